What follows belongs to an exercise in optimizing a design on an open flow for small area; a production flow would make more cautious choices.
RTL that was checked went through simulation tests only; none was proved equivalent to the original.
Runs are listed by start time; runs that overlapped did not see each other's results, and the first one shown may already differ from the original design.
The series may have gaps, and a smaller design here may also do less where the tests do not look.
Function not checked in runs 5 and 6: the RTL went through the layout flow alone.
Power and IR drop assume default switching activity. The clock port is modelled as an ideal driver; clocking choices that lean on that would not hold on a real chip.

--- design/flow/config.mk ---
export PLATFORM = sky130hd
export DESIGN_NAME = axi_bridge
export DESIGN_NICKNAME = axi_bridge
export VERILOG_FILES = /design/flow/design.v
export SDC_FILE = /design/flow/constraint.sdc
export NUM_CORES = 4
export LEC_CHECK = 0
export CAP_MARGIN = 20
export CORE_MARGIN = 2
export CORE_UTILIZATION = 40
export PLACE_DENSITY = 0.6
export SLEW_MARGIN = 20
--- design/flow/constraint.sdc ---
create_clock -name core_clock -period 5.0 [get_ports {axi_clk}]
set_input_delay 1.0000 -clock core_clock [delete_from_list [all_inputs] [get_ports {axi_clk}]]
set_output_delay 1.0000 -clock core_clock [all_outputs]
set_load 0.01 [all_outputs]
--- design/flow/design.v ---
`timescale 1ns/1ps
module axi_bridge (
    input               axi_clk         ,  
    input               axi_rst         ,  
    input     [31:00]   axi_araddr      ,  
    input     [02:00]   axi_arprot      ,  
    output reg          axi_arready     ,  
    input               axi_arvalid     ,  
    output reg[31:00]   axi_rdata       ,  
    input               axi_rready      ,  
    output reg[01:00]   axi_rresp       ,  
    output reg          axi_rvalid      ,  
    input     [31:00]   axi_awaddr      ,  
    input     [02:00]   axi_awprot      ,  
    output reg          axi_awready     ,  
    input               axi_awvalid     ,  
    input     [31:00]   axi_wdata       ,  
    output reg          axi_wready      ,  
    input     [03:00]   axi_wstrb       ,  
    input               axi_wvalid      ,  
    input               axi_bready      ,  
    output reg[01:00]   axi_bresp       ,  
    output reg          axi_bvalid      ,  
    output reg[31:00]   user_rd_data0   , 
    output reg[31:00]   user_rd_data1   , 
    output reg[31:00]   user_rd_data2   , 
    output reg[31:00]   user_rd_data3   , 
    output reg[31:00]   user_rd_data4   , 
    output reg[31:00]   user_rd_data5   , 
    output reg[31:00]   user_rd_data6   , 
    output reg[31:00]   user_rd_data7   , 
    input     [31:00]   user_wr_data0   , 
    input     [31:00]   user_wr_data1   , 
    input     [31:00]   user_wr_data2   , 
    input     [31:00]   user_wr_data3   , 
    input     [31:00]   user_wr_data4   , 
    input     [31:00]   user_wr_data5   , 
    input     [31:00]   user_wr_data6   , 
    input     [31:00]   user_wr_data7     
);
    reg             rd_addr_evt; 
    reg [15:00]     read_addr; 
    reg [31:00]     read_regtable[07:00];
    reg [31:00]     read_regtable_r0[07:00];
    reg [31:00]     read_regtable_r1[07:00]; 
    reg [15:00]     write_addr; 
    reg [31:00]     write_data; 
    reg             write_evt;
    reg [31:00]     rw_regtable[07:00];
    reg [31:00]     rw_regtable_r0[07:00];
    reg [31:00]     rw_regtable_r1[07:00];
    always @(posedge axi_clk or posedge axi_rst) begin
        if (axi_rst) begin 
            axi_arready <= 'b1;
            read_addr   <= 'h0; 
            rd_addr_evt <= 'b0;
        end else begin
            if (axi_arvalid) begin 
                axi_arready <= 0; 
            end else begin
                axi_arready <= 1;  
            end
            rd_addr_evt <= 0;
            if (axi_arready && axi_arvalid && axi_arprot == 3'b000) begin
                read_addr <= {2'h0,axi_araddr[15:02]};
                rd_addr_evt <= 1;
            end
        end
    end
    always @(posedge axi_clk) begin
        read_regtable[0] <= user_wr_data0;
        read_regtable[1] <= user_wr_data1;
        read_regtable[2] <= user_wr_data2;
        read_regtable[3] <= user_wr_data3;
        read_regtable[4] <= user_wr_data4;
        read_regtable[5] <= user_wr_data5;
        read_regtable[6] <= user_wr_data6;
        read_regtable[7] <= user_wr_data7;
    end
    generate
        begin: gen0 
            genvar i;
            for (i = 0; i < 8; i = i + 1)
            begin: axi_read 
                always @(posedge axi_clk) begin
                    read_regtable_r0[i] <= read_regtable[i];
                    read_regtable_r1[i] <= read_regtable_r0[i];
                end
            end
        end 
    endgenerate
    always @(posedge axi_clk or posedge axi_rst) begin
        if (axi_rst) begin 
            axi_rvalid <= 'b0;
            axi_rdata  <= 'h0; 
            axi_rresp  <= 'h0; 
        end else begin
            if (rd_addr_evt) begin 
                axi_rvalid <= 1;
            end else if (axi_rready && axi_rvalid) begin
                axi_rvalid <= 0; 
            end else begin
                axi_rvalid <= axi_rvalid;
            end
            if (rd_addr_evt) begin 
                axi_rresp <= 2'h0;  
                case(read_addr) 
                32'd0   : axi_rdata <= rw_regtable[0]; 
                32'd1   : axi_rdata <= rw_regtable[1]; 
                32'd2   : axi_rdata <= rw_regtable[2]; 
                32'd3   : axi_rdata <= rw_regtable[3]; 
                32'd4   : axi_rdata <= rw_regtable[4]; 
                32'd5   : axi_rdata <= rw_regtable[5]; 
                32'd6   : axi_rdata <= rw_regtable[6]; 
                32'd7   : axi_rdata <= rw_regtable[7]; 
                32'd8   : axi_rdata <= read_regtable_r1[0]; 
                32'd9   : axi_rdata <= read_regtable_r1[1]; 
                32'd10  : axi_rdata <= read_regtable_r1[2]; 
                32'd11  : axi_rdata <= read_regtable_r1[3]; 
                32'd12  : axi_rdata <= read_regtable_r1[4]; 
                32'd13  : axi_rdata <= read_regtable_r1[5]; 
                32'd14  : axi_rdata <= read_regtable_r1[6]; 
                32'd15  : axi_rdata <= read_regtable_r1[7]; 
                default : axi_rdata <= 32'h0         ; 
                endcase 
            end
        end
    end
    always @(posedge axi_clk or posedge axi_rst) begin
        if (axi_rst) begin
            axi_awready <= 'b1;
            write_addr  <= 'h0;
        end else begin
            if (axi_awvalid) begin 
                axi_awready <= 0; 
            end else begin 
                axi_awready <= 1;  
            end
            if (axi_awready && axi_awvalid && axi_awprot == 3'b000) begin
                write_addr <= {2'h0,axi_awaddr[15:02]}; 
            end
        end
    end
    always @(posedge axi_clk or posedge axi_rst) begin
        if (axi_rst) begin
            axi_wready <= 'b1;
            write_data <= 'h0;
            write_evt  <= 'b0;
        end else begin 
            if (axi_wvalid) begin 
                axi_wready <= 0; 
            end else begin 
                axi_wready <= 1;  
            end 
            write_evt <= 0;
            if (axi_wready && axi_wvalid && axi_wstrb == 4'hF) begin
                write_data <= axi_wdata;
                write_evt  <= 1;
            end
        end
    end
    always @(posedge axi_clk or posedge axi_rst) begin
        if (axi_rst) begin
            axi_bvalid   <= 'b0;
            axi_bresp    <= 'h0;
        end else begin 
            if (write_evt) begin
                axi_bvalid <= 1;
            end else if(axi_bready && axi_bvalid) begin
                axi_bvalid <= 0;
            end else begin
                axi_bvalid <= axi_bvalid;
            end
            if (write_evt) begin
                axi_bresp  <= 2'h0;  
            end
        end
    end
    always @(posedge axi_clk or posedge axi_rst) begin
        if (axi_rst) begin
            rw_regtable[0] <= 'h0;
            rw_regtable[1] <= 'h0;
            rw_regtable[2] <= 'h0;
            rw_regtable[3] <= 'h0;
            rw_regtable[4] <= 'h0;
            rw_regtable[5] <= 'h0;
            rw_regtable[6] <= 'h0;
            rw_regtable[7] <= 'h0;
        end else begin
            if (axi_bready && axi_bvalid) begin
                case(write_addr)
                32'd0   : rw_regtable[0] <= write_data;
                32'd1   : rw_regtable[1] <= write_data;
                32'd2   : rw_regtable[2] <= write_data;
                32'd3   : rw_regtable[3] <= write_data;
                32'd4   : rw_regtable[4] <= write_data;
                32'd5   : rw_regtable[5] <= write_data;
                32'd6   : rw_regtable[6] <= write_data;
                32'd7   : rw_regtable[7] <= write_data;
                default : ;
                endcase
            end  
        end
    end 
    generate
        begin : gen1 
            genvar i;
            for (i = 0; i < 8; i = i + 1)
            begin: axi_write 
                always @(posedge axi_clk) begin
                    rw_regtable_r0[i] <= rw_regtable[i];
                    rw_regtable_r1[i] <= rw_regtable_r0[i];
                end
            end
        end 
    endgenerate
    always @(posedge axi_clk) begin  
        user_rd_data0 <= rw_regtable_r1[0];
        user_rd_data1 <= rw_regtable_r1[1];
        user_rd_data2 <= rw_regtable_r1[2];
        user_rd_data3 <= rw_regtable_r1[3];
        user_rd_data4 <= rw_regtable_r1[4];
        user_rd_data5 <= rw_regtable_r1[5];
        user_rd_data6 <= rw_regtable_r1[6];
        user_rd_data7 <= rw_regtable_r1[7];
    end
endmodule 
--- design/flow/run.sh ---
#!/bin/bash
# synth_recipe.tcl (not shown) runs the flow's synth.tcl, then flattens the netlist and writes it again
# the make line also repeats each setting of config.mk as NAME=value (left out here)
make -C /OpenROAD-flow-scripts/flow DESIGN_CONFIG=/design/flow/config.mk WORK_HOME=/design/flow/orfs CLKGATE_MAP_FILE= SYNTH_SCRIPT=/design/flow/synth_recipe.tcl finish
==> impl_metrics.toml, run 1 <==
[synthesis]
synth_area_per_cell_um2 = 16.2
synth_seq_cells = 1891
yosys_warnings = 7
ys.flop_type = "dfxtp_1"
ys_seq_area_share_pct = 82.1
syn_inst = 2986
synth_edf_count = 0
yosysUniqueCellTypes = 60
syn_area_mm2 = 0.0483
async_reset_ff_share_pct = 18.8

[layout]
stdcell_area_mm2 = 0.0627
fill_cells = 10003
multi_input_area_mm2 = 0.00813
area_delta_synth_final_pct = 29.8
finalNetCount = 4088
final_cell_mix = "1536 x dfxtp_1, 625 x clkdlybuf4s50_1, 347 x dfrtp_1, 249 x mux2_2, 185 x clkbuf_16"
mostFrequentLayoutCell = "dfxtp_1"
seq_area_mm2 = 0.0396
drive_above_1_share_pct = 16.6

[detailed_routing]
wl_per_cell_um = 23.5
routed_via_density = 4.62
drc = 0
vias = 25393
dr.pass1.iters = 5
drtIter0Drc = 1584
drt-total-wl_mm = 129
ant_nets = 0

[floorplanning]
ioPinCount = 666
die_h_um = 351
dieArea_mm2 = 0.124
fp-row-count = 127
initial_core_util_pct = 40.3
core_mm2 = 0.120
fp.dieW_um = 351

[hold_path]
hp-class = "reg2reg"

[sta]
finalCritPeriodShare_pct = 68.7
rsz0062_at_grt = "false"
period_minus_slack_ps = 3440
relSlewSlack_pct = 23.2
fmax_mhz = 291
slew_violations = 0
setup_viol = 0
tns_ps = 0
tightestPinTransition_ps = 1150
whs_ps = 293
hold_viol_final = 0
finClkSkew_ps = 36.7

[setup_path]
path_delay_family = "compound AO/OA/AOI/OAI gates"
crit_path_top_delay_cell = "dfrtp_2"
critPathLaunchType = "register"
cp-end-kind = "register"
path_cells = "buf_4, nor4b_2, buf_4, a221o_1, o31ai_1, a31oi_1"
crit_type = "reg2reg"
crit_path_max_incr_delay_ps = 820
arrival_ps = 4060
cp_common_cell = "buf_4"
crit_required_ps = 5620
path_buf_inv = 2
cp_max_fo = 46

[job]
drv_cap = 0

[cts]
cts_root_buf = "clkbuf_16"
insertion_delay_ps = 780
cts_setup_buffers = 0
cts_made_buffers = 179
cts_max_path_buffers = 3
clkTransAtPathRegs_ps = 70
cts_tree = "built"
cts_htree_levels = 4
hold_buffers = 0
numClockSinks = 1891
post_cts_resized = 0

[status]
status = "timing/DRC/antenna clean"

[global_routing]
grt_start_max_net_pins = 92
grt_overflow = 0
grt_use_total_pct = 20.6
grt_antenna_before_repair = 22
grt_pass1_vias = 25414
grt_pass1_wl_mm = 179

[power]
p_sw_share_pct = 23.0
clkPwrFrac_pct = 43.6
p_sw_mw = 7.20
leakagePower_nw = 26.2
intPower_mw = 24.2
peakVddDrop_mv = 0.345
power_frac_comb_pct = 5.4
power.density_mw_per_mm2 = 501
power_frac_seq_pct = 51.1

[placement]
port_buffers = 625
dp_hpwl_mm = 88.7
place_area_mm2 = 0.0565
gp_congestion = 0.802
==> synth_stat cells, drive strengths merged, types with 2 or more instances <==
cell type     n  area [µm²]
or2           2        12.5
a21oi        58         290
a221oi       20         175
nor2         32         120
dfrtp       352        8810
o31ai         2        15.0
clkbuf       69         259
nor3b         4        52.6
a22o         34         298
a222oi       16         160
o221ai       10        87.6
o31a         18         158
a211oi        7        52.6
and3          6        37.5
nand2b        2        12.5
a22oi        93         698
a31oi         9        56.3
inv           8        30.0
a21boi       10        75.1
dfstp         3        78.8
nand3         8        52.6
nor4          9        75.1
o21ai        43         215
nor3          9        50.1
o22ai        23         144
a221o         2        20.0
or3b          5        43.8
nand3b       43         352
buf          58         399
nor2b         9        56.3
nor4bb        2        20.0
a21o         19         143
or4           5        37.5
mux2        304        3420
nand4         3        18.8
o22a          9        78.8
dfxtp      1536       30700
nand2        81         307
o221a         5        56.3
mux2i        49         490
==> kinds of logic (layout without fill, tap and decap cells) <==
kind of cell	after synthesis	in the layout	share of synthesized area, %
and+or+nand+nor	222	222	2.62
muxes	354	354	8.15
buffers and inverters	136	1022	1.43
DFF	1891	1891	82.1
AOI/OAI and AO/OA	382	382	5.71
other	1	11	0.00777
==> per-layer routing <==
| metal | up-vias | GRT usage, % | wire (µm) |
|---|---|---|---|
| li1 | 11756 | - | - |
| met2 | 858 | 32.4 | 59900 |
| met5 | - | 0 | 50 |
| met4 | 8 | 6.58 | 3090 |
| met3 | 190 | 5.08 | 8620 |
| met1 | 12581 | 27.9 | 57600 |
==> state kept, by name, indices dropped and copies added (netlist names), 14 cells and up <==
signal	cells
axi_rdata	32
read_addr	14
read_regtable	256
read_regtable_r0	256
read_regtable_r1	256
rw_regtable	256
rw_regtable_r0	256
rw_regtable_r1	256
user_rd_data0	32
user_rd_data1	32
user_rd_data2	32
user_rd_data3	32
user_rd_data4	32
user_rd_data5	32
user_rd_data6	32
user_rd_data7	32
write_addr	14
write_data	32
==> cell type report <==
type	count	area share, %
Antenna cell	7	0.0279
Inverter	9	0.0599
Timing Repair Buffer	676	10.7
Clock buffer	266	8.41
Clock inverter	71	1.41
Multi-Input combinational cell	962	13.0
Tap cell	1612	3.22
Sequential cell	1891	63.2
==> power groups by stage <==
stage          clock network (mW)  registers, mW  logic (mW)
3_5_place_dp                    0           16.4        1.71
3_3_place_gp                    0           16.3        1.70
4_1_cts                      14.0           16.0        1.71
2_1_floorplan                   0           16.1       0.779
5_1_grt                      14.6           16.1        1.79
6_report                     13.7           16.0        1.68
==> through the flow <==
step | utilization, % | std cells | worst slack [ps] | power (mW)
after CTS | 52.3 | 5487 | 1590 | 31.7
after detailed placement | 47.2 | 5150 | 1170 | 18.1
after global routing | 52.3 | 5490 | 1510 | 32.5
after floorplan | - | 2989 | -754 | 16.9
final | 52.3 | 5494 | 1560 | 31.4
after global placement | 47.2 | 5150 | 1270 | 18.0
==> final timing paths <==
kind	endpoint	cells past startpoint	slack [ps]	startpoint
min reg2reg	read_regtable_r0[2][23]	0	290	read_regtable[2][23]
min	read_regtable_r0[2][23]	0	290	read_regtable[2][23]
max reg2reg	axi_rdata[6]	6	1560	read_addr[3]
max	axi_rdata[6]	6	1560	read_addr[3]
max in group asynchronous	write_data[14]	4	3210	axi_rst
min in group asynchronous	axi_rdata[13]	2	680	axi_rst
==> worst reg2reg max path: cells and delay by family (launching register included) <==
| family | cells | cell delay (ps) |
|---|---|---|
| flip-flops | 1 | 820 |
| AND/OR/NAND/NOR | 1 | 150 |
| buffers and inverters | 2 | 920 |
| AO/OA/AOI/OAI | 3 | 1400 |
==> inputs of run 2 (changes only) <==
==> design/flow/design.v (replaced) <==
`timescale 1ns/1ps
module axi_bridge (
    input               axi_clk         ,
    input               axi_rst         ,
    input     [31:00]   axi_araddr      ,
    input     [02:00]   axi_arprot      ,
    output reg          axi_arready     ,
    input               axi_arvalid     ,
    output reg[31:00]   axi_rdata       ,
    input               axi_rready      ,
    output    [01:00]   axi_rresp       ,
    output reg          axi_rvalid      ,
    input     [31:00]   axi_awaddr      ,
    input     [02:00]   axi_awprot      ,
    output reg          axi_awready     ,
    input               axi_awvalid     ,
    input     [31:00]   axi_wdata       ,
    output reg          axi_wready      ,
    input     [03:00]   axi_wstrb       ,
    input               axi_wvalid      ,
    input               axi_bready      ,
    output    [01:00]   axi_bresp       ,
    output reg          axi_bvalid      ,
    output reg[31:00]   user_rd_data0   ,
    output reg[31:00]   user_rd_data1   ,
    output reg[31:00]   user_rd_data2   ,
    output reg[31:00]   user_rd_data3   ,
    output reg[31:00]   user_rd_data4   ,
    output reg[31:00]   user_rd_data5   ,
    output reg[31:00]   user_rd_data6   ,
    output reg[31:00]   user_rd_data7   ,
    input     [31:00]   user_wr_data0   ,
    input     [31:00]   user_wr_data1   ,
    input     [31:00]   user_wr_data2   ,
    input     [31:00]   user_wr_data3   ,
    input     [31:00]   user_wr_data4   ,
    input     [31:00]   user_wr_data5   ,
    input     [31:00]   user_wr_data6   ,
    input     [31:00]   user_wr_data7
);
    assign axi_rresp = 2'b00;
    assign axi_bresp = 2'b00;
    reg [255:0] smp_a, smp_b;
    always @(posedge axi_clk) begin
        smp_a <= {user_wr_data7, user_wr_data6, user_wr_data5, user_wr_data4,
                  user_wr_data3, user_wr_data2, user_wr_data1, user_wr_data0};
        smp_b <= smp_a;
    end
    reg  [2:0]  wa;       
    reg         wa_ok;    
    reg [31:0]  write_data;
    reg         write_evt;
    always @(posedge axi_clk or posedge axi_rst) begin
        if (axi_rst) begin
            axi_awready <= 1'b1;
            wa          <= 3'd0;
            wa_ok       <= 1'b1;
        end else begin
            axi_awready <= ~axi_awvalid;
            if (axi_awready && axi_awvalid && axi_awprot == 3'b000) begin
                wa    <= axi_awaddr[4:2];
                wa_ok <= (axi_awaddr[15:5] == 11'd0);
            end
        end
    end
    always @(posedge axi_clk or posedge axi_rst) begin
        if (axi_rst) begin
            axi_wready <= 1'b1;
            write_evt  <= 1'b0;
        end else begin
            axi_wready <= ~axi_wvalid;
            write_evt  <= axi_wready && axi_wvalid && axi_wstrb == 4'hF;
        end
    end
    always @(posedge axi_clk) begin
        if (axi_wready && axi_wvalid && axi_wstrb == 4'hF)
            write_data <= axi_wdata;
    end
    always @(posedge axi_clk or posedge axi_rst) begin
        if (axi_rst)
            axi_bvalid <= 1'b0;
        else if (write_evt)
            axi_bvalid <= 1'b1;
        else if (axi_bready && axi_bvalid)
            axi_bvalid <= 1'b0;
    end
    wire commit = axi_bvalid && axi_bready && wa_ok;
    reg         c0, c1, c2;       
    reg         v0, v1, v2;       
    reg  [2:0]  a0, a1, a2;
    reg [31:0]  e0, e1, e2;
    always @(posedge axi_clk or posedge axi_rst) begin
        if (axi_rst) c0 <= 1'b1;
        else         c0 <= 1'b0;
    end
    always @(posedge axi_clk) begin
        v0 <= commit;
        a0 <= wa;
        e0 <= write_data;
        c1 <= c0; v1 <= v0; a1 <= a0; e1 <= e0;
        c2 <= c1; v2 <= v1; a2 <= a1; e2 <= e1;
    end
    wire [31:0] e2m = c2 ? 32'd0 : e2;
    wire [7:0]  ld;
    genvar gk;
    generate
        for (gk = 0; gk < 8; gk = gk + 1) begin : g_ld
            assign ld[gk] = c2 || (v2 && a2 == gk);
        end
    endgenerate
    always @(posedge axi_clk) begin
        if (ld[0]) user_rd_data0 <= e2m;
        if (ld[1]) user_rd_data1 <= e2m;
        if (ld[2]) user_rd_data2 <= e2m;
        if (ld[3]) user_rd_data3 <= e2m;
        if (ld[4]) user_rd_data4 <= e2m;
        if (ld[5]) user_rd_data5 <= e2m;
        if (ld[6]) user_rd_data6 <= e2m;
        if (ld[7]) user_rd_data7 <= e2m;
    end
    wire [2:0] rw_w  = axi_araddr[4:2];
    wire       rd_hi = axi_araddr[5];
    wire       rd_ok = (axi_araddr[15:6] == 10'd0);
    reg [31:0] ud_sel;
    always @(*) begin
        case (rw_w)
            3'd0: ud_sel = user_rd_data0;
            3'd1: ud_sel = user_rd_data1;
            3'd2: ud_sel = user_rd_data2;
            3'd3: ud_sel = user_rd_data3;
            3'd4: ud_sel = user_rd_data4;
            3'd5: ud_sel = user_rd_data5;
            3'd6: ud_sel = user_rd_data6;
            default: ud_sel = user_rd_data7;
        endcase
    end
    wire [31:0] smp_sel = smp_b[rw_w*32 +: 32];
    wire [31:0] rw_val =
        (commit && wa == rw_w) ? write_data :
        c0                     ? 32'd0 :
        (v0 && a0 == rw_w)     ? e0 :
        c1                     ? 32'd0 :
        (v1 && a1 == rw_w)     ? e1 :
        c2                     ? 32'd0 :
        (v2 && a2 == rw_w)     ? e2 :
                                 ud_sel;
    wire [31:0] rd_val = !rd_ok ? 32'd0 : rd_hi ? smp_sel : rw_val;
    reg        rd_evt;
    reg [31:0] rd_next;
    always @(posedge axi_clk)
        rd_next <= rd_val;
    always @(posedge axi_clk or posedge axi_rst) begin
        if (axi_rst) begin
            axi_arready <= 1'b1;
            rd_evt      <= 1'b0;
            axi_rvalid  <= 1'b0;
            axi_rdata   <= 32'd0;
        end else begin
            axi_arready <= ~axi_arvalid;
            rd_evt      <= axi_arready && axi_arvalid && axi_arprot == 3'b000;
            if (rd_evt)
                axi_rvalid <= 1'b1;
            else if (axi_rready && axi_rvalid)
                axi_rvalid <= 1'b0;
            if (rd_evt)
                axi_rdata <= rd_next;
        end
    end
endmodule
==> impl_metrics.toml, run 2 <==
[status]
status = "timing/DRC/antenna clean"

[placement]
port_buffers = 625
place_area_mm2 = 0.0371
dp_hpwl_mm = 60.2
gp_congestion = 0.861

[synthesis]
synth_seq_cells = 986
synth-adder-area-share_pct = 0
syn_inst = 1876
yosysMostFrequentCell = "dfxtp_1"
synth.area.top_cells = "dfxtp_1 44%, edfxtp_1 29%, mux4_2 4.9%"
async_reset_ff_share_pct = 4.46
synth_edf_count = 288
synth_area_per_cell_um2 = 16.0
synth_top_family_by_area = "compound AO/OA/AOI/OAI gates"
synth_compound_area_share_pct = 10.9
synth_xor_area_share_pct = 0.375
syn_area_mm2 = 0.0300
yosys_warnings = 1
synthTopCellsByCount = "654 x dfxtp_1, 288 x edfxtp_1, 94 x nand2_1"
muxShareOfSynthArea_pct = 6.83
yosys.area_share.simple_pct = 3.28
synth_top_area_share_pct = 43.6
yosys.area.top_type = "dfxtp_1"
ys_seq_area_share_pct = 76.1
ys.flop_type = "dfxtp_1"
yosysUniqueCellTypes = 60

[setup_path]
path_cells = "buf_6, and2_0, nand2_1, o21ai_0, o21ai_0, o211ai_1, a211oi_2"
crit_type = "in2reg"
cp-end-kind = "register"
crit_path_max_incr_delay_ps = 720
cp_common_cell = "o21ai_0"
crit_required_ps = 5490
cp_max_fo = 59
crit_path_top_delay_cell = "nand2_1"
critPathLaunchType = "input port"
arrival_ps = 3770

[cts]
cts_root_buf = "clkbuf_16"
cts_setup_buffers = 0
numClockSinks = 986
hold_buffers = 0
cts_made_buffers = 95
cts_htree_levels = 3
cts_tree = "built"
insertion_delay_ps = 660
post_cts_resized = 0
cts_max_path_buffers = 3
clkTransAtPathRegs_ps = 60

[layout]
finalNetCount = 2876
mostFrequentLayoutCell = "dfxtp_1"
area_delta_synth_final_pct = 34.3
utilization_pct = 54.3
final_cell_mix = "653 x dfxtp_1, 621 x clkdlybuf4s50_1, 288 x edfxtp_1, 99 x clkbuf_16, 91 x nand2_1"
stdcell_area_mm2 = 0.0403
top_regs = "smp_a (256), smp_b (256)"
drive_above_1_share_pct = 14.7

[power]
leakagePower_nw = 15.1
clkPwrFrac_pct = 41.8
p_sw_share_pct = 21.8
p_sw_mw = 3.71
power_frac_seq_pct = 51.5
power_frac_comb_pct = 6.6
p_total_mw = 17.0
peakVddDrop_mv = 0.306
intPower_mw = 13.3
power.density_mw_per_mm2 = 421

[global_routing]
grt_pass1_vias = 18321
grt_overflow = 0
grt_start_max_net_pins = 116
grt_pass1_wl_mm = 122
grt_use_total_pct = 21.4
grt_antenna_before_repair = 7

[sta]
fmax_mhz = 305
tns_ps = 0
rsz0062_at_grt = "false"
finClkSkew_ps = 29.9
slew_violations = 0
tightestPinTransition_ps = 1140
period_minus_slack_ps = 3280
setup_viol = 0
hold_viol_final = 0
relSlewSlack_pct = 23.6
finalCritPeriodShare_pct = 65.5

[detailed_routing]
routed_via_density = 5.03
dr.pass1.iters = 6
drt-total-wl_mm = 84.8
wl_per_cell_um = 23.8
ant_nets = 0
drtIter0Drc = 1503
vias = 17889
drc = 0

[floorplanning]
fp-row-count = 100
fp.dieW_um = 278
dieArea_mm2 = 0.0772
ioPinCount = 666
die_h_um = 278
initial_core_util_pct = 40.4
core_mm2 = 0.0743

[job]
drv_cap = 0

[hold_path]
hp-class = "reg2reg"
[run 2: cell types whose count changed in the layout (fill, tap and decap cells not counted), moves of 40 or more]
cell	change
dfxtp_1	-883
a22oi_1	-88
mux4_2	+64
edfxtp_1	+288
mux2i_1	-41
nand3b_1	-40
mux2_1	-55
mux2_2	-204
dfrtp_1	-309
clkbuf_16	-86
[run 2: metrics by stage]
stage	hold WS, ps	instances	setup slack [ps]
after floorplan	310	1880	2110
after global placement	311	3379	1150
after detailed placement	312	3379	1140
after CTS	307	3556	1810
after global routing	315	3557	1550
final	311	3558	1720
[run 2: routing by layer]
metal / vias up / track usage, % / part of all wire, %
met4: 10 / 6.93 / 2.6
met2: 733 / 35.6 / 48
li1: 8199 / - / -
met1: 8814 / 27.5 / 42
met5: - / 0 / 0.074
met3: 133 / 5.01 / 7.1
[run 2: path summary, 6_finish.rpt]
path	startpoint	slack (ps)	cells after the start	end
setup / recovery	axi_araddr[2]	1720	7	rd_next[22]
hold / removal	smp_a[224]	310	0	smp_b[224]
setup reg to reg	a2[0]	2320	7	rd_next[18]
hold reg to reg	smp_a[224]	310	0	smp_b[224]
max in group asynchronous	axi_rst	3640	3	axi_rdata[2]
min in group asynchronous	axi_rst	870	3	axi_rdata[31]
[run 2: final cells by class]
type | instances | area [µm²]
fill | 6026 | 34000
sequential | 986 | 22900
multi-input combinational | 737 | 6470
timing repair buffer | 649 | 6460
clock buffer | 138 | 2760
tap | 969 | 1210
clock inverter | 39 | 412
inverter | 38 | 143
antenna | 2 | 5.00
[run 2: worst max-delay path: cells and delay by family]
kind                   cells  cell delay [ps]
buffers and inverters      1              390
AO/OA/AOI/OAI              4             1070
AND/OR/NAND/NOR            2             1240
[run 2: kinds of logic (layout without fill, tap and decap cells)]
logic type                Yosys count  count (layout)
AOI/OAI and AO/OA                 395             395
xor gates and xnor gates           12              12
buffers and inverters             157             864
DFF                               986             986
muxes                             118             118
other                               1               7
and+or+nand+nor                   207             207
[run 2: power by group through the flow]
stage	registers (mW)	logic [mW]	clock network (mW)
after CTS	8.76	1.14	7.27
after global placement	8.92	1.12	0
final	8.76	1.13	7.11
after global routing	8.79	1.19	7.59
after detailed placement	8.93	1.13	0
after floorplan	8.91	0.437	0
==> inputs of run 3 (changes only) <==
--- a/design/flow/config.mk
+++ b/design/flow/config.mk
@@ -5,8 +5,10 @@
 export SDC_FILE = /design/flow/constraint.sdc
 export NUM_CORES = 4
 export LEC_CHECK = 0
+export ABC_AREA = 1
 export CAP_MARGIN = 20
 export CORE_MARGIN = 2
 export CORE_UTILIZATION = 40
+export CTS_BUF_LIST = sky130_fd_sc_hd__clkbuf_4 sky130_fd_sc_hd__clkbuf_8
 export PLACE_DENSITY = 0.6
 export SLEW_MARGIN = 20
==> impl_metrics.toml, run 3 <==
[synthesis]
muxShareOfSynthArea_pct = 0
synth-adder-area-share_pct = 0
yosys.area_share.simple_pct = 18.9
ys.flop_type = "dfxtp_1"
syn_inst = 2752
async_reset_ff_share_pct = 4.46
ys_seq_area_share_pct = 74.8
syn_area_mm2 = 0.0305
yosysMostFrequentCell = "nand2_1"
synth_seq_cells = 986
yosysUniqueCellTypes = 38
synthTopCellsByCount = "893 x nand2_1, 654 x dfxtp_1, 288 x edfxtp_1"
synth_xor_area_share_pct = 0.143
synth_top_area_share_pct = 42.9
yosys_warnings = 1
synth.area.top_cells = "dfxtp_1 43%, edfxtp_1 28%, nand2_1 11%"
synth_edf_count = 288
synth_area_per_cell_um2 = 11.1
yosys.area.top_type = "dfxtp_1"
synth_top_family_by_area = "simple AND/OR/NAND/NOR gates"
synth_compound_area_share_pct = 2.36

[sta]
tightestPinTransition_ps = 960
finClkSkew_ps = 45.9
finalCritPeriodShare_pct = 59.8
period_minus_slack_ps = 2990
hold_viol_final = 0
setup_viol = 0
slew_violations = 0
tns_ps = 0
whs_ps = 314
timing.final.ws_setup_ps = 2010
rsz0062_at_grt = "false"
fmax_mhz = 334
relSlewSlack_pct = 35.8

[floorplanning]
core_mm2 = 0.0758
fp-row-count = 101
fp.dieW_um = 280
ioPinCount = 666
dieArea_mm2 = 0.0786
die_h_um = 280
initial_core_util_pct = 40.3

[layout]
final_cell_mix = "893 x nand2_1, 653 x dfxtp_1, 622 x clkdlybuf4s50_1, 288 x edfxtp_1, 193 x nor2_1"
top_regs = "smp_a (256), smp_b (256)"
utilization_pct = 54.5
area_delta_synth_final_pct = 35.3
drive_above_1_share_pct = 10.0
mostFrequentLayoutCell = "nand2_1"
finalNetCount = 3813

[setup_path]
r2r-start = "c2"
arrival_ps = 3710
crit_required_ps = 5720
cp-end-kind = "register"
critPathLaunchType = "input port"
r2r_cells = 4
crit_type = "in2reg"
worstSetupStartpoint = "axi_araddr[4]"
ff2ff_setup_slack_ps = 2640
cp_max_fo = 49

[cts]
cts_setup_buffers = 0
clkTransAtPathRegs_ps = 60
cts_root_buf = "clkbuf_8"
numClockSinks = 986
cts_htree_levels = 4
cts_max_path_buffers = 3
cts_made_buffers = 154
insertion_delay_ps = 800
hold_buffers = 0
post_cts_resized = 0
cts_tree = "built"

[global_routing]
grt_use_total_pct = 23.8
grt_pass1_wl_mm = 137
grt_start_max_net_pins = 113
grt_overflow = 0
grt_antenna_before_repair = 18
grt_pass1_vias = 22134

[detailed_routing]
ant_nets = 0
wl_per_cell_um = 20.9
dr.pass1.iters = 5
routed_via_density = 4.78
drc = 0
drtIter0Drc = 1572
drt-total-wl_mm = 95.2
vias = 21770

[power]
power.density_mw_per_mm2 = 415
peakVddDrop_mv = 0.324
p_total_mw = 17.1
leakagePower_nw = 17.4

[hold_path]
hp-class = "reg2reg"
worstHoldStart = "smp_a[237]"
hold_depth = 0

[placement]
dp_hpwl_mm = 67.2
dp_slack_ps = 1210
gp_congestion = 0.895
port_buffers = 625

[status]
status = "timing/DRC/antenna clean"

[job]
drv_cap = 0
## run 3: layout make-up
type                       count  area (µm²)
antenna                       10        25.0
clock inverter                49         502
clock buffer                 231        2860
tap                          978        1220
multi-input combinational   1513        6720
timing repair buffer         672        6700
sequential                   986       22800
fill                        6489       34500
inverter                     117         445
## run 3: stage by stage
stage                     instance area, µm²  std cells
after floorplan                        30600       2756
after global routing                   41300       4555
after CTS                              41300       4545
after global placement                 37900       4265
after detailed placement               37900       4265
final                                  41300       4556
## run 3: path summary, 6_finish.rpt
path / to
worst max register to register: user_rd_data2[16]
min in group asynchronous: axi_rdata[19]
worst max-delay path: rd_next[12]
max in group asynchronous: axi_rdata[16]
worst min-delay path: smp_b[237]
worst min register to register: smp_b[237]
## run 3: logic make-up after synthesis
group	count (synthesis)
xor gates and xnor gates	5
DFF	986
other	1
AOI/OAI and AO/OA	123
and+or+nand+nor	1380
buffers and inverters	257
## run 3: worst max-delay path, cell delays in order
cell,delay [ps]
buf_6,200
inv_4,450
buf_4,510
nand3_1,260
nand2_1,130
nor2_1,40
nand2_1,180
nand2_1,170
nand2_1,100
nand2_1,50
nand2_1,90
nand2_1,50
nand2_1,100
nand2_1,80
a21oi_1,160
## run 3: power by group
part / switching [mW] / total, mW / internal [mW]
combinational: 0.688 / 1.25 / 0.560
sequential: 0.149 / 8.75 / 8.60
clock: 3.19 / 7.14 / 3.95
total: 4.02 / 17.1 / 13.1
## run 3: metal layers
metal  track usage [%]  wire length, µm  share of wire [%]  vias up
met2              38.5            44800                 47      922
li1                  -                -                  -    10409
met1              29.4            39100                 41    10232
met5                 0               94              0.099        -
met3              6.60             7540                7.9      191
met4              11.5             3660                3.8       16
==> inputs of run 4 (changes only) <==
==> design/flow/flow/run.sh (new file) <==
#!/bin/bash
# Standard layout, with the smallest buffer on the ports.
set -euo pipefail
export BUFFER_PORTS_ARGS="-buffer_cell sky130_fd_sc_hd__buf_1"
bash standard.sh finish > flow_make.log 2>&1
==> design/flow/standard.sh (new file) <==
#!/bin/bash
# synth_recipe.tcl (not shown) runs the flow's synth.tcl, then flattens the netlist and writes it again
# the make line also repeats each setting of config.mk as NAME=value (left out here)
make -C /OpenROAD-flow-scripts/flow DESIGN_CONFIG=/design/flow/config.mk WORK_HOME=/design/flow/orfs CLKGATE_MAP_FILE= SYNTH_SCRIPT=/design/flow/synth_recipe.tcl "${@:-finish}"
removed: design/flow/run.sh
==> impl_metrics.toml, run 4 <==
[detailed_routing]
drtIter0Drc = 1348
wl_met1_mm = 39.1
met2_length_mm = 43.0
dr.pass1.iters = 9
ant_nets = 0
maxUsedRoutingLayer = "met5"
drc = 0
wl_per_cell_um = 20.3
vias = 21432
drt-total-wl_mm = 92.3
wl_met3_mm = 6.98
routed_via_density = 4.72

[global_routing]
grt_pass1_vias = 20764
grt_overflow = 0
grt_use_total_pct = 23.1
grt_antenna_before_repair = 17
grt_start_max_net_pins = 72
grt_pass1_wl_mm = 132

[layout]
mostFrequentLayoutCell = "nand2_1"
final_cell_mix = "893 x nand2_1, 653 x dfxtp_1, 622 x buf_1, 288 x edfxtp_1, 193 x nor2_1"
drive_above_1_share_pct = 9.81
area_delta_synth_final_pct = 22.2
multi_input_area_mm2 = 0.00672
seq_area_mm2 = 0.0228
finalNetCount = 3808
utilization_pct = 49.2
top_regs = "smp_a (256), smp_b (256)"
instances_no_fill = 4544
fill_cells = 7080

[synthesis]
yosys.area.top_type = "dfxtp_1"
ys.flop_type = "dfxtp_1"
yosysMostFrequentCell = "nand2_1"
synth.area.top_cells = "dfxtp_1 43%, edfxtp_1 28%, nand2_1 11%"
syn_area_mm2 = 0.0305
synth_top_area_share_pct = 42.9
yosysUniqueCellTypes = 38
yosys_warnings = 1
ys_seq_area_share_pct = 74.8
synth_seq_cells = 986
synthTopCellsByCount = "893 x nand2_1, 654 x dfxtp_1, 288 x edfxtp_1"
synth_area_per_cell_um2 = 11.1
syn_inst = 2752
synth_edf_count = 288
async_reset_ff_share_pct = 4.46

[cts]
clkTransAtPathRegs_ps = 60
cts_made_buffers = 154
cts_htree_levels = 4
cts_max_path_buffers = 3
post_cts_resized = 0
cts_root_buf = "clkbuf_8"
cts_tree = "built"
cts_setup_buffers = 0
hold_buffers = 0
numClockSinks = 986
insertion_delay_ps = 820

[sta]
finalCritPeriodShare_pct = 57.0
timing.final.ws_setup_ps = 2150
hold_viol_final = 0
finClkSkew_ps = 51.2
setup_viol = 0
tns_ps = 0
rsz0062_at_grt = "false"
relSlewSlack_pct = 36.7
fmax_mhz = 351
tightestPinTransition_ps = 948
slew_violations = 0
period_minus_slack_ps = 2850

[setup_path]
r2r_cells = 3
crit_required_ps = 5700
cp-end-kind = "register"
cp_max_fo = 20
arrival_ps = 3550
crit_type = "in2reg"
critPathLaunchType = "input port"

[floorplanning]
initial_core_util_pct = 40.3
fp-row-count = 101
dieArea_mm2 = 0.0786
die_h_um = 280
fp.dieW_um = 280
core_mm2 = 0.0758
ioPinCount = 666

[placement]
dp_slack_ps = 1270
dp_hpwl_mm = 63.9
port_buffers = 625
dpl.cell_count = 4260
gp_congestion = 0.834

[hold_path]
hp-class = "in2reg"
hold_depth = 1

[power]
peakVddDrop_mv = 0.301
power.density_mw_per_mm2 = 451
leakagePower_nw = 15.7
p_total_mw = 16.8

[status]
status = "timing/DRC/antenna clean"

[job]
drv_cap = 0
-- run 4: cell count changes in the layout (fill, tap and decap cells not counted), sizes merged --
cell	delta
diode	-1
clkinvlp	-2
bufinv	-1
buf	+614
clkbuf	+12
clkdlybuf4s50	-622
clkinv	-13
inv	+1
-- run 4: final cells by class --
type,count,area share [%]
Inverter,117,1.19
Timing Repair Buffer,667,7.31
Clock buffer,240,7.89
Clock inverter,34,1.06
Tap cell,978,3.28
Multi-Input combinational cell,1513,18.0
Sequential cell,986,61.2
Antenna cell,9,0.0603
-- run 4: critical path, cell delays in order --
cell,delay (ps)
clkbuf_2,220
inv_2,470
o22ai_1,230
nor3_4,740
buf_4,340
nand2_1,80
nand2_1,90
nand2_1,50
nand2_1,90
nand2_1,70
a21oi_1,160
-- run 4: stage by stage --
| stage | hold WS, ps | cell area (µm²) |
|---|---|---|
| finish | 267 | 37300 |
| global route | 211 | 37300 |
| CTS | 198 | 37300 |
| global placement | 310 | 33900 |
| floorplan | 310 | 30600 |
| detailed placement | 312 | 33900 |
-- run 4: final timing paths --
kind / from / end / slack, ps
setup / recovery: axi_araddr[3] / rd_next[13] / 2150
hold / removal: user_wr_data1[7] / smp_a[39] / 270
setup reg to reg: c2 / user_rd_data2[15] / 2350
hold reg to reg: smp_a[62] / smp_b[62] / 320
max in group asynchronous: axi_rst / axi_rdata[8] / 4170
min in group asynchronous: axi_rst / axi_rdata[6] / 380
-- run 4: power by group --
group,internal (mW),switching [mW],leakage [nW],total [mW]
logic,0.265,0.683,4.93,0.948
registers,8.60,0.141,8.99,8.74
clock network,3.97,3.16,1.77,7.13
total,12.8,3.98,15.7,16.8
-- run 4: kinds of logic after synthesis --
logic type	Yosys count	share of synthesized area, %
other	1	0.0123
AND/OR/NAND/NOR	1380	18.9
AO/OA/AOI/OAI	123	2.36
flip-flops	986	74.8
buffers and inverters	257	3.73
XOR/XNOR	5	0.143
-- run 4: metal layers --
metal	vias to the layer above	track usage [%]
li1	10388	-
met1	9940	29.1
met2	875	37.1
met3	207	6.64
met4	22	9.53
met5	-	0
==> inputs of run 5 (changes only) <==
--- a/design/flow/design.v
+++ b/design/flow/design.v
@@ -121,30 +121,29 @@
     wire [2:0] rw_w  = axi_araddr[4:2];
     wire       rd_hi = axi_araddr[5];
     wire       rd_ok = (axi_araddr[15:6] == 10'd0);
-    reg [31:0] ud_sel;
+    wire        rd_lo   = rd_ok && !rd_hi;
+    wire        hit_c   = commit && wa == rw_w;
+    wire        hit_0   = v0 && a0 == rw_w;
+    wire        hit_1   = v1 && a1 == rw_w;
+    wire        hit_2   = v2 && a2 == rw_w;
+    wire        sel_c   = rd_lo && hit_c;
+    wire        sel_0   = rd_lo && !hit_c && !c0 && hit_0;
+    wire        sel_1   = rd_lo && !hit_c && !c0 && !hit_0 && !c1 && hit_1;
+    wire        sel_2   = rd_lo && !hit_c && !c0 && !hit_0 && !c1 && !hit_1 && !c2 && hit_2;
+    wire        sel_y   = rd_lo && !hit_c && !c0 && !hit_0 && !c1 && !hit_1 && !c2 && !hit_2;
+    wire        sel_b   = rd_ok && rd_hi;
+    wire [255:0] ud_all = {user_rd_data7, user_rd_data6, user_rd_data5, user_rd_data4,
+                           user_rd_data3, user_rd_data2, user_rd_data1, user_rd_data0};
+    reg [31:0] rd_val;
+    integer k;
     always @(*) begin
-        case (rw_w)
-            3'd0: ud_sel = user_rd_data0;
-            3'd1: ud_sel = user_rd_data1;
-            3'd2: ud_sel = user_rd_data2;
-            3'd3: ud_sel = user_rd_data3;
-            3'd4: ud_sel = user_rd_data4;
-            3'd5: ud_sel = user_rd_data5;
-            3'd6: ud_sel = user_rd_data6;
-            default: ud_sel = user_rd_data7;
-        endcase
+        rd_val = ({32{sel_c}} & write_data) | ({32{sel_0}} & e0) |
+                 ({32{sel_1}} & e1) | ({32{sel_2}} & e2);
+        for (k = 0; k < 8; k = k + 1) begin
+            rd_val = rd_val | ({32{sel_y && rw_w == k}} & ud_all[k*32 +: 32])
+                            | ({32{sel_b && rw_w == k}} & smp_b[k*32 +: 32]);
+        end
     end
-    wire [31:0] smp_sel = smp_b[rw_w*32 +: 32];
-    wire [31:0] rw_val =
-        (commit && wa == rw_w) ? write_data :
-        c0                     ? 32'd0 :
-        (v0 && a0 == rw_w)     ? e0 :
-        c1                     ? 32'd0 :
-        (v1 && a1 == rw_w)     ? e1 :
-        c2                     ? 32'd0 :
-        (v2 && a2 == rw_w)     ? e2 :
-                                 ud_sel;
-    wire [31:0] rd_val = !rd_ok ? 32'd0 : rd_hi ? smp_sel : rw_val;
     reg        rd_evt;
     reg [31:0] rd_next;
     always @(posedge axi_clk)
==> design/flow/flow/run.sh (replaced) <==
#!/bin/bash
# Standard layout, with the smallest buffer on the ports and a clock tree
# of larger sink clusters without dummy loads.
set -euo pipefail
export BUFFER_PORTS_ARGS="-buffer_cell sky130_fd_sc_hd__buf_1"
export CTS_ARGS="-sink_clustering_enable -repair_clock_nets -dont_use_dummy_load -sink_clustering_size 30 -sink_clustering_max_diameter 100"
bash standard.sh finish > flow_make.log 2>&1
==> design/flow/config.mk (replaced) <==
export PLATFORM = sky130hd
export DESIGN_NAME = axi_bridge
export DESIGN_NICKNAME = axi_bridge
export VERILOG_FILES = /design/flow/design.v
export SDC_FILE = /design/flow/constraint.sdc
export NUM_CORES = 4
export LEC_CHECK = 0
export CAP_MARGIN = 20
export CORE_MARGIN = 2
export CORE_UTILIZATION = 40
export PLACE_DENSITY = 0.6
export SLEW_MARGIN = 20
==> impl_metrics.toml, run 5 <==
[setup_path]
crit_end = "rd_next[5]"
crit_required_ps = 5530
arrival_ps = 4220
r2r_cells = 6
crit_type = "in2reg"
worstSetupStartpoint = "axi_araddr[15]"
critPathLaunchType = "input port"
cp-end-kind = "register"
ff2ff_setup_slack_ps = 2180
r2r-start = "wa_ok"
cp_max_fo = 14
reg2reg_to = "rd_next[25]"

[synthesis]
syn_area_mm2 = 0.0292
async_reset_ff_share_pct = 4.46
yosysMostFrequentCell = "dfxtp_1"
synthTopCellsByCount = "654 x dfxtp_1, 288 x edfxtp_1, 79 x nand2_1"
yosys_warnings = 1
synth_xor_area_share_pct = 0.359
synth_edf_count = 288
synth_top_area_share_pct = 44.8
synth_top_family_by_area = "multiplexers"
yosysUniqueCellTypes = 75
synth-adder-area-share_pct = 0
synth_seq_cells = 986
ys_seq_area_share_pct = 78.1
muxShareOfSynthArea_pct = 8.06
synth_area_per_cell_um2 = 16.2
ys.flop_type = "dfxtp_1"
syn_inst = 1802
yosys.area_share.simple_pct = 4.52
synth_compound_area_share_pct = 7.00
yosys.area.top_type = "dfxtp_1"
synth.area.top_cells = "dfxtp_1 45%, edfxtp_1 30%, dfrtp_1 3.3%"

[placement]
dp_hpwl_mm = 68.8
gp_congestion = 0.846
port_buffers = 625

[sta]
period_minus_slack_ps = 3690
finalCritPeriodShare_pct = 73.8
slew_violations = 0
finClkSkew_ps = 71.0
tightestPinTransition_ps = 1140
relSlewSlack_pct = 24.3
rsz0062_at_grt = "false"
setup_viol = 0
tns_ps = 0
hold_viol_final = 0
fmax_mhz = 271

[layout]
final_cell_mix = "653 x dfxtp_1, 622 x buf_1, 288 x edfxtp_1, 79 x nand2_1, 77 x mux2i_1"
fill_cells = 6436
finalNetCount = 2799
utilization_pct = 46.6
mostFrequentLayoutCell = "dfxtp_1"
top_regs = "smp_a (256), smp_b (256)"
seq_area_mm2 = 0.0229
drive_above_1_share_pct = 9.88
area_delta_synth_final_pct = 15.8
multi_input_area_mm2 = 0.00592

[cts]
cts_htree_levels = 2
cts_max_path_buffers = 3
insertion_delay_ps = 610
cts_made_buffers = 42
numClockSinks = 986
cts_tree = "built"
clkTransAtPathRegs_ps = 110
cts_setup_buffers = 0
post_cts_resized = 0
cts_root_buf = "clkbuf_16"
hold_buffers = 0

[global_routing]
grt_util_met3_pct = 5.45
grt_pass1_vias = 17073
grt_use_total_pct = 23.9
grt_pass1_wl_mm = 126
busiest_layer = "met2"
use_met2_pct = 40.6
use_met1_pct = 30.8
grt_antenna_before_repair = 23
grt_start_max_net_pins = 44
grt_overflow = 0

[detailed_routing]
ant_nets = 0
drt-total-wl_mm = 92.9
routed_via_density = 5.14
drc = 0
vias = 17468
wl_per_cell_um = 27.3
dr.pass1.iters = 6
drtIter0Drc = 1551

[floorplanning]
fp-row-count = 99
die_h_um = 274
dieArea_mm2 = 0.0753
ioPinCount = 666
initial_core_util_pct = 40.2
fp.dieW_um = 274
core_mm2 = 0.0727

[status]
status = "timing/DRC/antenna clean"

[power]
peakVddDrop_mv = 0.316
leakagePower_nw = 12.6
power.density_mw_per_mm2 = 394

[job]
drv_cap = 0

[hold_path]
hp-class = "in2async"
## run 5: changes by cell type after synthesis, moves of 27 or more
cell and delta:
nor2b_1 +40, mux2i_1 +77, inv_1 -98, nand3_1 -140, nor2_1 -157, buf_2 -45, nand2_1 -814, mux4_2 +34
a22oi_1 +27, nand4_1 -104, o21ai_1 -30, mux2_2 +73
## run 5: cell families after synthesis
| family | after synthesis |
|---|---|
| XOR/XNOR | 12 |
| multiplexers | 184 |
| flip-flops | 986 |
| other | 1 |
| buffers and inverters | 109 |
| AO/OA/AOI/OAI | 267 |
| AND/OR/NAND/NOR | 243 |
## run 5: routing by layer
layer	up-vias	share of wire (%)
met3	116	7.2
met5	-	0.15
li1	7835	-
met4	22	2.6
met1	8768	41
met2	727	49
## run 5: cell type report
class / count / share of cell area [%]
flip-flops and latches: 986 / 67.5
multi-input cells: 711 / 17.5
repair buffers: 674 / 8.12
well taps: 959 / 3.54
clock buffers: 42 / 3.10
inverters: 15 / 0.166
diodes: 11 / 0.0813
## run 5: critical path: stages
cell,delay (ps)
buf_1,90
or4_1,810
nor4_4,460
nand4b_2,510
nor3_4,920
a222oi_1,230
nand4_1,180
## run 5: worst min path at each step
stage	start	endpoint	depth (start not counted)	slack, ps
floorplan	smp_a[0]	smp_b[0]	0	310
global placement	smp_a[74]	smp_b[74]	0	310
detailed placement	smp_a[102]	smp_b[102]	0	310
CTS	axi_rst	axi_bvalid	2	200
global route	axi_rst	axi_bvalid	2	210
finish	axi_rst	axi_bvalid	2	230
## run 5: report_power, final
part           internal, mW  leakage [nW]  switching (mW)
sequential             8.58          8.98           0.148
clock                  1.52         0.518            2.29
combinational         0.284          3.05           0.506
## run 5: per-stage QoR
stage / setup WS, ps / hold slack [ps] / instances / total power, mW / cell area, µm²
after global routing: 1150 / 214 / 3393 / 13.8 / 33800
after CTS: 1330 / 203 / 3387 / 13.4 / 33800
after floorplan: 2110 / 310 / 1806 / 9.26 / 29300
final: 1310 / 234 / 3398 / 13.3 / 33900
after global placement: 794 / 312 / 3345 / 9.69 / 32800
after detailed placement: 700 / 312 / 3345 / 9.71 / 32800
==> inputs of run 6 (changes only) <==
==> design/flow/flow/run.sh (replaced) <==
#!/bin/bash
# Standard layout, with the smallest buffer on the ports.
set -euo pipefail
export BUFFER_PORTS_ARGS="-buffer_cell sky130_fd_sc_hd__buf_1"
bash standard.sh finish > flow_make.log 2>&1
--- a/design/flow/config.mk
+++ b/design/flow/config.mk
@@ -8,5 +8,7 @@
 export CAP_MARGIN = 20
 export CORE_MARGIN = 2
 export CORE_UTILIZATION = 40
+export CTS_CLUSTER_DIAMETER = 100
+export CTS_CLUSTER_SIZE = 30
 export PLACE_DENSITY = 0.6
 export SLEW_MARGIN = 20
==> impl_metrics.toml, run 6 <==
[floorplanning]
fp-row-count = 99
die_h_um = 274
ioPinCount = 666
fp.dieW_um = 274
core_mm2 = 0.0727
initial_core_util_pct = 40.2
dieArea_mm2 = 0.0753

[synthesis]
ys_seq_area_share_pct = 78.1
synth_edf_count = 288
synth_top_area_share_pct = 44.8
yosysUniqueCellTypes = 75
yosysMostFrequentCell = "dfxtp_1"
synthTopCellsByCount = "654 x dfxtp_1, 288 x edfxtp_1, 79 x nand2_1"
syn_area_mm2 = 0.0292
synth.area.top_cells = "dfxtp_1 45%, edfxtp_1 30%, dfrtp_1 3.3%"
yosys.area.top_type = "dfxtp_1"
yosys_warnings = 1
synth_seq_cells = 986
async_reset_ff_share_pct = 4.46
ys.flop_type = "dfxtp_1"
syn_inst = 1802
synth_area_per_cell_um2 = 16.2

[detailed_routing]
routed_via_density = 5.11
wl_per_cell_um = 27.1
drt-total-wl_mm = 92.9
drtIter0Drc = 1436
ant_nets = 0
drc = 0
vias = 17508
dr.pass1.iters = 8

[setup_path]
ff2ff_setup_slack_ps = 2140
r2r_cells = 6
reg2reg_to = "rd_next[25]"
arrival_ps = 4220
crit_type = "in2reg"
cp-end-kind = "register"
worstSetupStartpoint = "axi_araddr[15]"
cp_max_fo = 14
crit_end = "rd_next[5]"
crit_required_ps = 5560
critPathLaunchType = "input port"
r2r-start = "wa_ok"

[global_routing]
grt_start_max_net_pins = 44
grt_use_total_pct = 24.0
grt_antenna_before_repair = 23
grt_overflow = 0
grt_pass1_vias = 17037
grt_pass1_wl_mm = 126

[cts]
cts_setup_buffers = 0
cts_max_path_buffers = 3
cts_made_buffers = 42
insertion_delay_ps = 620
cts_root_buf = "clkbuf_16"
numClockSinks = 986
clkTransAtPathRegs_ps = 110
cts_tree = "built"
post_cts_resized = 0
cts_htree_levels = 2
hold_buffers = 0

[sta]
slew_violations = 0
tns_ps = 0
whs_ps = 204
hold_viol_final = 0
relSlewSlack_pct = 23.7
setup_viol = 0
period_minus_slack_ps = 3660
tightestPinTransition_ps = 1140
fmax_mhz = 273
finalCritPeriodShare_pct = 73.1
finClkSkew_ps = 26.9
rsz0062_at_grt = "false"

[placement]
gp_congestion = 0.846
place_area_mm2 = 0.0328
dp_hpwl_mm = 68.8
port_buffers = 625

[status]
status = "timing/DRC/antenna clean"

[layout]
area_delta_synth_final_pct = 16.7
seq_area_mm2 = 0.0229
mostFrequentLayoutCell = "dfxtp_1"
finalNetCount = 2799
top_regs = "smp_a (256), smp_b (256)"
multi_input_area_mm2 = 0.00592
stdcell_area_mm2 = 0.0341
drive_above_1_share_pct = 10.3
final_cell_mix = "653 x dfxtp_1, 622 x buf_1, 288 x edfxtp_1, 79 x nand2_1, 77 x mux2i_1"
fill_cells = 6411

[power]
leakagePower_nw = 12.7
p_total_mw = 13.7
peakVddDrop_mv = 0.316
power.density_mw_per_mm2 = 401

[job]
drv_cap = 0

[hold_path]
hp-class = "in2async"
run 6: worst min path at each step:
stage | start | end | slack [ps] | depth (start not counted)
CTS | axi_rst | axi_bvalid | 180 | 2
detailed placement | smp_a[102] | smp_b[102] | 310 | 0
finish | axi_rst | axi_bvalid | 200 | 2
global placement | smp_a[74] | smp_b[74] | 310 | 0
floorplan | smp_a[0] | smp_b[0] | 310 | 0
global route | axi_rst | axi_bvalid | 180 | 2
run 6: layer usage:
| layer | vias to the layer above | GRT usage [%] | part of all wire, % |
|---|---|---|---|
| met5 | - | 0 | 0.15 |
| met4 | 22 | 6.71 | 2.6 |
| met3 | 126 | 5.28 | 7.2 |
| met2 | 763 | 40.5 | 49 |
| met1 | 8731 | 31.0 | 41 |
| li1 | 7866 | - | - |
run 6: layout make-up:
| class | count | area share, % |
|---|---|---|
| timing repair buffer | 674 | 8.06 |
| inverter | 15 | 0.165 |
| clock inverter | 14 | 0.572 |
| tap | 959 | 3.52 |
| sequential | 986 | 67.0 |
| clock buffer | 56 | 3.30 |
| antenna | 8 | 0.0587 |
| multi-input combinational | 711 | 17.4 |
run 6: power breakdown:
| part | switching (mW) | internal [mW] |
|---|---|---|
| Combinational | 0.507 | 0.284 |
| Clock | 2.50 | 1.68 |
| Sequential | 0.149 | 8.58 |
run 6: kinds of logic after synthesis:
kind of cell | Yosys count | synth area share, %
other cells | 1 | 0.0128
xor+xnor | 12 | 0.359
buf+inv | 109 | 1.92
mux | 184 | 8.06
simple gates | 243 | 4.52
compound gates | 267 | 7.00
flops | 986 | 78.1
run 6: metrics by stage:
stage               util [%]  cells  worst slack [ps]
floorplan                  -   1806              2110
global placement        45.0   3345               794
detailed placement      45.1   3345               700
CTS                     46.9   3415              1370
global route            46.9   3421              1200
finish                  46.9   3423              1340
run 6: critical path, stage by stage:
cell	delay (ps)
buf_1	90
or4_1	820
nor4_4	450
nand4b_2	510
nor3_4	930
a222oi_1	230
nand4_1	170
==> inputs of run 7 (changes only) <==
--- a/design/flow/design.v
+++ b/design/flow/design.v
@@ -121,33 +121,35 @@
     wire [2:0] rw_w  = axi_araddr[4:2];
     wire       rd_hi = axi_araddr[5];
     wire       rd_ok = (axi_araddr[15:6] == 10'd0);
-    wire        rd_lo   = rd_ok && !rd_hi;
-    wire        hit_c   = commit && wa == rw_w;
-    wire        hit_0   = v0 && a0 == rw_w;
-    wire        hit_1   = v1 && a1 == rw_w;
-    wire        hit_2   = v2 && a2 == rw_w;
-    wire        sel_c   = rd_lo && hit_c;
-    wire        sel_0   = rd_lo && !hit_c && !c0 && hit_0;
-    wire        sel_1   = rd_lo && !hit_c && !c0 && !hit_0 && !c1 && hit_1;
-    wire        sel_2   = rd_lo && !hit_c && !c0 && !hit_0 && !c1 && !hit_1 && !c2 && hit_2;
-    wire        sel_y   = rd_lo && !hit_c && !c0 && !hit_0 && !c1 && !hit_1 && !c2 && !hit_2;
-    wire        sel_b   = rd_ok && rd_hi;
-    wire [255:0] ud_all = {user_rd_data7, user_rd_data6, user_rd_data5, user_rd_data4,
-                           user_rd_data3, user_rd_data2, user_rd_data1, user_rd_data0};
-    reg [31:0] rd_val;
-    integer k;
-    always @(*) begin
-        rd_val = ({32{sel_c}} & write_data) | ({32{sel_0}} & e0) |
-                 ({32{sel_1}} & e1) | ({32{sel_2}} & e2);
-        for (k = 0; k < 8; k = k + 1) begin
-            rd_val = rd_val | ({32{sel_y && rw_w == k}} & ud_all[k*32 +: 32])
-                            | ({32{sel_b && rw_w == k}} & smp_b[k*32 +: 32]);
-        end
+    wire       rd_lo = rd_ok && !rd_hi;
+    wire       hit_c = commit && wa == rw_w;
+    wire       hit_0 = v0 && a0 == rw_w;
+    wire       hit_1 = v1 && a1 == rw_w;
+    reg [31:0] smp_w;
+    reg        q_b, q_e0, q_e1, q_e2;
+    reg  [7:0] q_y;
+    reg        rd_evt;
+    always @(posedge axi_clk) begin
+        smp_w <= smp_b[rw_w*32 +: 32];
+        q_b   <= rd_ok && rd_hi;
+        q_e0  <= rd_lo && hit_c;
+        q_e1  <= rd_lo && !hit_c && !c0 && hit_0;
+        q_e2  <= rd_lo && !hit_c && !c0 && !hit_0 && !c1 && hit_1;
+        q_y   <= {8{rd_lo && !hit_c && !c0 && !hit_0 && !c1 && !hit_1}} & (8'd1 << rw_w);
     end
-    reg        rd_evt;
-    reg [31:0] rd_next;
-    always @(posedge axi_clk)
-        rd_next <= rd_val;
+    wire [31:0] rd_val =
+        ({32{q_b}}    & smp_w) |
+        ({32{q_e0}}   & e0) |
+        ({32{q_e1}}   & e1) |
+        ({32{q_e2}}   & e2) |
+        ({32{q_y[0]}} & user_rd_data0) |
+        ({32{q_y[1]}} & user_rd_data1) |
+        ({32{q_y[2]}} & user_rd_data2) |
+        ({32{q_y[3]}} & user_rd_data3) |
+        ({32{q_y[4]}} & user_rd_data4) |
+        ({32{q_y[5]}} & user_rd_data5) |
+        ({32{q_y[6]}} & user_rd_data6) |
+        ({32{q_y[7]}} & user_rd_data7);
     always @(posedge axi_clk or posedge axi_rst) begin
         if (axi_rst) begin
             axi_arready <= 1'b1;
@@ -162,7 +164,7 @@
             else if (axi_rready && axi_rvalid)
                 axi_rvalid <= 1'b0;
             if (rd_evt)
-                axi_rdata <= rd_next;
+                axi_rdata <= rd_val;
         end
     end
 endmodule
==> design/flow/flow/run.sh (replaced) <==
#!/bin/bash
# Standard layout, with the smallest buffer on the ports and a clock tree
# of larger sink clusters without dummy loads.
set -euo pipefail
export BUFFER_PORTS_ARGS="-buffer_cell sky130_fd_sc_hd__buf_1"
export CTS_ARGS="-sink_clustering_enable -repair_clock_nets -dont_use_dummy_load -sink_clustering_size 30 -sink_clustering_max_diameter 100"
bash standard.sh finish > flow_make.log 2>&1
--- a/design/flow/config.mk
+++ b/design/flow/config.mk
@@ -8,7 +8,5 @@
 export CAP_MARGIN = 20
 export CORE_MARGIN = 2
 export CORE_UTILIZATION = 40
-export CTS_CLUSTER_DIAMETER = 100
-export CTS_CLUSTER_SIZE = 30
 export PLACE_DENSITY = 0.6
 export SLEW_MARGIN = 20
==> impl_metrics.toml, run 7 <==
[power]
p_sw_mw = 2.90
leakagePower_nw = 11.6
p_total_mw = 13.4
power_frac_comb_pct = 5.5
power_frac_seq_pct = 67.0
intPower_mw = 10.5
p_sw_share_pct = 21.6
power.density_mw_per_mm2 = 414
clkPwrFrac_pct = 27.5
peakVddDrop_mv = 0.311

[layout]
drive_above_1_share_pct = 8.68
finalNetCount = 2548
top_regs = "smp_a (256), smp_b (256)"
area_delta_synth_final_pct = 16.0
fill_cells = 6048
multi_input_area_mm2 = 0.00459
seq_area_mm2 = 0.0231
mostFrequentLayoutCell = "dfxtp_1"
final_cell_mix = "653 x dfxtp_1, 622 x buf_1, 288 x edfxtp_1, 128 x a22oi_1, 64 x mux4_2"

[setup_path]
r2r_cells = 2
arrival_ps = 2900
critPathLaunchType = "input port"
crit_required_ps = 5480
cp-end-kind = "register"
crit_type = "in2reg"
crit_path_top_delay_cell = "or4_1"
crit_path_max_incr_delay_ps = 680
path_cells = "clkbuf_4, xnor2_1, and4_1, or4_1, nor4_1"
cp_max_fo = 40

[floorplanning]
dieArea_mm2 = 0.0720
initial_core_util_pct = 40.6
core_mm2 = 0.0688
fp-row-count = 96
die_h_um = 268
fp.dieW_um = 268
ioPinCount = 666

[sta]
rsz0062_at_grt = "false"
hold_viol_final = 0
relSlewSlack_pct = 21.4
tns_ps = 0
finalCritPeriodShare_pct = 48.4
setup_viol = 0
fmax_mhz = 413
slew_violations = 0
tightestPinTransition_ps = 1180
timing.final.ws_setup_ps = 2580
period_minus_slack_ps = 2420
finClkSkew_ps = 52.0

[synthesis]
synth_seq_cells = 998
synth_top_area_share_pct = 47.7
yosysMostFrequentCell = "dfxtp_1"
synthTopCellsByCount = "666 x dfxtp_1, 288 x edfxtp_1, 128 x a22oi_1"
syn_inst = 1565
async_reset_ff_share_pct = 4.41
synth.area.top_cells = "dfxtp_1 48%, edfxtp_1 31%, mux4_2 5.2%"
yosysUniqueCellTypes = 33
synth_area_per_cell_um2 = 17.9
yosys_warnings = 1
yosys.area.top_type = "dfxtp_1"
ys_seq_area_share_pct = 82.6
syn_area_mm2 = 0.0279
synth_edf_count = 288
ys.flop_type = "dfxtp_1"

[cts]
clkTransAtPathRegs_ps = 110
cts_made_buffers = 40
cts_setup_buffers = 0
numClockSinks = 998
post_cts_resized = 0
cts_tree = "built"
cts_max_path_buffers = 3
cts_root_buf = "clkbuf_16"
cts_htree_levels = 2
hold_buffers = 0
insertion_delay_ps = 590

[global_routing]
grt_pass1_vias = 16103
grt_start_max_net_pins = 66
grt_pass1_wl_mm = 109
grt_overflow = 0
grt_use_total_pct = 21.3
grt_antenna_before_repair = 6

[detailed_routing]
routed_via_density = 5.07
drc = 0
dr.pass1.iters = 6
ant_nets = 0
vias = 15784
drtIter0Drc = 1560
drt-total-wl_mm = 79.1
wl_per_cell_um = 25.4

[status]
status = "timing/DRC/antenna clean"

[hold_path]
hold_depth = 0
hp-class = "reg2reg"

[placement]
dp_hpwl_mm = 55.1
port_buffers = 625
gp_congestion = 0.855
dp_slack_ps = 1950

[job]
drv_cap = 0
[run 7: cell types whose count changed in the layout (fill, tap and decap cells not counted), sizes merged, moves of 30 or more]
| cell | previous run | this run |
|---|---|---|
| a22oi | 49 | 128 |
| mux4 | 34 | 64 |
| nor2 | 42 | 7 |
| buf | 671 | 638 |
| nand2 | 79 | 40 |
| o22a | 0 | 32 |
| mux2i | 77 | 0 |
| a21oi | 41 | 0 |
| mux2 | 73 | 35 |
[run 7: kinds of logic (layout without fill, tap and decap cells)]
logic type,count (synthesis),count (layout),share of synthesized area (%)
buffers and inverters,83,691,1.23
AOI/OAI and AO/OA,203,203,5.92
other,1,9,0.0134
xor gates and xnor gates,9,9,0.282
and+or+nand+nor,172,172,3.35
muxes,99,99,6.57
DFF,998,998,82.6
[run 7: area by class of cell]
cell class                      count  share of cell area (%)
Sequential cell                   998                    71.3
Multi-Input combinational cell    488                    14.2
Timing Repair Buffer              641                    7.68
Tap cell                          931                    3.60
Clock buffer                       40                    3.09
Inverter                           10                   0.120
Antenna cell                        4                  0.0309
[run 7: layer usage]
metal  global-route usage (%)  wire [µm]  vias to the layer above
li1                         -          -                     7002
met5                        0         26                        -
met2                     36.9      39700                      715
met4                     7.40       2750                        4
met3                     5.19       6470                      129
met1                     25.9      30200                     7934
[run 7: power groups by stage]
stage          logic [mW]  clock network (mW)  registers (mW)
3_5_place_dp        0.747                   0            9.18
6_report            0.736                3.69            9.00
2_1_floorplan       0.289                   0            9.16
3_3_place_gp        0.740                   0            9.17
4_1_cts             0.749                3.79            9.00
5_1_grt             0.791                4.04            9.04
[run 7: path summary, 6_finish.rpt]
path	from	endpoint	slack, ps
worst max-delay path	axi_araddr[3]	q_y[7]	2580
worst min-delay path	smp_a[131]	smp_b[131]	290
worst max register to register	c2	user_rd_data7[14]	2770
worst min register to register	smp_a[131]	smp_b[131]	290
max in group asynchronous	axi_rst	axi_rdata[20]	3710
min in group asynchronous	axi_rst	axi_rdata[25]	600
[run 7: per-stage QoR]
step | std cells | util [%] | cell area (µm²) | hold slack [ps]
after floorplan | 1569 | - | 28000 | 310
after global placement | 3068 | 45.6 | 31400 | 311
after detailed placement | 3068 | 45.6 | 31400 | 312
after CTS | 3108 | 47.0 | 32400 | 285
after global routing | 3109 | 47.1 | 32400 | 285
final | 3112 | 47.1 | 32400 | 286
[run 7: worst max-delay path: cells and delay by family]
family        cells  cell delay [ps]
xor+xnor          1              110
simple gates      3             1240
buf+inv           1              540
==> inputs of run 8 (changes only) <==
==> design/flow/flow/run.sh (replaced) <==
#!/bin/bash
set -euo pipefail
export BUFFER_PORTS_ARGS="-buffer_cell sky130_fd_sc_hd__buf_1"
export CTS_ARGS="-sink_clustering_enable -repair_clock_nets -dont_use_dummy_load -sink_clustering_size 36 -sink_clustering_max_diameter 60"
bash standard.sh finish > flow_make.log 2>&1
==> impl_metrics.toml, run 8 <==
[setup_path]
crit_path_top_delay_cell = "or4_1"
worstSetupStartpoint = "axi_araddr[3]"
crit_type = "in2reg"
cp_max_fo = 40
critPathLaunchType = "input port"
r2r_cells = 2
crit_required_ps = 5490
path_cells = "clkbuf_4, xnor2_1, and4_1, or4_1, nor4_1"
arrival_ps = 2910
path_delay_family = "simple AND/OR/NAND/NOR gates"
path_buf_inv = 1
cp-end-kind = "register"
crit_path_max_incr_delay_ps = 690
ff2ff_setup_slack_ps = 2790
r2r-start = "c2"
cp_num_cells = 5
crit_end = "q_y[7]"
reg2reg_to = "user_rd_data7[25]"

[global_routing]
grt_pass1_wl_mm = 110
grt_start_max_net_pins = 66
grt_antenna_before_repair = 6
grt_pass1_vias = 16144
grt_overflow = 0
grt_use_total_pct = 21.4

[detailed_routing]
wl_per_cell_um = 25.4
vias = 15919
ant_nets = 0
drc = 0
drtIter0Drc = 1484
drt-total-wl_mm = 79.4
routed_via_density = 5.10
dr.pass1.iters = 5

[layout]
multi_input_area_mm2 = 0.00459
drive_above_1_share_pct = 9.18
top_regs = "smp_a (256), smp_b (256)"
seq_area_mm2 = 0.0231
mostFrequentLayoutCell = "dfxtp_1"
finalNetCount = 2560
fill_cells = 6008
area_delta_synth_final_pct = 17.0
final_cell_mix = "653 x dfxtp_1, 622 x buf_1, 288 x edfxtp_1, 128 x a22oi_1, 64 x mux4_2"

[sta]
setup_viol = 0
slew_violations = 0
fmax_mhz = 412
relSlewSlack_pct = 22.2
timing.final.ws_setup_ps = 2570
tns_ps = 0
hold_viol_final = 0
tightestPinTransition_ps = 1170
period_minus_slack_ps = 2430
finalCritPeriodShare_pct = 48.5
finClkSkew_ps = 46.6
rsz0062_at_grt = "false"

[synthesis]
yosysMostFrequentCell = "dfxtp_1"
syn_area_mm2 = 0.0279
ys.flop_type = "dfxtp_1"
yosys.area.top_type = "dfxtp_1"
synth_edf_count = 288
synth_seq_cells = 998
syn_inst = 1565
synth_top_area_share_pct = 47.7
async_reset_ff_share_pct = 4.41
ys_seq_area_share_pct = 82.6
synth_area_per_cell_um2 = 17.9
yosysUniqueCellTypes = 33
synth.area.top_cells = "dfxtp_1 48%, edfxtp_1 31%, mux4_2 5.2%"
synthTopCellsByCount = "666 x dfxtp_1, 288 x edfxtp_1, 128 x a22oi_1"
yosys_warnings = 1

[cts]
insertion_delay_ps = 630
cts_root_buf = "clkbuf_16"
cts_made_buffers = 52
cts_htree_levels = 2
cts_tree = "built"
clkTransAtPathRegs_ps = 110
numClockSinks = 998
post_cts_resized = 0
cts_setup_buffers = 0
hold_buffers = 0
cts_max_path_buffers = 3

[floorplanning]
initial_core_util_pct = 40.6
core_mm2 = 0.0688
ioPinCount = 666
die_h_um = 268
dieArea_mm2 = 0.0720
fp-row-count = 96
fp.dieW_um = 268

[placement]
gp_congestion = 0.855
dp_hpwl_mm = 55.1
port_buffers = 625
dp_slack_ps = 1950

[job]
drv_cap = 0

[power]
power.density_mw_per_mm2 = 425
leakagePower_nw = 11.7
peakVddDrop_mv = 0.328

[hold_path]
hp-class = "reg2reg"

[status]
status = "timing/DRC/antenna clean"
## run 8: cell types whose count changed in the layout (fill, tap and decap cells not counted)
cell       before  now
clkbuf_16      40   52
diode_2         4    3
## run 8: worst min-delay path by stage
stage | from | end | depth (start not counted)
floorplan | smp_a[0] | smp_b[0] | 0
detailed placement | smp_a[107] | smp_b[107] | 0
global route | smp_a[168] | smp_b[168] | 0
global placement | smp_a[113] | smp_b[113] | 0
finish | smp_a[168] | smp_b[168] | 0
CTS | smp_a[168] | smp_b[168] | 0
## run 8: cell type report
class / count / area share [%]
Antenna cell: 3 / 0.0230
Clock buffer: 52 / 3.98
Inverter: 10 / 0.119
Multi-Input combinational cell: 488 / 14.0
Sequential cell: 998 / 70.7
Tap cell: 931 / 3.56
Timing Repair Buffer: 641 / 7.61
## run 8: layer usage
| layer | wire (µm) | vias up | track usage, % | part of all wire, % |
|---|---|---|---|---|
| met1 | 30100 | 7987 | 25.9 | 38 |
| met2 | 39700 | 755 | 36.7 | 50 |
| met5 | 26 | - | 0 | 0.033 |
| met3 | 6770 | 144 | 5.71 | 8.5 |
| li1 | - | 7029 | - | - |
| met4 | 2840 | 4 | 7.61 | 3.6 |
## run 8: kinds of logic (layout without fill, tap and decap cells)
kind of cell,count (synthesis),after routing,share of synthesized area (%)
flops,998,998,82.6
other cells,1,8,0.0134
compound gates,203,203,5.92
mux,99,99,6.57
simple gates,172,172,3.35
xor+xnor,9,9,0.282
buf+inv,83,703,1.23
## run 8: where the power goes
group | leakage [nW] | switching (mW) | internal, mW
sequential | 9.03 | 0.228 | 8.77
clock | 0.641 | 2.32 | 1.85
combinational | 2.06 | 0.434 | 0.303
## run 8: through the flow
step,std cells,total power [mW],hold WS [ps],utilization (%),instance area (µm²)
2_1_floorplan,1569,9.45,310,-,28000
3_3_place_gp,3068,9.91,311,45.6,31400
3_5_place_dp,3068,9.93,312,45.6,31400
4_1_cts,3120,14.0,297,47.5,32700
5_1_grt,3121,14.4,299,47.5,32700
6_report,3123,13.9,293,47.5,32700
==> inputs of run 9 (changes only) <==
==> design/flow/flow/run.sh (replaced) <==
#!/bin/bash
set -euo pipefail
export BUFFER_PORTS_ARGS="-buffer_cell sky130_fd_sc_hd__buf_1"
export CTS_ARGS="-sink_clustering_enable -repair_clock_nets -dont_use_dummy_load -sink_clustering_size 30 -sink_clustering_max_diameter 100"
bash standard.sh finish > flow_make.log 2>&1
==> design/flow/config.mk (replaced) <==
export PLATFORM = sky130hd
export DESIGN_NAME = axi_bridge
export DESIGN_NICKNAME = axi_bridge
export VERILOG_FILES = /design/flow/design.v
export SDC_FILE = /design/flow/constraint.sdc
export NUM_CORES = 4
export LEC_CHECK = 0
export CAP_MARGIN = 10
export CORE_MARGIN = 2
export CORE_UTILIZATION = 65
export PLACE_DENSITY = 0.8
export SLEW_MARGIN = 10
==> impl_metrics.toml, run 9 <==
[synthesis]
yosysMostFrequentCell = "dfxtp_1"
yosys_warnings = 1
async_reset_ff_share_pct = 4.41
synthTopCellsByCount = "666 x dfxtp_1, 288 x edfxtp_1, 128 x a22oi_1"
ys.flop_type = "dfxtp_1"
synth.area.top_cells = "dfxtp_1 48%, edfxtp_1 31%, mux4_2 5.2%"
synth_area_per_cell_um2 = 17.9
yosysUniqueCellTypes = 33
synth_edf_count = 288
syn_inst = 1565
yosys.area.top_type = "dfxtp_1"
syn_area_mm2 = 0.0279
synth_seq_cells = 998
ys_seq_area_share_pct = 82.6
synth_top_area_share_pct = 47.7

[global_routing]
grt_use_total_pct = 33.7
grt_antenna_before_repair = 6
grt_start_max_net_pins = 66
grt_overflow = 0
grt_pass1_wl_mm = 106
grt_pass1_vias = 16527

[hold_path]
hp-class = "reg2reg"
hold_depth = 0

[setup_path]
crit_required_ps = 5180
crit_path_top_delay_cell = "a31o_2"
path_buf_inv = 0
crit_type = "reg2reg"
r2r_cells = 1
cp_num_cells = 1
cp_max_fo = 40
arrival_ps = 2810
cp-end-kind = "register"
crit_path_max_incr_delay_ps = 1130
path_delay_family = "compound AO/OA/AOI/OAI gates"
critPathLaunchType = "register"
path_cells = "a31o_2"

[cts]
hold_buffers = 0
clkTransAtPathRegs_ps = 110
cts_max_path_buffers = 3
cts_root_buf = "clkbuf_16"
cts_htree_levels = 2
cts_tree = "built"
cts_setup_buffers = 0
post_cts_resized = 0
insertion_delay_ps = 610
numClockSinks = 998
cts_made_buffers = 39

[floorplanning]
dieArea_mm2 = 0.0447
ioPinCount = 666
fp-row-count = 75
core_mm2 = 0.0422
die_h_um = 211
initial_core_util_pct = 66.2
fp.dieW_um = 211

[sta]
hold_viol_final = 0
rsz0062_at_grt = "false"
period_minus_slack_ps = 2640
setup_viol = 0
tightestPinTransition_ps = 1350
finalCritPeriodShare_pct = 52.7
slew_violations = 0
relSlewSlack_pct = 9.95
finClkSkew_ps = 62.4
fmax_mhz = 379
tns_ps = 0

[power]
clkPwrFrac_pct = 27.1
intPower_mw = 10.5
power_frac_seq_pct = 67.4
power.density_mw_per_mm2 = 421
peakVddDrop_mv = 0.435
power_frac_comb_pct = 5.5
p_sw_mw = 2.89
p_total_mw = 13.4
p_sw_share_pct = 21.6
leakagePower_nw = 11.5

[layout]
instances_no_fill = 2714
top_regs = "smp_a (256), smp_b (256)"
finalNetCount = 2540
mostFrequentLayoutCell = "dfxtp_1"
drive_above_1_share_pct = 8.34
fill_cells = 2450
stdcell_area_mm2 = 0.0318
area_delta_synth_final_pct = 13.7
final_cell_mix = "653 x dfxtp_1, 622 x buf_1, 288 x edfxtp_1, 128 x a22oi_1, 64 x mux4_2"

[job]
drv_cap = 0

[status]
status = "timing/DRC/antenna clean"

[detailed_routing]
drt-total-wl_mm = 76.5
wl_per_cell_um = 28.2
routed_via_density = 6.05
vias = 16407
dr.pass1.iters = 9
ant_nets = 0
drc = 0
drtIter0Drc = 1715

[placement]
dpl.cell_count = 2669
port_buffers = 625
dp_hpwl_mm = 51.0
gp_congestion = 0.864
place_area_mm2 = 0.0308
-- run 9: cell count changes in the layout (fill, tap and decap cells not counted), moves of 3 or more --
cell,before,now
clkbuf_16,52,39
buf_4,15,8
a31o_2,0,4
a31o_4,4,0
diode_2,3,6
-- run 9: layout make-up --
cell class / count / area (µm²) / share of cell area, %
diodes: 6 / 15.0 / 0.0472
clock buffers: 39 / 976 / 3.07
inverters: 10 / 37.5 / 0.118
multi-input cells: 488 / 4530 / 14.3
flip-flops and latches: 998 / 23100 / 72.7
well taps: 539 / 674 / 2.12
repair buffers: 634 / 2430 / 7.66
-- run 9: path summary, 6_finish.rpt --
kind / slack (ps) / start / end
min in group asynchronous: 600 / axi_rst / axi_rdata[29]
setup reg to reg: 2360 / c2 / user_rd_data1[17]
setup / recovery: 2360 / c2 / user_rd_data1[17]
max in group asynchronous: 3840 / axi_rst / rd_evt
hold reg to reg: 270 / smp_a[162] / smp_b[162]
hold / removal: 270 / smp_a[162] / smp_b[162]
-- run 9: power groups by stage --
stage          sequential [mW]  clock, mW  combinational (mW)
3_3_place_gp              9.16          0               0.712
6_report                  9.01       3.62               0.742
5_1_grt                   9.04       3.93               0.783
2_1_floorplan             9.16          0               0.289
4_1_cts                   9.00       3.66               0.741
3_5_place_dp              9.18          0               0.731
-- run 9: cell families after synthesis --
| group | synth area share (%) |
|---|---|
| simple gates | 3.35 |
| flops | 82.6 |
| compound gates | 5.92 |
| other cells | 0.0134 |
| xor+xnor | 0.282 |
| buf+inv | 1.23 |
| mux | 6.57 |
-- run 9: stage by stage --
| step | util (%) | hold WS, ps | worst slack (ps) |
|---|---|---|---|
| floorplan | - | 310 | 2110 |
| global placement | 72.9 | 310 | 2100 |
| detailed placement | 72.9 | 312 | 1970 |
| CTS | 75.2 | 272 | 2370 |
| global route | 75.2 | 268 | 2350 |
| finish | 75.3 | 269 | 2360 |
-- run 9: metal layers --
| metal | up-vias | global-route usage [%] | part of all wire, % |
|---|---|---|---|
| met1 | 8050 | 38.8 | 33 |
| met5 | - | 0 | 0.041 |
| met3 | 212 | 10.0 | 12 |
| met4 | 4 | 18.6 | 5.7 |
| li1 | 6997 | - | - |
| met2 | 1144 | 57.0 | 50 |
==> inputs of run 10 (changes only) <==
--- a/design/flow/config.mk
+++ b/design/flow/config.mk
@@ -7,6 +7,6 @@
 export LEC_CHECK = 0
 export CAP_MARGIN = 10
 export CORE_MARGIN = 2
-export CORE_UTILIZATION = 65
-export PLACE_DENSITY = 0.8
+export CORE_UTILIZATION = 75
+export PLACE_DENSITY = 0.85
 export SLEW_MARGIN = 10
==> impl_metrics.toml, run 10 <==
[status]
status = "timing/DRC/antenna clean"

[setup_path]
arrival_ps = 3100
critPathLaunchType = "input port"
cp_num_cells = 5
path_cells = "clkbuf_4, xnor2_1, and4_1, or4_1, nor4_1"
r2r-start = "c2"
path_delay_family = "simple AND/OR/NAND/NOR gates"
crit_required_ps = 5460
crit_type = "in2reg"
cp-end-kind = "register"
crit_path_top_delay_cell = "or4_1"
path_buf_inv = 1
worstSetupStartpoint = "axi_araddr[2]"
crit_path_max_incr_delay_ps = 700
r2r_cells = 1
cp_max_fo = 34

[layout]
mostFrequentLayoutCell = "dfxtp_1"
utilization_pct = 86.6
finalNetCount = 2543
top_regs = "smp_a (256), smp_b (256)"
area_delta_synth_final_pct = 13.5
final_cell_mix = "653 x dfxtp_1, 622 x buf_1, 288 x edfxtp_1, 128 x a22oi_1, 64 x mux4_2"
fill_cells = 1543
drive_above_1_share_pct = 8.47
instances_no_fill = 2652

[sta]
fmax_mhz = 379
tightestPinTransition_ps = 1150
setup_viol = 0
timing.final.ws_setup_ps = 2360
whs_ps = 330
finalCritPeriodShare_pct = 52.7
relSlewSlack_pct = 23.2
finClkSkew_ps = 57.8
rsz0062_at_grt = "false"
period_minus_slack_ps = 2640
tns_ps = 0
slew_violations = 0
hold_viol_final = 0

[synthesis]
synth_edf_count = 288
synth_compound_area_share_pct = 5.92
yosys.area.top_type = "dfxtp_1"
muxShareOfSynthArea_pct = 6.57
synth_top_family_by_area = "multiplexers"
synth_top_area_share_pct = 47.7
synthTopCellsByCount = "666 x dfxtp_1, 288 x edfxtp_1, 128 x a22oi_1"
syn_area_mm2 = 0.0279
ys_seq_area_share_pct = 82.6
synth_area_per_cell_um2 = 17.9
yosys.area_share.simple_pct = 3.35
yosysUniqueCellTypes = 33
synth.area.top_cells = "dfxtp_1 48%, edfxtp_1 31%, mux4_2 5.2%"
syn_inst = 1565
async_reset_ff_share_pct = 4.41
ys.flop_type = "dfxtp_1"
synth_seq_cells = 998
synth-adder-area-share_pct = 0
yosys_warnings = 1
synth_xor_area_share_pct = 0.282
yosysMostFrequentCell = "dfxtp_1"

[detailed_routing]
wl_per_cell_um = 31.3
drtIter0Drc = 2100
vias = 17237
dr.pass1.iters = 9
ant_nets = 0
drc = 0
drt-total-wl_mm = 83.1
routed_via_density = 6.50

[hold_path]
hold_depth = 0
hp-class = "reg2reg"
worstHoldStart = "smp_a[181]"

[cts]
cts_made_buffers = 39
numClockSinks = 998
cts_htree_levels = 2
post_cts_resized = 0
cts_root_buf = "clkbuf_16"
cts_setup_buffers = 0
clkTransAtPathRegs_ps = 110
cts_tree = "built"
hold_buffers = 0
cts_max_path_buffers = 3
insertion_delay_ps = 580

[job]
drv_cap = 0

[global_routing]
grt_overflow = 0
grt_pass1_vias = 17331
grt_start_max_net_pins = 66
grt_pass1_wl_mm = 114
grt_use_total_pct = 41.9
grt_antenna_before_repair = 11

[power]
power.density_mw_per_mm2 = 425
peakVddDrop_mv = 0.375
leakagePower_nw = 11.5

[floorplanning]
fp.dieW_um = 197
fp-row-count = 70
initial_core_util_pct = 76.3
die_h_um = 197
dieArea_mm2 = 0.0388
ioPinCount = 666
core_mm2 = 0.0366

[placement]
dp_slack_ps = 1830
dp_hpwl_mm = 53.6
dpl.cell_count = 2601
gp_congestion = 0.945
port_buffers = 625
run 10: where the power goes:
group	internal (mW)	switching [mW]	total [mW]
Sequential	8.77	0.263	9.04
Combinational	0.302	0.472	0.775
Clock	1.42	2.24	3.65
run 10: layout make-up:
type	instances	area, µm²	area share, %
clock buffers	39	976	3.08
flip-flops and latches	998	23100	72.9
repair buffers	637	2440	7.71
inverters	10	37.5	0.118
diodes	12	30.0	0.0947
well taps	468	586	1.85
multi-input cells	488	4530	14.3
run 10: final timing paths:
kind	end	slack, ps
worst min-delay path	smp_b[181]	330
min in group asynchronous	axi_rdata[13]	630
worst max-delay path	q_y[7]	2360
max in group asynchronous	rd_evt	3840
worst max register to register	user_rd_data7[15]	2520
worst min register to register	smp_b[181]	330
run 10: per-stage QoR:
| stage | cell area (µm²) | power (mW) |
|---|---|---|
| after floorplan | 28000 | 9.45 |
| after global placement | 30700 | 9.87 |
| after detailed placement | 30700 | 9.93 |
| after CTS | 31700 | 13.4 |
| after global routing | 31700 | 13.8 |
| final | 31700 | 13.5 |
run 10: cells by family (layout without fill, tap and decap cells):
family / Yosys count / after routing
mux: 99 / 99
buf+inv: 83 / 686
flops: 998 / 998
xor+xnor: 9 / 9
other cells: 1 / 17
simple gates: 172 / 172
compound gates: 203 / 203
run 10: per-layer routing:
| metal | vias to the layer above | GRT usage [%] | wire length, µm |
|---|---|---|---|
| li1 | 7007 | - | - |
| met1 | 8473 | 47.9 | 25000 |
| met2 | 1424 | 71.4 | 41600 |
| met3 | 331 | 10.8 | 10000 |
| met4 | 2 | 25.5 | 6500 |
| met5 | - | 0 | 12 |
==> inputs of run 11 (changes only) <==
==> design/flow/flow/run.sh (replaced) <==
#!/bin/bash
set -euo pipefail
export BUFFER_PORTS_ARGS="-buffer_cell sky130_fd_sc_hd__buf_1"
export CTS_ARGS="-sink_clustering_enable -repair_clock_nets -dont_use_dummy_load -sink_clustering_size 32 -sink_clustering_max_diameter 100"
bash standard.sh finish > flow_make.log 2>&1
--- a/design/flow/config.mk
+++ b/design/flow/config.mk
@@ -7,6 +7,7 @@
 export LEC_CHECK = 0
 export CAP_MARGIN = 10
 export CORE_MARGIN = 2
-export CORE_UTILIZATION = 75
-export PLACE_DENSITY = 0.85
+export CORE_UTILIZATION = 65
+export GPL_TIMING_DRIVEN = 0
+export PLACE_DENSITY = 0.8
 export SLEW_MARGIN = 10
==> impl_metrics.toml, run 11 <==
[layout]
drive_above_1_share_pct = 7.70
area_delta_synth_final_pct = 14.7
stdcell_area_mm2 = 0.0320
top_regs = "smp_a (256), smp_b (256)"
mostFrequentLayoutCell = "dfxtp_1"
instances_no_fill = 2776
utilization_pct = 75.9
finalNetCount = 2605
seq_area_mm2 = 0.0231
multi_input_area_mm2 = 0.00454
final_cell_mix = "666 x dfxtp_1, 625 x buf_1, 288 x edfxtp_1, 128 x a22oi_1, 64 x mux4_2"
fill_cells = 2482

[setup_path]
crit_required_ps = 5460
crit_type = "in2reg"
critPathLaunchType = "input port"
cp_max_fo = 10
cp-end-kind = "register"
arrival_ps = 3130

[cts]
clkTransAtPathRegs_ps = 120
cts_setup_buffers = 0
numClockSinks = 998
cts_made_buffers = 37
cts_htree_levels = 2
cts_tree = "built"
cts_root_buf = "clkbuf_16"
post_cts_resized = 0
cts_max_path_buffers = 3
hold_buffers = 0
insertion_delay_ps = 620

[synthesis]
synth_area_per_cell_um2 = 17.9
synth_top_area_share_pct = 47.7
synth.area.top_cells = "dfxtp_1 48%, edfxtp_1 31%, mux4_2 5.2%"
synthTopCellsByCount = "666 x dfxtp_1, 288 x edfxtp_1, 128 x a22oi_1"
yosysMostFrequentCell = "dfxtp_1"
yosys_warnings = 1
async_reset_ff_share_pct = 4.41
syn_inst = 1565
synth_seq_cells = 998
ys.flop_type = "dfxtp_1"
yosys.area.top_type = "dfxtp_1"
yosysUniqueCellTypes = 33
syn_area_mm2 = 0.0279
ys_seq_area_share_pct = 82.6
synth_edf_count = 288

[sta]
hold_viol_final = 0
whs_ps = 258
fmax_mhz = 374
relSlewSlack_pct = 9.34
period_minus_slack_ps = 2670
tightestPinTransition_ps = 1360
rsz0062_at_grt = "false"
setup_viol = 0
finalCritPeriodShare_pct = 53.5
timing.final.ws_setup_ps = 2330
slew_violations = 0
finClkSkew_ps = 60.0
tns_ps = 0

[power]
peakVddDrop_mv = 0.393
p_total_mw = 13.4
power.density_mw_per_mm2 = 418
leakagePower_nw = 11.6

[global_routing]
grt_pass1_wl_mm = 116
grt_pass1_vias = 17077
grt_antenna_before_repair = 4
grt_use_total_pct = 37.6
grt_start_max_net_pins = 45
grt_overflow = 0

[detailed_routing]
routed_via_density = 6.17
drtIter0Drc = 2192
drc = 0
drt-total-wl_mm = 85.0
ant_nets = 0
dr.pass1.iters = 6
wl_per_cell_um = 30.6
vias = 17128

[floorplanning]
fp-row-count = 75
initial_core_util_pct = 66.2
ioPinCount = 666
die_h_um = 211
core_mm2 = 0.0422
fp.dieW_um = 211
dieArea_mm2 = 0.0447

[status]
status = "timing/DRC/antenna clean"

[placement]
dpl.cell_count = 2736
place_area_mm2 = 0.0311
dp_hpwl_mm = 60.3
port_buffers = 623
gp_congestion = 0.912
dp_slack_ps = 1740

[job]
drv_cap = 0

[hold_path]
hp-class = "reg2reg"
==> run 11: worst paths after layout <==
kind	start	endpoint	slack, ps	cells after the start
setup / recovery	axi_araddr[4]	smp_w[19]	2330	4
hold / removal	smp_a[67]	smp_b[67]	260	0
setup reg to reg	c2	user_rd_data4[20]	2580	2
hold reg to reg	smp_a[67]	smp_b[67]	260	0
max in group asynchronous	axi_rst	axi_rdata[16]	3940	2
min in group asynchronous	axi_rst	axi_rdata[29]	540	2
==> run 11: layout make-up <==
class                           count  area share (%)
Sequential cell                   998            72.1
Multi-Input combinational cell    488            14.2
Timing Repair Buffer              628            7.66
Clock buffer                       37            2.89
Tap cell                          539            2.10
Buffer                             73           0.957
Inverter                           10           0.125
Antenna cell                        3          0.0234
==> run 11: power by group <==
part	switching, mW	internal, mW	leakage [nW]
Clock	2.26	1.35	0.456
Combinational	0.484	0.312	2.14
Sequential	0.227	8.77	9.03
==> run 11: routing by layer <==
metal,track usage [%],part of all wire (%)
met1,45.3,33
met2,64.2,49
met3,9.15,12
met4,18.0,5.3
met5,0,0.028
==> run 11: worst max-delay path, stage by stage <==
cell and delay [ps]:
buf_1 260, buf_1 510, clkbuf_1 860, mux2_2 490
==> run 11: cell families after synthesis <==
group	synth area share [%]
multiplexers	6.57
XOR/XNOR	0.282
AND/OR/NAND/NOR	3.35
AO/OA/AOI/OAI	5.92
other	0.0134
buffers and inverters	1.23
flip-flops	82.6
==> inputs of run 12 (changes only) <==
==> design/flow/flow/run.sh (replaced) <==
#!/bin/bash
# The standard layout (standard.sh, unchanged synthesis and steps) with two
# changes: the port buffers use the smallest buffer cell, and the clock tree
# uses larger sink clusters (30 flip-flops per leaf buffer) without dummy
# loads. The make output goes to flow_make.log; each ORFS step keeps its own
# log under orfs/logs/.
set -euo pipefail
export BUFFER_PORTS_ARGS="-buffer_cell sky130_fd_sc_hd__buf_1"
export CTS_ARGS="-sink_clustering_enable -repair_clock_nets -dont_use_dummy_load -sink_clustering_size 30 -sink_clustering_max_diameter 100"
bash standard.sh finish > flow_make.log 2>&1
--- a/design/flow/config.mk
+++ b/design/flow/config.mk
@@ -8,6 +8,5 @@
 export CAP_MARGIN = 10
 export CORE_MARGIN = 2
 export CORE_UTILIZATION = 65
-export GPL_TIMING_DRIVEN = 0
 export PLACE_DENSITY = 0.8
 export SLEW_MARGIN = 10
==> impl_metrics.toml, run 12 <==
[synthesis]
syn_inst = 1565
yosys.area.top_type = "dfxtp_1"
async_reset_ff_share_pct = 4.41
synth_edf_count = 288
synth_top_area_share_pct = 47.7
synthTopCellsByCount = "666 x dfxtp_1, 288 x edfxtp_1, 128 x a22oi_1"
yosysUniqueCellTypes = 33
synth_area_per_cell_um2 = 17.9
syn_area_mm2 = 0.0279
ys.flop_type = "dfxtp_1"
ys_seq_area_share_pct = 82.6
synth_seq_cells = 998
synth.area.top_cells = "dfxtp_1 48%, edfxtp_1 31%, mux4_2 5.2%"
yosys_warnings = 1
yosysMostFrequentCell = "dfxtp_1"

[setup_path]
path_delay_family = "compound AO/OA/AOI/OAI gates"
path_cells = "a31o_2"
crit_required_ps = 5180
ff2ff_setup_slack_ps = 2360
cp-end-kind = "register"
crit_path_top_delay_cell = "a31o_2"
arrival_ps = 2810
cp_max_fo = 40
r2r_cells = 1
crit_path_max_incr_delay_ps = 1130
critPathLaunchType = "register"
path_buf_inv = 0
reg2reg_to = "user_rd_data1[17]"
r2r-start = "c2"
crit_type = "reg2reg"

[hold_path]
worstHoldEndpoint = "smp_b[162]"
worstHoldStart = "smp_a[162]"
hold_depth = 0
hp-class = "reg2reg"

[detailed_routing]
wl_per_cell_um = 28.2
drc = 0
dr.pass1.iters = 9
drt-total-wl_mm = 76.5
drtIter0Drc = 1715
routed_via_density = 6.05
ant_nets = 0
vias = 16407

[placement]
gp_congestion = 0.864
dp_hpwl_mm = 51.0
port_buffers = 625
place_area_mm2 = 0.0308

[sta]
tightestPinTransition_ps = 1350
hold_viol_final = 0
finalCritPeriodShare_pct = 52.7
rsz0062_at_grt = "false"
setup_viol = 0
finClkSkew_ps = 62.4
fmax_mhz = 379
tns_ps = 0
relSlewSlack_pct = 9.95
period_minus_slack_ps = 2640
whs_ps = 269
slew_violations = 0

[layout]
finalNetCount = 2540
multi_input_area_mm2 = 0.00453
fill_cells = 2450
mostFrequentLayoutCell = "dfxtp_1"
drive_above_1_share_pct = 8.34
top_regs = "smp_a (256), smp_b (256)"
stdcell_area_mm2 = 0.0318
final_cell_mix = "653 x dfxtp_1, 622 x buf_1, 288 x edfxtp_1, 128 x a22oi_1, 64 x mux4_2"
area_delta_synth_final_pct = 13.7
seq_area_mm2 = 0.0231

[power]
leakagePower_nw = 11.5
peakVddDrop_mv = 0.435
power.density_mw_per_mm2 = 421

[cts]
post_cts_resized = 0
cts_setup_buffers = 0
cts_tree = "built"
hold_buffers = 0
numClockSinks = 998
cts_made_buffers = 39
insertion_delay_ps = 610
cts_root_buf = "clkbuf_16"
clkTransAtPathRegs_ps = 110
cts_htree_levels = 2
cts_max_path_buffers = 3

[floorplanning]
die_h_um = 211
ioPinCount = 666
fp-row-count = 75
core_mm2 = 0.0422
fp.dieW_um = 211
dieArea_mm2 = 0.0447
initial_core_util_pct = 66.2

[status]
status = "timing/DRC/antenna clean"

[job]
drv_cap = 0

[global_routing]
grt_use_total_pct = 33.7
grt_overflow = 0
grt_pass1_wl_mm = 106
grt_antenna_before_repair = 6
grt_pass1_vias = 16527
grt_start_max_net_pins = 66
run 12: cell count changes in the layout (fill, tap and decap cells not counted), sizes merged:
| cell | previous run | this run |
|---|---|---|
| clkbuf | 94 | 42 |
| diode | 3 | 6 |
| buf | 644 | 631 |
run 12: metal layers:
metal,wire [µm],vias to the layer above,track usage (%)
met5,31,-,0
met4,4380,4,18.6
met3,8910,212,10.0
met2,37900,1144,57.0
met1,25200,8050,38.8
li1,-,6997,-
run 12: layout make-up:
| class | instances | share of cell area (%) |
|---|---|---|
| antenna | 6 | 0.0472 |
| clock buffer | 39 | 3.07 |
| inverter | 10 | 0.118 |
| multi-input combinational | 488 | 14.3 |
| sequential | 998 | 72.7 |
| tap | 539 | 2.12 |
| timing repair buffer | 634 | 7.66 |
run 12: worst max-delay path by stage:
| stage | cells after the start | end | slack, ps | startpoint |
|---|---|---|---|---|
| 2_1_floorplan | 2 | write_data[0] | 2110 | axi_wstrb[2] |
| 3_3_place_gp | 4 | smp_w[24] | 2100 | axi_araddr[3] |
| 3_5_place_dp | 6 | q_y[5] | 1970 | axi_araddr[3] |
| 4_1_cts | 1 | user_rd_data1[17] | 2370 | c2 |
| 5_1_grt | 1 | user_rd_data1[17] | 2350 | c2 |
| 6_report | 1 | user_rd_data1[17] | 2360 | c2 |
run 12: kinds of logic after synthesis:
logic type / after synthesis / synth area share [%]
compound gates: 203 / 5.92
xor+xnor: 9 / 0.282
buf+inv: 83 / 1.23
flops: 998 / 82.6
mux: 99 / 6.57
other cells: 1 / 0.0134
simple gates: 172 / 3.35
run 12: per-stage QoR:
stage	instances	utilization [%]	setup WS (ps)	power, mW
floorplan	1569	-	2110	9.45
global placement	2669	72.9	2100	9.87
detailed placement	2669	72.9	1970	9.91
CTS	2708	75.2	2370	13.4
global route	2712	75.2	2350	13.8
finish	2714	75.3	2360	13.4
run 12: power by group:
part | switching (mW) | internal [mW] | total, mW
Sequential | 0.235 | 8.77 | 9.01
Clock | 2.21 | 1.41 | 3.62
Combinational | 0.441 | 0.301 | 0.742
Total | 2.89 | 10.5 | 13.4
==> inputs of run 13 (changes only) <==
==> design/flow/flow/run.sh (replaced) <==
#!/bin/bash
set -euo pipefail
export BUFFER_PORTS_ARGS="-buffer_cell sky130_fd_sc_hd__buf_1"
export CTS_ARGS="-sink_clustering_enable -repair_clock_nets -dont_use_dummy_load -sink_clustering_size 20 -sink_clustering_max_diameter 80 -buf_list sky130_fd_sc_hd__clkbuf_8"
bash standard.sh finish > flow_make.log 2>&1
==> impl_metrics.toml, run 13 <==
[setup_path]
crit_path_max_incr_delay_ps = 1120
crit_path_top_delay_cell = "a31o_2"
reg2reg_to = "user_rd_data1[17]"
r2r_cells = 1
cp-end-kind = "register"
path_buf_inv = 0
r2r-start = "c2"
arrival_ps = 2880
path_delay_family = "compound AO/OA/AOI/OAI gates"
critPathLaunchType = "register"
crit_type = "reg2reg"
cp_num_cells = 1
ff2ff_setup_slack_ps = 2370
path_cells = "a31o_2"
crit_required_ps = 5250
cp_max_fo = 40

[power]
power_frac_seq_pct = 69.7
peakVddDrop_mv = 0.370
leakagePower_nw = 11.4
intPower_mw = 10.1
p_total_mw = 12.9
p_sw_share_pct = 22.0
power.density_mw_per_mm2 = 409
p_sw_mw = 2.85
clkPwrFrac_pct = 24.6
power_frac_comb_pct = 5.7

[cts]
cts_setup_buffers = 0
cts_made_buffers = 55
numClockSinks = 998
insertion_delay_ps = 680
cts_max_path_buffers = 3
post_cts_resized = 0
hold_buffers = 0
cts_htree_levels = 2
clkTransAtPathRegs_ps = 120
cts_root_buf = "clkbuf_8"
cts_tree = "built"

[detailed_routing]
dr.pass1.iters = 8
drtIter0Drc = 1606
vias = 16258
drt-total-wl_mm = 74.8
wl_per_cell_um = 27.4
routed_via_density = 5.96
drc = 0
ant_nets = 0

[floorplanning]
die_h_um = 211
fp.dieW_um = 211
fp-row-count = 75
initial_core_util_pct = 66.2
core_mm2 = 0.0422
dieArea_mm2 = 0.0447
ioPinCount = 666

[global_routing]
grt_pass1_wl_mm = 105
grt_overflow = 0
grt_antenna_before_repair = 8
grt_use_total_pct = 33.0
grt_start_max_net_pins = 66
grt_pass1_vias = 16459

[synthesis]
syn_inst = 1565
ys_seq_area_share_pct = 82.6
yosys.area.top_type = "dfxtp_1"
yosysMostFrequentCell = "dfxtp_1"
synth_area_per_cell_um2 = 17.9
syn_area_mm2 = 0.0279
async_reset_ff_share_pct = 4.41
synthTopCellsByCount = "666 x dfxtp_1, 288 x edfxtp_1, 128 x a22oi_1"
synth_seq_cells = 998
synth_top_area_share_pct = 47.7
ys.flop_type = "dfxtp_1"
synth_edf_count = 288
yosys_warnings = 1
synth.area.top_cells = "dfxtp_1 48%, edfxtp_1 31%, mux4_2 5.2%"
yosysUniqueCellTypes = 33

[hold_path]
worstHoldEndpoint = "e2[19]"
hp-class = "reg2reg"
hold_depth = 0
worstHoldStart = "e1[19]"

[sta]
slew_violations = 0
relSlewSlack_pct = 11.1
period_minus_slack_ps = 2630
finalCritPeriodShare_pct = 52.7
fmax_mhz = 380
finClkSkew_ps = 68.5
tightestPinTransition_ps = 1330
whs_ps = 311
tns_ps = 0
hold_viol_final = 0
rsz0062_at_grt = "false"
setup_viol = 0

[layout]
top_regs = "smp_a (256), smp_b (256)"
finalNetCount = 2556
stdcell_area_mm2 = 0.0316
drive_above_1_share_pct = 9.02
fill_cells = 2521
mostFrequentLayoutCell = "dfxtp_1"
area_delta_synth_final_pct = 13.0
final_cell_mix = "653 x dfxtp_1, 622 x buf_1, 288 x edfxtp_1, 128 x a22oi_1, 64 x mux4_2"

[job]
drv_cap = 0

[placement]
place_area_mm2 = 0.0308
dp_hpwl_mm = 51.0
port_buffers = 625
gp_congestion = 0.864

[status]
status = "timing/DRC/antenna clean"
-- run 13: layer usage --
layer,track usage (%),share of wire (%),up-vias,wire length (µm)
li1,-,-,7020,-
met1,38.7,34,7936,25500
met2,55.0,49,1085,36700
met3,9.55,11,211,8250
met4,18.4,5.7,6,4280
met5,0,0.064,-,48
-- run 13: area by class of cell --
class / instances / area, µm² / share of cell area, %
well taps: 539 / 674 / 2.14
clock buffers: 55 / 757 / 2.40
multi-input cells: 488 / 4530 / 14.4
flip-flops and latches: 998 / 23100 / 73.2
repair buffers: 634 / 2430 / 7.72
diodes: 6 / 15.0 / 0.0476
inverters: 10 / 37.5 / 0.119
-- run 13: cell families after synthesis --
| group | share of synthesized area [%] |
|---|---|
| AOI/OAI and AO/OA | 5.92 |
| and+or+nand+nor | 3.35 |
| other | 0.0134 |
| buffers and inverters | 1.23 |
| xor gates and xnor gates | 0.282 |
| DFF | 82.6 |
| muxes | 6.57 |
-- run 13: stage by stage --
stage          util [%]  worst slack, ps  std cells
2_1_floorplan         -             2110       1569
3_3_place_gp       72.9             2100       2669
3_5_place_dp       72.9             1970       2669
4_1_cts            74.7             2350       2724
5_1_grt            74.7             2350       2728
6_report           74.7             2370       2730
-- run 13: worst max-delay path by stage --
stage                         to          start
5_1_grt        user_rd_data1[20]             c2
6_report       user_rd_data1[17]             c2
3_5_place_dp              q_y[5]  axi_araddr[3]
3_3_place_gp           smp_w[24]  axi_araddr[3]
2_1_floorplan      write_data[0]   axi_wstrb[2]
4_1_cts        user_rd_data1[16]             c2
-- run 13: power by group through the flow --
stage               Sequential (mW)  Combinational, mW  Clock (mW)
CTS                            9.00              0.735        3.22
global placement               9.16              0.712           0
detailed placement             9.18              0.731           0
floorplan                      9.16              0.289           0
global route                   9.04              0.776        3.50
finish                         9.00              0.733        3.18
==> inputs of run 14 (changes only) <==
==> design/flow/flow/run.sh (replaced) <==
#!/bin/bash
set -euo pipefail
export BUFFER_PORTS_ARGS="-buffer_cell sky130_fd_sc_hd__buf_1"
export CTS_ARGS="-sink_clustering_enable -repair_clock_nets -dont_use_dummy_load -sink_clustering_size 17 -sink_clustering_max_diameter 70 -buf_list sky130_fd_sc_hd__clkbuf_8"
bash standard.sh finish > flow_make.log 2>&1
==> impl_metrics.toml, run 14 <==
[status]
status = "timing/DRC/antenna clean"

[setup_path]
reg2reg_to = "user_rd_data1[21]"
cp_max_fo = 40
path_buf_inv = 0
path_cells = "a31o_2"
cp_num_cells = 1
crit_required_ps = 5250
r2r_cells = 1
crit_path_max_incr_delay_ps = 1140
r2r-start = "c2"
crit_type = "reg2reg"
crit_path_top_delay_cell = "a31o_2"
critPathLaunchType = "register"
arrival_ps = 2880
ff2ff_setup_slack_ps = 2360
path_delay_family = "compound AO/OA/AOI/OAI gates"
cp-end-kind = "register"

[synthesis]
synth_area_per_cell_um2 = 17.9
syn_area_mm2 = 0.0279
ys_seq_area_share_pct = 82.6
yosys_warnings = 1
syn_inst = 1565
yosysUniqueCellTypes = 33
synth_top_area_share_pct = 47.7
synth_seq_cells = 998
synthTopCellsByCount = "666 x dfxtp_1, 288 x edfxtp_1, 128 x a22oi_1"
yosys.area.top_type = "dfxtp_1"
ys.flop_type = "dfxtp_1"
yosysMostFrequentCell = "dfxtp_1"
synth.area.top_cells = "dfxtp_1 48%, edfxtp_1 31%, mux4_2 5.2%"
synth_edf_count = 288
async_reset_ff_share_pct = 4.41

[cts]
cts_max_path_buffers = 3
cts_made_buffers = 68
cts_root_buf = "clkbuf_8"
cts_tree = "built"
cts_htree_levels = 3
insertion_delay_ps = 670
cts_setup_buffers = 0
numClockSinks = 998
post_cts_resized = 0
hold_buffers = 0
clkTransAtPathRegs_ps = 110

[detailed_routing]
ant_nets = 0
vias = 16446
drc = 0
drtIter0Drc = 1628
routed_via_density = 5.99
dr.pass1.iters = 6
drt-total-wl_mm = 75.2
wl_per_cell_um = 27.4

[sta]
whs_ps = 307
tightestPinTransition_ps = 1370
finClkSkew_ps = 55.7
fmax_mhz = 379
tns_ps = 0
finalCritPeriodShare_pct = 52.8
hold_viol_final = 0
relSlewSlack_pct = 8.98
slew_violations = 0
rsz0062_at_grt = "false"
setup_viol = 0
period_minus_slack_ps = 2640

[power]
clkPwrFrac_pct = 26.4
intPower_mw = 10.3
power_frac_comb_pct = 5.6
p_sw_mw = 2.91
p_total_mw = 13.2
power.density_mw_per_mm2 = 416
p_sw_share_pct = 22.1
power_frac_seq_pct = 68.1
peakVddDrop_mv = 0.451
leakagePower_nw = 11.5

[layout]
finalNetCount = 2569
final_cell_mix = "653 x dfxtp_1, 622 x buf_1, 288 x edfxtp_1, 128 x a22oi_1, 68 x clkbuf_8"
top_regs = "smp_a (256), smp_b (256)"
mostFrequentLayoutCell = "dfxtp_1"
area_delta_synth_final_pct = 13.6
drive_above_1_share_pct = 9.55
fill_cells = 2516

[global_routing]
grt_antenna_before_repair = 9
grt_start_max_net_pins = 66
grt_overflow = 0
grt_pass1_wl_mm = 105
grt_pass1_vias = 16528
grt_use_total_pct = 33.2

[floorplanning]
die_h_um = 211
dieArea_mm2 = 0.0447
fp-row-count = 75
ioPinCount = 666
core_mm2 = 0.0422
initial_core_util_pct = 66.2
fp.dieW_um = 211

[placement]
gp_congestion = 0.864
port_buffers = 625
dp_hpwl_mm = 51.0

[job]
drv_cap = 0

[hold_path]
hp-class = "reg2reg"
worstHoldStart = "smp_a[98]"
worstHoldEndpoint = "smp_b[98]"
hold_depth = 0
run 14: cell count changes in the layout (fill, tap and decap cells not counted), sizes merged:
cell,previous run,this run
diode,6,7
clkbuf,58,71
run 14: area by class of cell:
| cell class | count | area [µm²] | area share [%] |
|---|---|---|---|
| clock buffers | 68 | 936 | 2.95 |
| repair buffers | 634 | 2430 | 7.67 |
| inverters | 10 | 37.5 | 0.118 |
| multi-input cells | 488 | 4530 | 14.3 |
| flip-flops and latches | 998 | 23100 | 72.8 |
| well taps | 539 | 674 | 2.12 |
| diodes | 7 | 17.5 | 0.0552 |
run 14: how the worst max path moves through the flow:
stage | startpoint | to | slack, ps
detailed placement | axi_araddr[3] | q_y[5] | 1970
global route | c2 | user_rd_data1[19] | 2370
global placement | axi_araddr[3] | smp_w[24] | 2100
floorplan | axi_wstrb[2] | write_data[0] | 2110
finish | c2 | user_rd_data1[21] | 2360
CTS | c2 | user_rd_data1[19] | 2380
run 14: metrics by stage:
step	instance area (µm²)	std cells	utilization, %	setup slack [ps]
2_1_floorplan	28000	1569	-	2110
3_3_place_gp	30800	2669	72.9	2100
3_5_place_dp	30800	2669	72.9	1970
4_1_cts	31700	2737	75.1	2380
5_1_grt	31700	2741	75.1	2370
6_report	31700	2744	75.2	2360
run 14: per-layer routing:
layer / GRT usage [%] / wire [µm]
met1: 39.0 / 25900
met2: 55.8 / 37200
met3: 9.66 / 8190
met4: 17.7 / 3850
met5: 0 / 45
run 14: cell families (layout without fill, tap and decap cells):
kind of cell              count (synthesis)  after routing  synth area share, %
DFF                                     998            998                 82.6
AOI/OAI and AO/OA                       203            203                 5.92
and+or+nand+nor                         172            172                 3.35
muxes                                    99             99                 6.57
buffers and inverters                    83            712                 1.23
xor gates and xnor gates                  9              9                0.282
other                                     1             12               0.0134
run 14: power groups by stage:
stage	clock [mW]	sequential [mW]	combinational, mW
after floorplan	0	9.16	0.289
after global placement	0	9.16	0.712
after detailed placement	0	9.18	0.731
after CTS	3.52	9.00	0.735
after global routing	3.80	9.04	0.776
final	3.48	9.00	0.734
==> inputs of run 15 (changes only) <==
==> design/flow/flow/run.sh (replaced) <==
#!/bin/bash
# The standard layout (standard.sh, unchanged synthesis and steps) with two
# changes: the port buffers use the smallest buffer cell, and the clock tree
# is built from clkbuf_8 leaf buffers driving up to 17 flip-flops each,
# without dummy loads. The make output goes to flow_make.log; each ORFS step
# keeps its own log under orfs/logs/.
set -euo pipefail
export BUFFER_PORTS_ARGS="-buffer_cell sky130_fd_sc_hd__buf_1"
export CTS_ARGS="-sink_clustering_enable -repair_clock_nets -dont_use_dummy_load -sink_clustering_size 17 -sink_clustering_max_diameter 70 -buf_list sky130_fd_sc_hd__clkbuf_8"
bash standard.sh finish > flow_make.log 2>&1
==> impl_metrics.toml, run 15 <==
[status]
status = "timing/DRC/antenna clean"

[layout]
mostFrequentLayoutCell = "dfxtp_1"
top_regs = "smp_a (256), smp_b (256)"
drive_above_1_share_pct = 9.55
area_delta_synth_final_pct = 13.6
utilization_pct = 75.2
finalNetCount = 2569
final_cell_mix = "653 x dfxtp_1, 622 x buf_1, 288 x edfxtp_1, 128 x a22oi_1, 68 x clkbuf_8"

[cts]
clkTransAtPathRegs_ps = 110
numClockSinks = 998
cts_tree = "built"
insertion_delay_ps = 670
post_cts_resized = 0
cts_made_buffers = 68
cts_htree_levels = 3
cts_setup_buffers = 0
hold_buffers = 0
cts_max_path_buffers = 3
cts_root_buf = "clkbuf_8"

[placement]
gp_congestion = 0.864
dp_hpwl_mm = 51.0
port_buffers = 625

[sta]
relSlewSlack_pct = 8.98
setup_viol = 0
finClkSkew_ps = 55.7
rsz0062_at_grt = "false"
period_minus_slack_ps = 2640
fmax_mhz = 379
hold_viol_final = 0
finalCritPeriodShare_pct = 52.8
tightestPinTransition_ps = 1370
tns_ps = 0
slew_violations = 0

[synthesis]
synth_top_area_share_pct = 47.7
synth_area_per_cell_um2 = 17.9
yosys_warnings = 1
syn_inst = 1565
syn_area_mm2 = 0.0279
ys.flop_type = "dfxtp_1"
async_reset_ff_share_pct = 4.41
ys_seq_area_share_pct = 82.6
yosys.area.top_type = "dfxtp_1"
synthTopCellsByCount = "666 x dfxtp_1, 288 x edfxtp_1, 128 x a22oi_1"
synth_edf_count = 288
yosysMostFrequentCell = "dfxtp_1"
synth.area.top_cells = "dfxtp_1 48%, edfxtp_1 31%, mux4_2 5.2%"
synth_seq_cells = 998
yosysUniqueCellTypes = 33

[setup_path]
arrival_ps = 2880
r2r_cells = 1
crit_type = "reg2reg"
critPathLaunchType = "register"
r2r-start = "c2"
ff2ff_setup_slack_ps = 2360
path_cells = "a31o_2"
worstSetupStartpoint = "c2"
cp_max_fo = 40
path_delay_family = "compound AO/OA/AOI/OAI gates"
cp-end-kind = "register"
crit_required_ps = 5250
crit_path_top_delay_cell = "a31o_2"
crit_path_max_incr_delay_ps = 1140
reg2reg_to = "user_rd_data1[21]"
path_buf_inv = 0

[power]
power.density_mw_per_mm2 = 416
leakagePower_nw = 11.5
peakVddDrop_mv = 0.451

[hold_path]
worstHoldStart = "smp_a[98]"
hold_depth = 0
hp-class = "reg2reg"
worstHoldEndpoint = "smp_b[98]"

[floorplanning]
initial_core_util_pct = 66.2
fp-row-count = 75
dieArea_mm2 = 0.0447
core_mm2 = 0.0422
ioPinCount = 666
die_h_um = 211
fp.dieW_um = 211

[detailed_routing]
ant_nets = 0
drtIter0Drc = 1628
drt-total-wl_mm = 75.2
wl_per_cell_um = 27.4
dr.pass1.iters = 6
drc = 0
routed_via_density = 5.99
vias = 16446

[global_routing]
grt_start_max_net_pins = 66
grt_pass1_vias = 16528
grt_overflow = 0
grt_use_total_pct = 33.2
grt_antenna_before_repair = 9
grt_pass1_wl_mm = 105

[job]
drv_cap = 0
## run 15: cell counts in the layout (fill, tap and decap cells not counted)
Identical to the previous run, type by type.
## run 15: metrics by stage
stage               std cells  cell area, µm²  setup slack [ps]  hold WS [ps]  total power [mW]
floorplan                1569           28000              2110           310              9.45
global route             2741           31700              2370           314              13.6
detailed placement       2669           30800              1970           312              9.91
finish                   2744           31700              2360           307              13.2
CTS                      2737           31700              2380           309              13.3
global placement         2669           30800              2100           310              9.87
## run 15: layout make-up
| cell class | count | area (µm²) |
|---|---|---|
| clock buffer | 68 | 936 |
| tap | 539 | 674 |
| antenna | 7 | 17.5 |
| sequential | 998 | 23100 |
| inverter | 10 | 37.5 |
| fill | 2516 | 10500 |
| timing repair buffer | 634 | 2430 |
| multi-input combinational | 488 | 4530 |
## run 15: cells by family (layout without fill, tap and decap cells)
group                     Yosys count  after routing  synth area share, %
xor gates and xnor gates            9              9                0.282
muxes                              99             99                 6.57
and+or+nand+nor                   172            172                 3.35
DFF                               998            998                 82.6
buffers and inverters              83            712                 1.23
AOI/OAI and AO/OA                 203            203                 5.92
other                               1             12               0.0134
## run 15: metal layers
metal	GRT usage, %	part of all wire (%)
met1	39.0	34
met2	55.8	49
met3	9.66	11
met4	17.7	5.1
met5	0	0.060
## run 15: report_power, final
group	leakage, nW	total [mW]	internal, mW	switching, mW
combinational	2.01	0.734	0.301	0.433
clock	0.489	3.48	1.23	2.25
sequential	9.03	9.00	8.77	0.229
total	11.5	13.2	10.3	2.91
## run 15: worst max-delay path by stage
stage | end | slack, ps | cells past startpoint
4_1_cts | user_rd_data1[19] | 2380 | 1
3_3_place_gp | smp_w[24] | 2100 | 4
3_5_place_dp | q_y[5] | 1970 | 6
6_report | user_rd_data1[21] | 2360 | 1
5_1_grt | user_rd_data1[19] | 2370 | 1
2_1_floorplan | write_data[0] | 2110 | 2

-- port drivers added, routing unchanged --
In the flow no input, the clock included, has a driving cell. The finished layouts below were timed again as built, in two steps.
Step 1, drivers: a clkbuf_16 drives axi_clk and a buf_2 each remaining input, both assumed.
Step 2 moves the port delays by t, midway between the first and last clock arrival at a register: inputs arrive t later, outputs are due t later. That takes back most of the time a late clock gives input paths.
Three values: no drivers, after step 1, after step 2; two values: the first two.
run | t, ns | setup slack, ns | worst setup path at the end
run 1 | 0.840 | 1.563 / 1.563 / 1.145 | input to register
run 2 | 0.703 | 1.724 / 1.750 / 1.047 | input to register
run 3 | 0.843 | 2.008 / 2.023 / 1.180 | input to register
run 4 | 0.855 | 2.151 / 2.150 / 1.295 | input to register
run 5 | 0.645 | 1.308 / 1.338 / 0.693 | input to register
run 6 | 0.676 | 1.343 / 1.373 / 0.697 | input to register
run 7 | 0.630 | 2.580 / 2.614 / 1.984 | input to register
run 8 | 0.663 | 2.574 / 2.598 / 1.947 | input to register
run 9 | 0.638 | 2.363 / 2.363 / 1.989 | input to register
run 10 | 0.614 | 2.363 / 2.370 / 1.756 | input to register
run 11 | 0.645 | 2.326 / 2.329 / 1.684 | input to register
run 12 | 0.638 | 2.363 / 2.363 / 1.989 | input to register
run 13 | 0.703 | 2.366 / 2.366 / 1.986 | input to register
run 14 | 0.698 | 2.361 / 2.361 / 1.985 | input to register
run 15 | 0.698 | 2.361 / 2.361 / 1.985 | input to register
After both steps setup and hold are still met in every run listed. For run 4, which loses most, drivers alone change the setup slack by -0.001 ns; drivers and shift together by -0.856 ns.
